What follows belongs to an exercise in optimizing a design on an open flow for small area; a production flow would make more cautious choices.
RTL that was checked went through simulation tests only; none was proved equivalent to the original.
Order is by start time. A run may have started before the one above it ended, and the first run may already hold edits.
Some runs may be left out. An edit can pass the tests and still lose a function that they never use.
For run 6, only the layout was checked, not whether the RTL still works.
The clock cells of runs 5 to 10 come from the design's own scripts or RTL, not from TritonCTS.
The flow treats the clock pin as an ideal source. Dropping or thinning the clock tree relies on that and would not hold on a real chip.
No activity file was given, so power comes from the tool's default toggle rates.

$ cat run.sh
#!/bin/bash
# synth_recipe.tcl (not shown) runs the flow's synth.tcl, then flattens the netlist and writes it again
# the make line also repeats each setting of config.mk as NAME=value (left out here)
make -C /OpenROAD-flow-scripts/flow DESIGN_CONFIG=/design/flow/config.mk WORK_HOME=/design/flow/orfs CLKGATE_MAP_FILE= SYNTH_SCRIPT=/design/flow/synth_recipe.tcl finish
$ cat config.mk
export PLATFORM = sky130hd
export DESIGN_NAME = top
export DESIGN_NICKNAME = top
export VERILOG_FILES = /design/flow/design.v
export SDC_FILE = /design/flow/constraint.sdc
export NUM_CORES = 4
export LEC_CHECK = 0
export CAP_MARGIN = 20
export CORE_MARGIN = 2
export CORE_UTILIZATION = 40
export SLEW_MARGIN = 20
$ cat design.v
 module top
 (
    input clk,
    input rst,              
    output [7:0] segments,  
    output [3:0] digits     
 );
reg [7:0]   _segments;
reg [3:0]   _digits;
reg [31:0]  _total_segments;
reg [14:0]  _time;               
reg [8:0]   _timer_counter;      
reg [2:0]   _switch_counter;     
assign segments = ~_segments;    
assign digits   = _digits;       
function [7:0] digit_to_segments;
    input [3:0] digit;
    begin
        case (digit)
            4'd0: digit_to_segments = 8'b11111100;
            4'd1: digit_to_segments = 8'b01100000;
            4'd2: digit_to_segments = 8'b11011010;
            4'd3: digit_to_segments = 8'b11110010;
            4'd4: digit_to_segments = 8'b01100110;
            4'd5: digit_to_segments = 8'b10110110;
            4'd6: digit_to_segments = 8'b10111110;
            4'd7: digit_to_segments = 8'b11100000;
            4'd8: digit_to_segments = 8'b11111110;
            4'd9: digit_to_segments = 8'b11110110;
            default:
                  digit_to_segments = 8'b00000000;
        endcase
    end
endfunction
function [31:0] time_to_total_segments;
    input [14:0] time_seconds;
    begin
        time_to_total_segments = {
            digit_to_segments(time_seconds / 1000),          
            digit_to_segments((time_seconds % 1000) / 100),  
            digit_to_segments((time_seconds % 100) / 10),    
            digit_to_segments(time_seconds % 10)             
        };
    end
endfunction
always @(posedge clk)
begin
    if (rst) begin
        _segments       <= 8'b0;
        _digits         <= 4'b1000;
        _total_segments = 32'b0;
        _time           <= 15'b0;
        _timer_counter  <= 9'b0;
        _switch_counter <= 3'b0;
    end else begin
        _timer_counter  <= _timer_counter + 1'b1;
        _switch_counter <= _switch_counter + 1'b1;
        if (_timer_counter >= 270) begin
            _total_segments = time_to_total_segments(_time);
            _timer_counter  <= 9'b0;
            _time           <= (_time < 9999) ? (_time + 1'b1) : (15'b0);
        end
        if (_switch_counter >= 5) begin
            _segments   <= (_digits == 4'b1000) ? (_total_segments[23:16])  :
                           (_digits == 4'b0100) ? (_total_segments[15:8])   :
                           (_digits == 4'b0010) ? (_total_segments[7:0])    :
                           (_digits == 4'b0001) ? (_total_segments[31:24])  :
                                                  (8'b0);
            _digits     <= (_digits == 4'b0001) ? (4'b1000) : (_digits >> 1);
            _switch_counter <= 3'b0;
        end
    end
end
endmodule
$ cat constraint.sdc
create_clock -name core_clock -period 13.5 [get_ports {clk}]
set_input_delay 2.7000 -clock core_clock [delete_from_list [all_inputs] [get_ports {clk}]]
set_output_delay 2.7000 -clock core_clock [all_outputs]
set_load 0.01 [all_outputs]
==> flow_metrics.env, run 1 <==
export IMPL_worst_slew_pin_slew_ps=1100
export IMPL_yosys_top_cells_count="202 x nor2_1, 187 x nand2_1, 127 x a21oi_1"
export IMPL_start_util=0.406
export IMPL_dr_first_iter_drc_count=1687
export IMPL_async_reset_ff_frac=0
export IMPL_area_delta_synth_final_pct=6.14
export IMPL_finClkSkew_ps=13.2
export IMPL_critPathRequiredTime_ps=13720
export IMPL_critPathLaunch="_time[10]"
export IMPL_ioPinCount=14
export IMPL_cts_made_buffers=9
export IMPL_max_cap_violations=0
export IMPL_worstPathArrival_ps=12850
export IMPL_netlist_instances=1909
export IMPL_hold_buffers=0
export IMPL_min_from="_total_segments[8]"
export IMPL_rows=66
export IMPL_wl_mm=40.2
export IMPL_drt_vias_per_instance=6.35
export IMPL_drt_first_pass_iters=6
export IMPL_die_area_mm2=0.0346
export IMPL_crit_type="reg2reg"
export IMPL_wl_per_cell_um=17.4
export IMPL_core_mm2=0.0326
export IMPL_grt_max_degree=43
export IMPL_r2r_start="_time[10]"
export IMPL_final_max_slew_viol_count=0
export IMPL_final_antenna_net_count=0
export IMPL_holdWs_ps=461
export IMPL_crit_fanout=18
export IMPL_synth_top_area_frac=0.107
export IMPL_ctsLongestPathBuffers=2
export IMPL_syn_avg_cell_area_um2=6.94
export IMPL_cts_tree="yes"
export IMPL_synth_ff_type="dfxtp_1"
export IMPL_fp_dieH_um=186
export IMPL_synth_distinct_cells=129
export IMPL_diodes=0
export IMPL_clock_latency_ps=340
export IMPL_grt_antenna_before_repair=0
export IMPL_finalNonFillerCells=2307
export IMPL_synthTopCellsByArea="dfxtp_1 11%, nor2_1 5.7%, nand2_1 5.3%"
export IMPL_dp_hpwl_mm=30.2
export IMPL_die_width_um=186
export IMPL_status="complete, no violations"
export IMPL_setup_viol=0
export IMPL_maxClockFrequency_mhz=79.2
export IMPL_dp_cells=2289
export IMPL_grt_pass1_wl_mm=67.1
export IMPL_cts_sinks=71
export IMPL_h_tree_depth=3
export IMPL_fin_crit_sh=0.936
export IMPL_clkSlewWorstSetupHoldPaths_ps=60
export IMPL_fin_nets=1897
export IMPL_start_kind="register"
export IMPL_via_count=14700
export IMPL_grt_use_total=0.230
export IMPL_slew_headroom=0.261
export IMPL_mappedNetlistNets=1946
export IMPL_drive_above_1_share=0.0933
export IMPL_utilization=0.431
export IMPL_yosysTopAreaCell="dfxtp_1"
export IMPL_yosysMostFrequentCell="nor2_1"
export IMPL_globalplace_congestion=0.919
export IMPL_period_minus_slack_ps=12630
export IMPL_finalHoldViolCount=0
export IMPL_overflow=0
export IMPL_grt_pass1_vias=13300
export IMPL_yosys_warnings=1
export IMPL_cp_slowest_cell="or4_1"
export IMPL_syn_area_mm2=0.0133
export IMPL_cp_end_kind="register"
export IMPL_io_buffers=13
export IMPL_drcViolationCount=0
export IMPL_synth_edff_count=0
export IMPL_clockRootBuffer="clkbuf_16"
export IMPL_max_stage_delay_ps=690
export IMPL_synth_seq_cells=71
export IMPL_yosysSeqAreaShare=0.107
export IMPL_hp_class="reg2reg"
-- placed cells by master (no fill, tap or decap), types with 38 or more instances in the layout --
cell type,count
xnor2_1,76
o211ai_1,38
a21oi_1,127
inv_1,48
o21ai_0,93
nand3_1,70
nand2_1,187
buf_4,41
nor2_1,201
dfxtp_1,70
nor3_1,81
-- kinds of logic (layout without fill, tap and decap cells) --
kind of cell    count (synthesis)  in the layout  synth area share
simple gates                  776            776             0.289
compound gates                715            715             0.411
buf+inv                       166            122            0.0550
xor+xnor                      101            101            0.0679
flops                          71             71             0.107
fa+ha+maj                      46             46            0.0414
mux                            34             34            0.0287
-- through the flow --
stage | area (µm²) | setup WS, ps | setup TNS (ps)
after detailed placement | 13700 | 624 | 0
after CTS | 14000 | 582 | 0
after global routing | 14100 | -9.53 | -9.53
after floorplan | 13300 | 2160 | 0
after global placement | 13700 | 997 | 0
final | 14100 | 868 | 0
-- final timing paths --
kind | endpoint | slack, ps | cells after the start
max | _segments[6] | 870 | 43
min | _total_segments[8] | 460 | 1
max reg2reg | _segments[6] | 870 | 43
min reg2reg | _total_segments[8] | 460 | 1
-- worst max-delay path: cells and delay by family, from the launching register on --
kind            cells  cell delay (ps)
fa+ha+maj           3             1020
compound gates     25             7330
buf+inv             2              310
flops               1              330
simple gates       12             3090
mux                 1              410
-- timing repair --
action,4_1_cts,5_1_grt
setup endpoints to repair,0,18
gates resized for setup,0,8
setup buffers,0,2
-- metal layers --
layer  GRT usage  wire length, µm
met4      0.0466              420
met1       0.318            18900
met3      0.0184             2090
met2       0.390            18800
met5           0                0
-- state kept, by name, indices dropped and copies added, names as in the netlist --
| register | flops |
|---|---|
| _digits | 4 |
| _segments | 8 |
| _switch_counter | 3 |
| _time | 15 |
| _timer_counter | 9 |
| _total_segments | 32 |
-- layout make-up --
class	instances	area (µm²)
fillers	3382	18500
multi-input cells	1672	11200
flip-flops and latches	71	1420
well taps	442	553
repair buffers	54	438
clock buffers	10	229
inverters	52	195
clock inverters	6	68.8
Power of run 1 is not shown: the default activity estimate is doubtful for this run.
==> inputs of run 2 (changes only) <==
==> design.v (replaced) <==
module top
(
    input clk,
    input rst,              
    output [7:0] segments,  
    output [3:0] digits     
);
reg  [8:0] tmr;
wire       sec = tmr[8] & ~tmr[4] & tmr[3] & tmr[2] & ~tmr[1] & tmr[0];
reg  [2:0] sw_cnt;
wire       sw = sw_cnt[2] & ~sw_cnt[1];
reg  [1:0] pos;
reg        pend;
reg  [3:0] d3, d2, d1, d0;
wire inc = sw & (sec | pend);
function [3:0] bcd_inc;
    input [3:0] d;
    begin
        bcd_inc[0] = ~d[0];
        bcd_inc[1] = ~d[3] & (d[1] ^ d[0]);
        bcd_inc[2] = d[2] ^ (d[1] & d[0]);
        bcd_inc[3] = d[3] ^ (d[0] & (d[3] | (d[2] & d[1])));
    end
endfunction
wire c0 = inc;
wire c1 = c0 & d0[3] & d0[0];
wire c2 = c1 & d1[3] & d1[0];
wire c3 = c2 & d2[3] & d2[0];
always @(posedge clk) begin
    if (rst) begin
        tmr    <= 9'h001;
        sw_cnt <= 3'b000;
        pos    <= 2'b00;
        pend   <= 1'b0;
        d0     <= 4'hF;
        d1     <= 4'hF;
        d2     <= 4'hF;
        d3     <= 4'hF;
    end else begin
        tmr    <= sec ? 9'h001 : {tmr[7:0], tmr[8] ^ tmr[3]};
        sw_cnt <= {sw_cnt[1:0], ~sw_cnt[2]};
        pend   <= ~sw & (sec | pend);
        if (sw)
            pos <= {pos[0], ~pos[1]};
        if (c0) d0 <= bcd_inc(d0);
        if (c1) d1 <= bcd_inc(d1);
        if (c2) d2 <= bcd_inc(d2);
        if (c3) d3 <= bcd_inc(d3);
    end
end
wire [3:0] d = (pos == 2'b00) ? d3 :
               (pos == 2'b01) ? d2 :
               (pos == 2'b11) ? d1 : d0;
assign digits = {pos == 2'b00, pos == 2'b01, pos == 2'b11, pos == 2'b10};
assign segments[7] = (~d[3] & ~d[2] & ~d[1] & d[0]) | (d[3] & d[2]) | (d[2] & ~d[1] & ~d[0]);
assign segments[6] = (d[3] & d[2]) | (d[2] & ~d[1] & d[0]) | (d[2] & d[1] & ~d[0]);
assign segments[5] = (d[3] & d[2]) | (~d[2] & d[1] & ~d[0]);
assign segments[4] = (~d[3] & ~d[2] & ~d[1] & d[0]) | (d[2] & ~d[1] & ~d[0]) | (d[2] & d[1] & d[0]);
assign segments[3] = (d[2] & ~d[1]) | d[0];
assign segments[2] = (~d[3] & ~d[2] & d[0]) | (~d[2] & d[1]) | (d[1] & d[0]);
assign segments[1] = (~d[3] & ~d[2] & ~d[1]) | (d[2] & d[1] & d[0]);
assign segments[0] = 1'b1;
endmodule
==> run 2 against run 1 <==
Compared with the run above:
- via count down 92%
- worst setup slack better by 7600 ps
- fmax up 150%
- cell count down 91%
- critical path depth down 38
- largest cell class unchanged
==> flow_metrics.env, run 2 <==
export IMPL_yosysSeqAreaShare=0.407
export IMPL_synth_seq_cells=31
export IMPL_peakVddDrop_mv=0.0598
export IMPL_cp_end_kind="primary output"
export IMPL_finClkSkew_ps=6.77
export IMPL_synth_top_area_frac=0.407
export IMPL_wl_mm=2.94
export IMPL_fp_dieH_um=65.7
export IMPL_dp_hpwl_mm=2.12
export IMPL_cts_resized=0
export IMPL_critPathRequiredTime_ps=10800
export IMPL_clockPowerShare=0.464
export IMPL_grt_max_degree=15
export IMPL_globalplace_congestion=0.814
export IMPL_fillers=340
export IMPL_power_total_uw=188
export IMPL_wl_per_cell_um=13.5
export IMPL_internal_power_uw=150
export IMPL_critPathCapture="segments[6]"
export IMPL_pwr_density_cell_mw_per_mm2=108
export IMPL_syn_area_mm2=0.00152
export IMPL_yosys_top_cells_count="31 x dfxtp_1, 11 x nand2_1, 11 x o21ai_0"
export IMPL_drcViolationCount=0
export IMPL_netlist_instances=162
export IMPL_reg2regPathDepth=4
export IMPL_pwr_share_comb=0.035
export IMPL_cts_sinks=31
export IMPL_diodes=0
export IMPL_overflow=0
export IMPL_clkSlewWorstSetupHoldPaths_ps=70
export IMPL_fin_crit_sh=0.375
export IMPL_multi_input_area_um2=801
export IMPL_final_cell_mix="31 x dfxtp_1, 12 x clkdlybuf4s50_1, 11 x o21ai_0, 11 x nand2_1"
export IMPL_yosys_warnings=1
export IMPL_worstPathArrival_ps=2360
export IMPL_syn_avg_cell_area_um2=9.41
export IMPL_hp_class="reg2reg"
export IMPL_p_seq_frac=0.501
export IMPL_final_max_slew_viol_count=0
export IMPL_rows=22
export IMPL_mappedNetlistNets=168
export IMPL_r2r_start="sw_cnt[1]"
export IMPL_layout_commonest_cell="dfxtp_1"
export IMPL_switchingPower_uw=38.0
export IMPL_grt_pass1_wl_mm=5.00
export IMPL_grt_pass1_vias=1106
export IMPL_ctsLongestPathBuffers=2
export IMPL_r2r_slack_ps=11870
export IMPL_crit_fanout=10
export IMPL_max_cap_violations=0
export IMPL_setup_viol=0
export IMPL_start_kind="register"
export IMPL_synth_edff_count=0
export IMPL_dr_first_iter_drc_count=53
export IMPL_grt_antenna_before_repair=0
export IMPL_fin_nets=176
export IMPL_start_util=0.416
export IMPL_ff_latch_area_um2=621
export IMPL_hold_buffers=0
export IMPL_synthTopCellsByArea="dfxtp_1 41%, mux4_2 5.9%, o21ai_0 3.6%"
export IMPL_grt_use_total=0.151
export IMPL_core_mm2=0.00366
export IMPL_clock_latency_ps=280
export IMPL_worst_slew_pin_slew_ps=560
export IMPL_critPathLaunch="pos[0]"
export IMPL_cts_made_buffers=5
export IMPL_via_count=1201
export IMPL_drt_first_pass_iters=4
export IMPL_post_cts_buffers=0
export IMPL_h_tree_depth=2
export IMPL_ioPinCount=14
export IMPL_crit_type="reg2out"
export IMPL_cts_tree="yes"
export IMPL_yosysTopAreaCell="dfxtp_1"
export IMPL_largest_reg_flops=9
export IMPL_finalHoldViolCount=0
export IMPL_maxClockFrequency_mhz=198
export IMPL_die_width_um=65.7
export IMPL_p_leak_uw=0.000700
export IMPL_synth_distinct_cells=45
export IMPL_io_buffers=12
export IMPL_fin_setup_tns_ps=0
export IMPL_final_antenna_net_count=0
export IMPL_period_minus_slack_ps=5060
export IMPL_p_sw_frac=0.203
export IMPL_yosysMostFrequentCell="dfxtp_1"
export IMPL_reg2reg_to="d3[1]"
export IMPL_async_reset_ff_frac=0
export IMPL_slew_headroom=0.626
export IMPL_status="complete, no violations"
export IMPL_clockRootBuffer="clkbuf_8"
export IMPL_die_area_mm2=0.00432
export IMPL_area_delta_synth_final_pct=14.0
export IMPL_drive_above_1_share=0.100
export IMPL_drt_vias_per_instance=5.51
export IMPL_synth_ff_type="dfxtp_1"
export IMPL_grt_setup_unrepaired="no"
[run 2: cell types whose count changed after synthesis, moves of 76 or more]
cell	change
nor3_1	-79
xnor2_1	-76
o21ai_0	-83
a21oi_1	-122
nor2_1	-194
nand2_1	-176
[run 2: kinds of logic (layout without fill, tap and decap cells)]
family | Yosys count | after routing | synth area share
flip-flops | 31 | 31 | 0.407
AND/OR/NAND/NOR | 63 | 63 | 0.245
adder cells (fa/ha/maj) | 4 | 4 | 0.0328
AO/OA/AOI/OAI | 36 | 36 | 0.167
XOR/XNOR | 2 | 2 | 0.0115
multiplexers | 5 | 5 | 0.0657
other | 1 | 1 | 0.00246
buffers and inverters | 20 | 28 | 0.0673
[run 2: final cells by class]
class / instances / share of cell area
flip-flops and latches: 31 / 0.357
repair buffers: 12 / 0.0691
clock buffers: 6 / 0.0418
well taps: 48 / 0.0346
inverters: 9 / 0.0194
multi-input cells: 111 / 0.461
clock inverters: 1 / 0.0173
[run 2: metrics by stage]
stage / cells / worst slack (ps) / hold WS [ps] / utilization / cell area (µm²)
finish: 218 / 8440 / 428 / 0.475 / 1740
floorplan: 162 / 9360 / 406 / - / 1520
global route: 218 / 8260 / 451 / 0.475 / 1740
detailed placement: 211 / 8720 / 414 / 0.447 / 1640
CTS: 218 / 8410 / 430 / 0.475 / 1740
global placement: 211 / 8760 / 409 / 0.447 / 1640
[run 2: critical path, cell delays in order (launching register included)]
cell and delay, ps:
dfxtp_1 540, mux4_2 630, xor2_1 230, nor2_1 60, nor2_1 80, clkdlybuf4s50_1 540
[run 2: power groups by stage]
| stage | Combinational, µW | Sequential, µW | Clock (µW) |
|---|---|---|---|
| finish | 6.55 | 94.1 | 87.1 |
| global route | 7.15 | 94.2 | 92.2 |
| CTS | 6.63 | 94.1 | 89.2 |
| detailed placement | 6.62 | 96.1 | 0 |
| global placement | 6.43 | 96.1 | 0 |
| floorplan | 5.57 | 95.5 | 0 |
[run 2: worst min path at each step]
stage | start | depth (start not counted) | to | slack (ps)
after floorplan | tmr[5] | 1 | tmr[6] | 410
after global placement | tmr[7] | 1 | tmr[8] | 410
after detailed placement | tmr[7] | 1 | tmr[8] | 410
after CTS | tmr[7] | 1 | tmr[8] | 430
after global routing | tmr[7] | 1 | tmr[8] | 450
final | tmr[7] | 1 | tmr[8] | 430
[run 2: metal layers]
layer	vias up	track usage	share of wire
li1	603	-	-
met1	574	0.187	0.48
met2	18	0.246	0.47
met3	6	0.0411	0.036
met4	0	0.0625	0.015
met5	-	0	0
==> inputs of run 3 (changes only) <==
==> flow/run.sh (new file) <==
#!/bin/bash
# Standard ORFS layout (standard.sh) with smaller port buffers and a lean clock tree.
set -euo pipefail
cd "$(dirname "$0")/.."
export BUFFER_PORTS_ARGS="-buffer_cell sky130_fd_sc_hd__buf_1"
export CTS_ARGS="-sink_clustering_enable -repair_clock_nets -dont_use_dummy_load -buf_list sky130_fd_sc_hd__clkbuf_4 -root_buf sky130_fd_sc_hd__clkbuf_4 -sink_clustering_size 50 -sink_clustering_max_diameter 500"
bash standard.sh > standard.log 2>&1
==> standard.sh (new file) <==
#!/bin/bash
# synth_recipe.tcl (not shown) runs the flow's synth.tcl, then flattens the netlist and writes it again
# the make line also repeats each setting of config.mk as NAME=value (left out here)
make -C /OpenROAD-flow-scripts/flow DESIGN_CONFIG=/design/flow/config.mk WORK_HOME=/design/flow/orfs CLKGATE_MAP_FILE= SYNTH_SCRIPT=/design/flow/synth_recipe.tcl "${@:-finish}"
--- a/config.mk
+++ b/config.mk
@@ -5,6 +5,7 @@
 export SDC_FILE = /design/flow/constraint.sdc
 export NUM_CORES = 4
 export LEC_CHECK = 0
+export ABC_AREA = 1
 export CAP_MARGIN = 20
 export CORE_MARGIN = 2
 export CORE_UTILIZATION = 40
removed: run.sh
==> run 3 against run 2 <==
Compared with the run above:
- critical path type unchanged
- clock-buffer cell count decreased by 1
- flip-flop and latch count unchanged
- wire length decreased by 3.5%
- power decreased by 19%
- worst hold slack got worse by 16 ps
- first-iteration DRC count increased by 13%
- clock skew increased by 11 ps
- fmax increased by 9.8%
- sequential power about the same
- critical path depth increased by 4
- clock power decreased by 47%
==> flow_metrics.env, run 3 <==
export IMPL_final_cell_mix="38 x nand2_1, 31 x dfxtp_1, 28 x inv_1"
export IMPL_synth_distinct_cells=33
export IMPL_die_width_um=65.9
export IMPL_layout_commonest_cell="nand2_1"
export IMPL_clock_latency_ps=330
export IMPL_yosysSeqAreaShare=0.405
export IMPL_status="complete, no violations"
export IMPL_slew_headroom=0.661
export IMPL_overflow=0
export IMPL_wl_mm=2.83
export IMPL_final_antenna_net_count=0
export IMPL_drive_above_1_share=0.0981
export IMPL_finalHoldViolCount=0
export IMPL_die_area_mm2=0.00434
export IMPL_yosysMostFrequentCell="nand2_1"
export IMPL_setup_viol=0
export IMPL_rows=22
export IMPL_max_cap_violations=0
export IMPL_synth_ff_type="dfxtp_1"
export IMPL_grt_pass1_wl_mm=4.96
export IMPL_grt_use_total=0.150
export IMPL_r2r_slack_ps=12030
export IMPL_mappedNetlistNets=208
export IMPL_dpl_cell_area_mm2=0.00160
export IMPL_grt_setup_unrepaired="no"
export IMPL_finClkSkew_ps=18.0
export IMPL_area_delta_synth_final_pct=7.03
export IMPL_grt_antenna_before_repair=0
export IMPL_async_reset_ff_frac=0
export IMPL_synth_top_area_frac=0.405
export IMPL_fp_dieH_um=65.9
export IMPL_largest_reg_flops=9
export IMPL_critPathCapture="segments[7]"
export IMPL_grt_pass1_vias=1114
export IMPL_worstPathArrival_ps=1910
export IMPL_worst_slew_pin_slew_ps=505
export IMPL_fin_crit_sh=0.341
export IMPL_yosys_warnings=1
export IMPL_cts_sinks=31
export IMPL_power_total_uw=153
export IMPL_synth_edff_count=0
export IMPL_design_area_mm2=0.00164
export IMPL_grt_max_degree=19
export IMPL_clockRootBuffer="clkbuf_4"
export IMPL_drt_vias_per_instance=4.79
export IMPL_cp_end_kind="primary output"
export IMPL_fin_nets=222
export IMPL_reg2regPathDepth=9
export IMPL_ctsLongestPathBuffers=2
export IMPL_maxClockFrequency_mhz=217
export IMPL_drcViolationCount=0
export IMPL_peakVddDrop_mv=0.0602
export IMPL_cts_tree="yes"
export IMPL_fin_setup_tns_ps=0
export IMPL_synthTopCellsByArea="dfxtp_1 41%, nand2_1 9.3%, inv_1 6.9%"
export IMPL_io_buffers=12
export IMPL_drt_first_pass_iters=4
export IMPL_diodes=0
export IMPL_yosysTopAreaCell="dfxtp_1"
export IMPL_wl_per_cell_um=10.8
export IMPL_hp_class="reg2reg"
export IMPL_synth_seq_cells=31
export IMPL_r2r_start="tmr[3]"
export IMPL_h_tree_depth=2
export IMPL_yosys_top_cells_count="38 x nand2_1, 31 x dfxtp_1, 28 x inv_1"
export IMPL_start_util=0.418
export IMPL_p_leak_uw=0.000729
export IMPL_globalplace_congestion=0.719
export IMPL_cts_resized=0
export IMPL_netlist_instances=202
export IMPL_min_from="sw_cnt[0]"
export IMPL_crit_type="reg2out"
export IMPL_start_kind="register"
export IMPL_cts_made_buffers=5
export IMPL_pwr_density_cell_mw_per_mm2=93.1
export IMPL_syn_area_mm2=0.00153
export IMPL_ioPinCount=14
export IMPL_final_max_slew_viol_count=0
export IMPL_clkSlewWorstSetupHoldPaths_ps=100
export IMPL_reg2reg_to="d3[1]"
export IMPL_critPathLaunch="pos[0]"
export IMPL_via_count=1255
export IMPL_dp_hpwl_mm=2.08
export IMPL_core_mm2=0.00366
export IMPL_period_minus_slack_ps=4610
export IMPL_syn_avg_cell_area_um2=7.58
export IMPL_hold_buffers=0
export IMPL_critPathRequiredTime_ps=10800
export IMPL_fillers=402
export IMPL_post_cts_buffers=0
export IMPL_crit_fanout=9
export IMPL_dr_first_iter_drc_count=60
==> run 3: cell count changes in the layout (fill, tap and decap cells not counted), moves of 6 or more <==
cell / previous run / this run
inv_1: 8 / 28
and2_1: 7 / 0
nor2_1: 8 / 22
nand2_1: 11 / 38
buf_1: 0 / 12
nor2b_1: 6 / 0
clkdlybuf4s50_1: 12 / 0
nand3_1: 7 / 19
==> run 3: cell type report <==
type | instances | area [µm²] | share of cell area
Tap cell | 48 | 60.1 | 0.0366
Timing Repair Buffer | 12 | 45.0 | 0.0275
Inverter | 32 | 120 | 0.0733
Sequential cell | 31 | 621 | 0.379
Clock buffer | 5 | 37.5 | 0.0229
Multi-Input combinational cell | 134 | 756 | 0.461
==> run 3: per-stage QoR <==
step / worst slack [ps] / utilization / std cells / hold WS (ps)
after floorplan: 9540 / - / 202 / 388
after CTS: 8900 / 0.448 / 262 / 416
after detailed placement: 9250 / 0.437 / 257 / 401
after global routing: 8660 / 0.448 / 262 / 425
after global placement: 9270 / 0.437 / 257 / 390
final: 8890 / 0.448 / 262 / 411
==> run 3: kinds of logic after synthesis <==
logic type               after synthesis  share of synthesized area
flip-flops                            31                      0.405
AND/OR/NAND/NOR                       95                      0.314
buffers and inverters                 37                      0.101
XOR/XNOR                               4                     0.0229
adder cells (fa/ha/maj)                4                     0.0327
AO/OA/AOI/OAI                         30                      0.122
other                                  1                    0.00245
==> run 3: worst min path at each step <==
stage                endpoint  slack [ps]  depth (start not counted)
floorplan           sw_cnt[1]         390                          2
global route           tmr[6]         430                          2
detailed placement  sw_cnt[1]         400                          2
CTS                 sw_cnt[1]         420                          2
global placement    sw_cnt[1]         390                          2
finish              sw_cnt[1]         410                          2
==> run 3: per-layer routing <==
| metal | routed length (µm) | global-route usage | part of all wire |
|---|---|---|---|
| met1 | 1440 | 0.198 | 0.51 |
| met2 | 1230 | 0.225 | 0.43 |
| met4 | 48 | 0.0547 | 0.017 |
| met5 | 0 | 0 | 0 |
| met3 | 109 | 0.0511 | 0.038 |
==> run 3: where the power goes <==
part	internal, µW	leakage [µW]	switching [µW]
clock network	17.4	0.0000230	29.2
logic	3.77	0.000454	8.11
registers	92.9	0.000252	1.37
==> run 3: critical path: stages, from the launching register on <==
cell and delay, ps:
dfxtp_1 510, inv_1 160, o21ai_1 140, o211ai_1 130, o21ai_2 130, inv_2 70
nor2_1 130, nand2_1 90, nand3_1 80, buf_1 150
==> inputs of run 4 (changes only) <==
==> flow/run.sh (replaced) <==
#!/bin/bash
# The standard layout (standard.sh) with three changes:
#  - synthesis maps the logic with an area-oriented ABC script (synth.tcl, area.abc);
#  - port buffers are the smallest buffer, sky130_fd_sc_hd__buf_1;
#  - a lean clock tree: no dummy loads, few clock buffers.
set -euo pipefail
cd "$(dirname "$0")/.."
W=$PWD
sed "s#SYNTH_SCRIPT=[^ ]*#SYNTH_SCRIPT=$W/flow/synth.tcl#" standard.sh > my_standard.sh
grep -q "SYNTH_SCRIPT=$W/flow/synth.tcl" my_standard.sh
export BUFFER_PORTS_ARGS="-buffer_cell sky130_fd_sc_hd__buf_1"
export CTS_ARGS="-sink_clustering_enable -repair_clock_nets -dont_use_dummy_load -buf_list sky130_fd_sc_hd__clkbuf_4 -root_buf sky130_fd_sc_hd__clkbuf_4 -sink_clustering_size 50 -sink_clustering_max_diameter 500"
bash my_standard.sh > standard.log 2>&1
==> flow/area.abc (new file) <==
strash
&get -n
&deepsyn -T 30
&dch -f
&nf -R 1000
&put
topo
==> flow/synth.tcl (new file) <==
# The standard flow's synthesis script (synth_recipe.tcl) with one change: ABC maps the logic with
# area.abc, an area-oriented script, in place of ORFS's own ABC script.
set area_abc [file join [file dirname [file normalize [info script]]] area.abc]
proc synth {args} { yosys synth -nofsm -noshare {*}$args }
proc abc {args} {
  set i [lsearch -exact $args -script]
  if { $i >= 0 } { lset args [expr { $i + 1 }] $::area_abc }
  yosys abc {*}$args
}
source $::env(SCRIPTS_DIR)/synth.tcl
# left out here: clear keep_hierarchy, flatten, clean up, hide names made inside functions, write 1_2_yosys.v
--- a/config.mk
+++ b/config.mk
@@ -5,8 +5,8 @@
 export SDC_FILE = /design/flow/constraint.sdc
 export NUM_CORES = 4
 export LEC_CHECK = 0
-export ABC_AREA = 1
 export CAP_MARGIN = 20
 export CORE_MARGIN = 2
-export CORE_UTILIZATION = 40
+export CORE_UTILIZATION = 65
+export PLACE_DENSITY = 0.75
 export SLEW_MARGIN = 20
==> run 4 against run 3 <==
Compared with the run above:
- wire length is 19% lower
- sequential power is 0.6% lower
- clock-buffer cell count stayed put
- critical endpoint is now segments[6]
- largest power group unchanged
==> flow_metrics.env, run 4 <==
export IMPL_status="complete, no violations"
export IMPL_final_antenna_net_count=0
export IMPL_largest_reg_flops=9
export IMPL_fin_crit_sh=0.393
export IMPL_synth_ff_type="dfxtp_1"
export IMPL_drt_first_pass_iters=4
export IMPL_pwr_share_comb=0.079
export IMPL_synth_top_area_frac=0.482
export IMPL_post_cts_buffers=0
export IMPL_cts_sinks=31
export IMPL_synth_edff_count=0
export IMPL_yosys_top_cells_count="31 x dfxtp_1, 16 x o21ai_0, 11 x nand2_1"
export IMPL_internal_power_uw=115
export IMPL_drt_vias_per_instance=5.62
export IMPL_finClkSkew_ps=3.53
export IMPL_grt_use_total=0.220
export IMPL_clkSlewWorstSetupHoldPaths_ps=80
export IMPL_finalNonFillerCells=185
export IMPL_die_area_mm2=0.00235
export IMPL_fin_setup_tns_ps=0
export IMPL_mappedNetlistNets=148
export IMPL_clockRootBuffer="clkbuf_4"
export IMPL_setup_viol=0
export IMPL_area_delta_synth_final_pct=8.46
export IMPL_cpMostUsedCell="o21ai_0"
export IMPL_multi_input_area_um2=636
export IMPL_wl_per_cell_um=12.4
export IMPL_yosys_warnings=1
export IMPL_cts_resized=0
export IMPL_worstPathArrival_ps=2600
export IMPL_clock_latency_ps=320
export IMPL_ff_latch_area_um2=621
export IMPL_drive_above_1_share=0.0316
export IMPL_ioPinCount=14
export IMPL_crit_fanout=9
export IMPL_max_cap_violations=0
export IMPL_start_util=0.669
export IMPL_rows=16
export IMPL_dr_first_iter_drc_count=27
export IMPL_synth_seq_cells=31
export IMPL_layout_commonest_cell="dfxtp_1"
export IMPL_clockPowerShare=0.294
export IMPL_grt_pass1_wl_mm=3.92
export IMPL_die_width_um=48.5
export IMPL_period_minus_slack_ps=5300
export IMPL_hold_buffers=0
export IMPL_worst_slew_pin_slew_ps=945
export IMPL_hp_class="reg2reg"
export IMPL_syn_avg_cell_area_um2=9.06
export IMPL_cp_slowest_cell="a21boi_0"
export IMPL_dp_cells=180
export IMPL_crit_type="reg2out"
export IMPL_peakVddDrop_mv=0.0972
export IMPL_netlist_instances=142
export IMPL_fin_nets=166
export IMPL_core_mm2=0.00192
export IMPL_wl_mm=2.30
export IMPL_fillers=151
export IMPL_async_reset_ff_frac=0
export IMPL_switchingPower_uw=34.7
export IMPL_max_stage_delay_ps=550
export IMPL_finalHoldViolCount=0
export IMPL_globalplace_congestion=0.849
export IMPL_drcViolationCount=0
export IMPL_pwr_density_cell_mw_per_mm2=107
export IMPL_io_buffers=12
export IMPL_dp_hpwl_mm=1.67
export IMPL_syn_area_mm2=0.00129
export IMPL_yosysTopAreaCell="dfxtp_1"
export IMPL_start_kind="register"
export IMPL_fp_dieH_um=48.5
export IMPL_h_tree_depth=2
export IMPL_final_cell_mix="31 x dfxtp_1, 16 x o21ai_0, 12 x buf_1"
export IMPL_grt_setup_unrepaired="no"
export IMPL_yosysSeqAreaShare=0.482
export IMPL_cts_made_buffers=5
export IMPL_yosysMostFrequentCell="dfxtp_1"
export IMPL_grt_pass1_vias=924
export IMPL_grt_antenna_before_repair=0
export IMPL_maxClockFrequency_mhz=189
export IMPL_cp_end_kind="primary output"
export IMPL_final_max_slew_viol_count=0
export IMPL_critPathRequiredTime_ps=10800
export IMPL_ctsLongestPathBuffers=2
export IMPL_p_leak_uw=0.000547
export IMPL_slew_headroom=0.370
export IMPL_overflow=0
export IMPL_p_sw_frac=0.232
export IMPL_synth_distinct_cells=27
export IMPL_utilization=0.726
export IMPL_synthTopCellsByArea="dfxtp_1 48%, o21ai_0 6.2%, and2_0 3.9%"
export IMPL_p_seq_frac=0.627
export IMPL_via_count=1040
export IMPL_diodes=0
export IMPL_crit_chain="nor2b_1 > a222oi_1 > a21boi_0 > o21ai_0 > o21ai_0 > nand2_1 > o21ai_0 > buf_1"
export IMPL_cts_tree="yes"
export IMPL_grt_max_degree=27
==> run 4: cell count changes after synthesis, moves of 8 or more <==
cell | previous run | this run
nand2b_1 | 0 | 8
inv_1 | 28 | 0
nand2_1 | 38 | 11
and2_0 | 0 | 8
nand3_1 | 19 | 0
nor2_1 | 22 | 8
==> run 4: path summary, 6_finish.rpt <==
check / startpoint / to / slack (ps) / cells past startpoint
min reg2reg: sw_cnt[2] / sw_cnt[0] / 440 / 1
max: pos[0] / segments[6] / 8200 / 8
min: sw_cnt[2] / sw_cnt[0] / 440 / 1
max reg2reg: tmr[3] / d3[3] / 10940 / 10
==> run 4: stage by stage <==
| stage | hold WS, ps | area, µm² | power, µW | worst slack [ps] |
|---|---|---|---|---|
| 4_1_cts | 450 | 1400 | 150 | 8200 |
| 2_1_floorplan | 403 | 1290 | 104 | 8650 |
| 5_1_grt | 470 | 1400 | 156 | 7930 |
| 3_3_place_gp | 415 | 1360 | 107 | 8790 |
| 6_report | 443 | 1400 | 149 | 8200 |
| 3_5_place_dp | 425 | 1360 | 108 | 8560 |
==> run 4: layout make-up <==
| class | count | share of cell area |
|---|---|---|
| multi-input combinational | 104 | 0.456 |
| inverter | 6 | 0.0161 |
| clock buffer | 5 | 0.0269 |
| timing repair buffer | 12 | 0.0323 |
| sequential | 31 | 0.445 |
| tap | 27 | 0.0242 |
==> run 4: worst max-delay path: cells and delay by family, from the launching register on <==
kind | cells | cell delay [ps]
compound gates | 5 | 1440
buf+inv | 1 | 170
flops | 1 | 450
simple gates | 2 | 230
==> run 4: per-layer routing <==
layer | wire length [µm] | global-route usage
met5 | 0 | 0
met4 | 48 | 0.133
met3 | 100 | 0.0679
met2 | 1050 | 0.347
met1 | 1100 | 0.265
==> run 4: logic make-up (layout without fill, tap and decap cells) <==
group / Yosys count / in the layout / share of synthesized area
AND/OR/NAND/NOR: 55 / 55 / 0.229
adder cells (fa/ha/maj): 4 / 4 / 0.0389
flip-flops: 31 / 31 / 0.482
other: 1 / 1 / 0.00292
AO/OA/AOI/OAI: 41 / 41 / 0.203
XOR/XNOR: 3 / 3 / 0.0204
buffers and inverters: 7 / 23 / 0.0233
==> run 4: power groups by stage <==
stage	clock (µW)	sequential, µW	combinational [µW]
3_5_place_dp	0	95.8	11.7
4_1_cts	44.9	93.6	11.8
2_1_floorplan	0	95.5	7.98
5_1_grt	48.9	93.8	13.0
6_report	43.9	93.6	11.7
3_3_place_gp	0	95.7	11.4
==> inputs of run 5 (changes only) <==
--- a/flow/run.sh
+++ b/flow/run.sh
@@ -9,5 +9,7 @@
 sed "s#SYNTH_SCRIPT=[^ ]*#SYNTH_SCRIPT=$W/flow/synth.tcl#" standard.sh > my_standard.sh
 grep -q "SYNTH_SCRIPT=$W/flow/synth.tcl" my_standard.sh
 export BUFFER_PORTS_ARGS="-buffer_cell sky130_fd_sc_hd__buf_1"
-export CTS_ARGS="-sink_clustering_enable -repair_clock_nets -dont_use_dummy_load -buf_list sky130_fd_sc_hd__clkbuf_4 -root_buf sky130_fd_sc_hd__clkbuf_4 -sink_clustering_size 50 -sink_clustering_max_diameter 500"
+export PRE_CTS_TCL=$W/flow/cts_hook.tcl
+export CLK_SLEW_TARGET=0.110
+export CLK_TREE_CONFIGS="clkbuf_4:2 clkbuf_4:3 clkbuf_16:1 clkbuf_8:2 clkbuf_4:4 clkbuf_8:3 clkbuf_8:4"
 bash my_standard.sh > standard.log 2>&1
==> flow/area.abc (replaced) <==
strash
&get -n
&deepsyn -T 30
&put
dch -f
amap -F 20 -A 30
topo
==> flow/cts_hook.tcl (new file) <==
proc cts_clusters {nbuf} {
  set sinks {}
  foreach p [get_pins -hierarchical */CLK] {
    set loc [[sta::sta_to_db_inst [get_cells -of_objects $p]] getLocation]
    lappend sinks [list $p [lindex $loc 0] [lindex $loc 1]]
  }
  set n [llength $sinks]
  set sorted [lsort -real -index 1 $sinks]
  set cent {}
  for {set k 0} {$k < $nbuf} {incr k} {
    set s [lindex $sorted [expr {int(($k + 0.5) * $n / $nbuf)}]]
    lappend cent [list [lindex $s 1] [lindex $s 2]]
  }
  for {set it 0} {$it < 50} {incr it} {
    set groups [lrepeat $nbuf {}]
    foreach s $sinks {
      set best 0
      set bd 1e18
      for {set k 0} {$k < $nbuf} {incr k} {
        set c [lindex $cent $k]
        set d [expr {abs([lindex $s 1] - [lindex $c 0]) + abs([lindex $s 2] - [lindex $c 1])}]
        if {$d < $bd} {
          set bd $d
          set best $k
        }
      }
      lset groups $best [concat [lindex $groups $best] [list $s]]
    }
    set cent {}
    foreach g $groups {
      set sx 0.0
      set sy 0.0
      foreach s $g {
        set sx [expr {$sx + [lindex $s 1]}]
        set sy [expr {$sy + [lindex $s 2]}]
      }
      set m [expr {max(1, [llength $g])}]
      lappend cent [list [expr {$sx / $m}] [expr {$sy / $m}]]
    }
  }
  return [list $groups $cent]
}

proc cts_max_clk_slew {} {
  set worst 0.0
  foreach p [get_pins -hierarchical */CLK] {
    set s [expr {max([get_property $p slew_max_rise], [get_property $p slew_max_fall])}]
    if {$s > $worst} { set worst $s }
  }
  return $worst
}

proc clock_tree_synthesis {args} {
  set block [ord::get_db_block]
  set dbu [$block getDbUnitsPerMicron]
  set target $::env(CLK_SLEW_TARGET)
  set_propagated_clock [all_clocks]
  foreach cfg $::env(CLK_TREE_CONFIGS) {
    lassign [split $cfg :] cell nbuf
    lassign [cts_clusters $nbuf] groups cent
    set bufs {}
    set k 0
    foreach g $groups c $cent {
      if {[llength $g] == 0} continue
      set pins {}
      foreach s $g { lappend pins [lindex $s 0] }
      insert_buffer -buffer_cell sky130_fd_sc_hd__$cell -net clk -load_pins $pins \
        -location [list [expr {double([lindex $c 0]) / $dbu}] [expr {double([lindex $c 1]) / $dbu}]] \
        -buffer_name clkbuf_leaf_${k}_clk -net_name clknet_leaf_${k}_clk
      incr k
    }
    set bufs [get_cells clkbuf_leaf_*]
    detailed_placement
    estimate_parasitics -placement
    set slew [cts_max_clk_slew]
    puts "clock tree $cfg: [llength $bufs] buffers, max clock-pin slew [format %.1f [expr {$slew * 1e3}]] ps"
    if {$slew <= $target} break
    if {[llength $bufs] > 0} { remove_buffers {*}$bufs }
  }
  set_propagated_clock [all_clocks]
}
==> flow/synth.tcl (replaced) <==
# The standard flow's synthesis script (synth_recipe.tcl) with two changes: ABC maps the logic with
# area.abc, an area-oriented script, in place of ORFS's own ABC script; and no half or full
# adder cells are extracted first, so ABC maps that logic too.
set area_abc [file join [file dirname [file normalize [info script]]] area.abc]
proc synth {args} { yosys synth -nofsm -noshare {*}$args }
proc abc {args} {
  set i [lsearch -exact $args -script]
  if { $i >= 0 } { lset args [expr { $i + 1 }] $::area_abc }
  yosys abc {*}$args
}
proc extract_fa {args} {}
source $::env(SCRIPTS_DIR)/synth.tcl
# left out here: clear keep_hierarchy, flatten, clean up, hide names made inside functions, write 1_2_yosys.v
--- a/config.mk
+++ b/config.mk
@@ -6,7 +6,7 @@
 export NUM_CORES = 4
 export LEC_CHECK = 0
 export CAP_MARGIN = 20
-export CORE_MARGIN = 2
-export CORE_UTILIZATION = 65
-export PLACE_DENSITY = 0.75
+export CORE_AREA = 2.3 2.72 61.64 61.2
+export DIE_AREA = 0 0 64 64
+export PLACE_DENSITY = 0.85
 export SLEW_MARGIN = 20
==> run 5 against run 4 <==
Compared with the run above:
- still clean
- sequential power about the same
- critical path depth up 1
- power down 6.9%
- sequential share of layout area up 1.7 points
- global-route usage down 10 points
- largest power group unchanged
==> flow_metrics.env, run 5 <==
export IMPL_drive_above_1_share=0.0179
export IMPL_overflow=0
export IMPL_rows=21
export IMPL_dp_hpwl_mm=1.76
export IMPL_die_area_mm2=0.00410
export IMPL_synth_ff_type="dfxtp_1"
export IMPL_hold_buffers=0
export IMPL_synth_edff_count=0
export IMPL_crit_type="reg2out"
export IMPL_setup_slack_ps=8540
export IMPL_drcViolationCount=0
export IMPL_grt_pass1_vias=897
export IMPL_dr_first_iter_drc_count=78
export IMPL_yosysMostFrequentCell="dfxtp_1"
export IMPL_layout_commonest_cell="dfxtp_1"
export IMPL_fin_nets=172
export IMPL_pwr_density_cell_mw_per_mm2=103
export IMPL_max_cap_violations=0
export IMPL_syn_area_mm2=0.00122
export IMPL_yosysTopAreaCell="dfxtp_1"
export IMPL_critPathRequiredTime_ps=10800
export IMPL_period_minus_slack_ps=4960
export IMPL_synthTopCellsByArea="dfxtp_1 51%, nor2_1 7.7%, o21ai_0 6.9%"
export IMPL_synth_top_area_frac=0.507
export IMPL_grt_antenna_before_repair=0
export IMPL_wl_mm=2.26
export IMPL_netlist_instances=154
export IMPL_io_buffers=12
export IMPL_setup_viol=0
export IMPL_globalplace_congestion=0.839
export IMPL_dp_cells=211
export IMPL_clkSlewWorstSetupHoldPaths_ps=110
export IMPL_finClkSkew_ps=13.3
export IMPL_cp_end_kind="primary output"
export IMPL_async_reset_ff_frac=0
export IMPL_ioPinCount=14
export IMPL_via_count=1008
export IMPL_dpl_cell_area_mm2=0.00132
export IMPL_fin_crit_sh=0.368
export IMPL_critPathCapture="segments[6]"
export IMPL_grt_pass1_wl_mm=4.00
export IMPL_grt_setup_unrepaired="no"
export IMPL_yosys_warnings=1
export IMPL_mappedNetlistNets=156
export IMPL_r2r_start="tmr[3]"
export IMPL_area_delta_synth_final_pct=9.60
export IMPL_diodes=0
export IMPL_largest_reg_flops=9
export IMPL_p_leak_uw=0.000520
export IMPL_yosysSeqAreaShare=0.507
export IMPL_wl_per_cell_um=10.5
export IMPL_fin_setup_tns_ps=0
export IMPL_reg2reg_to="d3[2]"
export IMPL_status="complete, no violations"
export IMPL_finalHoldViolCount=0
export IMPL_utilization=0.396
export IMPL_crit_fanout=5
export IMPL_dp_slack_ps=8760
export IMPL_finalNonFillerCells=214
export IMPL_final_max_slew_viol_count=0
export IMPL_slew_headroom=0.653
export IMPL_post_cts_buffers=0
export IMPL_synth_distinct_cells=22
export IMPL_critPathLaunch="pos[0]"
export IMPL_worst_slew_pin_slew_ps=517
export IMPL_worstPathArrival_ps=2260
export IMPL_drt_vias_per_instance=4.71
export IMPL_fp_dieH_um=64
export IMPL_grt_use_total=0.116
export IMPL_final_antenna_net_count=0
export IMPL_core_mm2=0.00339
export IMPL_reg2regPathDepth=14
export IMPL_peakVddDrop_mv=0.0565
export IMPL_start_util=0.361
export IMPL_syn_avg_cell_area_um2=7.95
export IMPL_maxClockFrequency_mhz=202
export IMPL_final_cell_mix="31 x dfxtp_1, 25 x nor2_1, 22 x clkinv_1"
export IMPL_design_area_mm2=0.00134
export IMPL_grt_max_degree=14
export IMPL_clock_latency_ps=170
export IMPL_yosys_top_cells_count="31 x dfxtp_1, 25 x nor2_1, 22 x clkinv_1"
export IMPL_start_kind="register"
export IMPL_drt_first_pass_iters=4
export IMPL_r2r_slack_ps=10490
export IMPL_hp_class="reg2reg"
export IMPL_synth_seq_cells=31
export IMPL_die_width_um=64
export IMPL_cts_resized=0
[run 5: through the flow]
stage | hold slack, ps | power [µW]
floorplan | 400 | 105
global placement | 415 | 109
detailed placement | 414 | 109
CTS | 431 | 140
global route | 444 | 147
finish | 426 | 139
[run 5: critical path: stages (launching register included)]
cell      delay, ps
dfxtp_1         370
clkinv_1        130
nor2_1          320
a222oi_1        180
o21ai_0         160
clkinv_1        160
o21a_1          210
or2_0           230
o21ai_0         150
buf_1           170
[run 5: where the power goes]
part	switching [µW]	internal, µW	total, µW
Combinational	8.80	4.44	13.2
Clock	21.5	10.7	32.2
Sequential	0.680	92.8	93.5
Total	31.0	108	139
[run 5: cell families after synthesis]
family / share of synthesized area
other: 0.00306
and+or+nand+nor: 0.248
DFF: 0.507
AOI/OAI and AO/OA: 0.169
buffers and inverters: 0.0735
[run 5: layer usage]
metal / wire length [µm] / vias to the layer above / part of all wire / GRT usage
met4: 34 / 0 / 0.015 / 0.0217
li1: - / 545 / - / -
met5: 0 / - / 0 / 0
met3: 98 / 3 / 0.043 / 0.0141
met1: 1070 / 441 / 0.48 / 0.162
met2: 1050 / 19 / 0.47 / 0.193
[run 5: worst min path at each step]
| stage | slack, ps | depth (start not counted) | end | start |
|---|---|---|---|---|
| finish | 430 | 2 | tmr[2] | tmr[1] |
| floorplan | 400 | 2 | tmr[5] | tmr[4] |
| global placement | 420 | 2 | tmr[2] | tmr[1] |
| global route | 440 | 2 | tmr[5] | tmr[4] |
| detailed placement | 410 | 2 | tmr[5] | tmr[4] |
| CTS | 430 | 2 | tmr[5] | tmr[4] |
[run 5: layout make-up, clock buffers not listed]
| cell class | count | area, µm² |
|---|---|---|
| timing repair buffer | 12 | 45.0 |
| multi-input combinational | 100 | 514 |
| inverter | 22 | 82.6 |
| tap | 46 | 57.6 |
| sequential | 31 | 621 |
| fill | 329 | 2050 |
==> inputs of run 6 (changes only) <==
==> design.v (replaced) <==
module top
(
    input clk,
    input rst,
    output [7:0] segments,
    output [3:0] digits
);
reg  [8:0] tmr_q;
wire [8:0] tmr = tmr_q ^ 9'd173;
wire       sec = tmr[8] & ~tmr[4] & tmr[3] & tmr[2] & ~tmr[1] & tmr[0];
reg  [2:0] sw_q;
wire [2:0] sw_cnt = sw_q ^ 3'd2;
wire       sw = sw_cnt[2] & ~sw_cnt[1];
reg  [1:0] pos_q;
wire [1:0] pos = pos_q ^ 2'd0;
reg        pend_q;
wire       pend = pend_q ^ 1'd0;
reg  [3:0] d3_q, d2_q, d1_q, d0_q;
wire [3:0] d3 = d3_q ^ 4'd11, d2 = d2_q ^ 4'd13, d1 = d1_q ^ 4'd15, d0 = d0_q ^ 4'd11;
wire inc = sw & (sec | pend);
function [3:0] nxt;
    input [3:0] d;
    begin
        nxt[0] = (~d[0]);
        nxt[1] = (~d[3]&~d[1]&d[0]) | (d[1]&~d[0]);
        nxt[2] = (~d[2]&d[1]&d[0]) | (d[2]&~d[1]) | (d[2]&~d[0]);
        nxt[3] = (~d[3]&d[2]&d[1]&d[0]) | (d[3]&~d[0]);
    end
endfunction
function cy;
    input [3:0] d;
    cy = (d[3]&d[0]);
endfunction
wire c0 = inc;
wire c1 = c0 & cy(d0);
wire c2 = c1 & cy(d1);
wire c3 = c2 & cy(d2);
always @(posedge clk) begin
    if (rst) begin
        tmr_q  <= 9'h001 ^ 9'd173;
        sw_q   <= 3'b000 ^ 3'd2;
        pos_q  <= 2'b00 ^ 2'd0;
        pend_q <= 1'b0 ^ 1'd0;
        d0_q   <= 4'd15 ^ 4'd11;
        d1_q   <= 4'd15 ^ 4'd15;
        d2_q   <= 4'd15 ^ 4'd13;
        d3_q   <= 4'd15 ^ 4'd11;
    end else begin
        tmr_q  <= (sec ? 9'h001 : {tmr[7:0], tmr[8] ^ tmr[3]}) ^ 9'd173;
        sw_q   <= {sw_cnt[1:0], ~sw_cnt[2]} ^ 3'd2;
        pend_q <= (~sw & (sec | pend)) ^ 1'd0;
        if (sw)
            pos_q <= {pos[0], ~pos[1]} ^ 2'd0;
        if (c0) d0_q <= nxt(d0) ^ 4'd11;
        if (c1) d1_q <= nxt(d1) ^ 4'd15;
        if (c2) d2_q <= nxt(d2) ^ 4'd13;
        if (c3) d3_q <= nxt(d3) ^ 4'd11;
    end
end
wire [3:0] d = (pos == 2'b00) ? d3 :
               (pos == 2'b01) ? d2 :
               (pos == 2'b11) ? d1 : d0;
assign digits = {pos == 2'b00, pos == 2'b01, pos == 2'b11, pos == 2'b10};
assign segments[7] = (~d[3]&~d[2]&~d[1]&d[0]) | (d[3]&d[2]) | (d[2]&~d[1]&~d[0]);
assign segments[6] = (d[3]&d[2]) | (d[2]&~d[1]&d[0]) | (d[2]&d[1]&~d[0]);
assign segments[5] = (d[3]&d[2]) | (~d[2]&d[1]&~d[0]);
assign segments[4] = (~d[3]&~d[2]&~d[1]&d[0]) | (d[2]&~d[1]&~d[0]) | (d[2]&d[1]&d[0]);
assign segments[3] = (d[2]&~d[1]) | (d[0]);
assign segments[2] = (~d[3]&~d[2]&d[0]) | (~d[2]&d[1]) | (d[1]&d[0]);
assign segments[1] = (~d[3]&~d[2]&~d[1]) | (d[2]&d[1]&d[0]);
assign segments[0] = 1'b1;
endmodule
==> flow/area.abc (replaced) <==
strash
dch -f
amap -F 20 -A 30
topo
==> run 6 against run 5 <==
Compared with the run above:
- cell count decreased by 5.6%
- wire length down 4.6%
- combinational power fell by 63%
- still clean on timing, DRC and antenna
- first-iteration DRC count fell by 62%
- largest cell class unchanged
- flip-flop and latch count unchanged
- die area stayed put
==> flow_metrics.env, run 6 <==
export IMPL_switchingPower_uw=25.7
export IMPL_via_count=999
export IMPL_synthTopCellsByArea="dfxtp_1 53%, nor2_1 9.9%, a21oi_1 5.1%"
export IMPL_ff_latch_area_um2=621
export IMPL_drt_vias_per_instance=4.95
export IMPL_whs_endpoint="tmr_q[7]"
export IMPL_grt_use_total=0.111
export IMPL_drt_first_pass_iters=4
export IMPL_rows=21
export IMPL_fin_crit_sh=0.372
export IMPL_die_area_mm2=0.00410
export IMPL_p_leak_uw=0.000442
export IMPL_multi_input_area_um2=510
export IMPL_final_antenna_net_count=0
export IMPL_hp_class="reg2reg"
export IMPL_dr_first_iter_drc_count=30
export IMPL_drive_above_1_share=0.0128
export IMPL_fp_dieH_um=64
export IMPL_diodes=0
export IMPL_min_path_cells=1
export IMPL_wl_per_cell_um=10.7
export IMPL_synth_seq_cells=31
export IMPL_dp_hpwl_mm=1.65
export IMPL_fin_setup_tns_ps=0
export IMPL_dpl_cell_area_mm2=0.00127
export IMPL_reg2regPathDepth=10
export IMPL_design_area_mm2=0.00130
export IMPL_cts_resized=0
export IMPL_clockPowerShare=0.260
export IMPL_area_delta_synth_final_pct=10.4
export IMPL_final_cell_mix="31 x nor2_1, 31 x dfxtp_1, 13 x nand2_1"
export IMPL_async_reset_ff_frac=0
export IMPL_r2r_slack_ps=10310
export IMPL_globalplace_congestion=0.923
export IMPL_slew_headroom=0.505
export IMPL_grt_setup_unrepaired="no"
export IMPL_crit_type="reg2out"
export IMPL_crit_fanout=8
export IMPL_max_cap_violations=0
export IMPL_wl_mm=2.15
export IMPL_worst_slew_pin_slew_ps=742
export IMPL_post_cts_buffers=0
export IMPL_worstPathArrival_ps=2320
export IMPL_synth_edff_count=0
export IMPL_hold_buffers=0
export IMPL_syn_area_mm2=0.00118
export IMPL_finalHoldViolCount=0
export IMPL_overflow=0
export IMPL_r2r_start="tmr_q[3]"
export IMPL_period_minus_slack_ps=5020
export IMPL_grt_antenna_before_repair=0
export IMPL_start_util=0.348
export IMPL_ioPinCount=14
export IMPL_min_from="tmr_q[6]"
export IMPL_grt_max_degree=18
export IMPL_mappedNetlistNets=145
export IMPL_fin_nets=160
export IMPL_clock_latency_ps=150
export IMPL_die_width_um=64
export IMPL_maxClockFrequency_mhz=199
export IMPL_internal_power_uw=108
export IMPL_reg2reg_to="d3_q[2]"
export IMPL_start_kind="register"
export IMPL_drcViolationCount=0
export IMPL_io_buffers=12
export IMPL_setup_viol=0
export IMPL_status="complete, no violations"
export IMPL_yosysTopAreaCell="dfxtp_1"
export IMPL_finClkSkew_ps=3.19
export IMPL_grt_pass1_wl_mm=3.87
export IMPL_p_sw_frac=0.192
export IMPL_peakVddDrop_mv=0.0789
export IMPL_synth_top_area_frac=0.526
export IMPL_yosys_top_cells_count="31 x dfxtp_1, 31 x nor2_1, 13 x nand2_1"
export IMPL_cp_end_kind="primary output"
export IMPL_synth_distinct_cells=21
export IMPL_pwr_share_comb=0.037
export IMPL_p_seq_frac=0.703
export IMPL_clkSlewWorstSetupHoldPaths_ps=90
export IMPL_syn_avg_cell_area_um2=8.25
export IMPL_fillers=347
export IMPL_utilization=0.384
export IMPL_final_max_slew_viol_count=0
export IMPL_holdWs_ps=376
export IMPL_critPathRequiredTime_ps=10800
export IMPL_grt_pass1_vias=937
export IMPL_core_mm2=0.00339
export IMPL_synth_ff_type="dfxtp_1"
export IMPL_pwr_density_cell_mw_per_mm2=102
export IMPL_yosysSeqAreaShare=0.526
export IMPL_netlist_instances=143
export IMPL_yosys_warnings=1
run 6: changes by cell type in the layout (fill, tap and decap cells not counted), sizes merged, moves of 2 or more:
cell | before | now
clkinv | 22 | 11
nor2b | 7 | 0
o21ai | 17 | 10
a21oi | 6 | 12
nor2 | 25 | 31
a31oi | 0 | 5
or2 | 7 | 3
a211oi | 0 | 3
and3 | 3 | 0
o22ai | 3 | 0
nor3 | 4 | 6
or3 | 2 | 4
run 6: per-stage QoR:
step                      worst slack, ps  cells  power, µW
after floorplan                      8890    143       98.9
after global placement               8810    200        101
after detailed placement             8650    200        101
after CTS                            8480    202        135
after global routing                 8180    202        139
final                                8480    202        133
run 6: worst max-delay path by stage:
stage,from,to,slack (ps),depth (start not counted)
floorplan,pos_q[0],segments[4],8890,8
global placement,pos_q[0],segments[4],8810,10
detailed placement,pos_q[0],segments[7],8650,9
CTS,pos_q[0],segments[7],8480,9
global route,pos_q[0],segments[4],8180,9
finish,pos_q[0],segments[7],8480,9
run 6: layout make-up, clock buffers not listed:
cell class / count / area share
Sequential cell: 31 / 0.476
Timing Repair Buffer: 12 / 0.0346
Tap cell: 46 / 0.0442
Multi-Input combinational cell: 100 / 0.392
Inverter: 11 / 0.0317
run 6: logic make-up (layout without fill, tap and decap cells):
family	Yosys count	in the layout	share of synthesized area
AO/OA/AOI/OAI	39	39	0.209
other	1	1	0.00318
buffers and inverters	12	25	0.0414
AND/OR/NAND/NOR	60	60	0.221
flip-flops	31	31	0.526
run 6: worst max-delay path, stage by stage, from the launching register on:
cell,delay [ps]
dfxtp_1,390
clkinv_1,210
nor2_1,320
a222oi_1,170
o32ai_1,210
clkinv_1,200
nor3_1,260
o21a_1,150
nand2b_1,100
buf_1,150
run 6: metal layers:
metal / vias to the layer above / part of all wire / global-route usage
met2: 14 / 0.45 / 0.190
met4: 0 / 0.0084 / 0.0190
met3: 4 / 0.036 / 0.0106
met1: 451 / 0.50 / 0.153
li1: 530 / - / -
met5: - / 0 / 0
run 6: power by group through the flow:
stage	Sequential (µW)	Clock [µW]	Combinational, µW
floorplan	95.7	0	3.26
global placement	95.9	0	4.76
detailed placement	95.9	0	4.93
CTS	93.8	36.3	4.89
global route	94.0	39.6	5.57
finish	93.8	34.6	4.92
==> inputs of run 7 (changes only) <==
==> design.v (replaced) <==
module top
(
    input clk,
    input rst,
    output [7:0] segments,
    output [3:0] digits
);
reg  [8:0] tmr_q;
wire [8:0] tmr = tmr_q ^ 9'd165;
wire       sec = tmr[8] & ~tmr[4] & tmr[3] & tmr[2] & ~tmr[1] & tmr[0];
reg  [2:0] sw_q;
wire [2:0] sw_cnt = sw_q ^ 3'd2;
wire       sw = sw_cnt[2] & ~sw_cnt[1];
reg  [1:0] pos_q;
wire [1:0] pos = pos_q ^ 2'd3;
reg        pend_q;
wire       pend = pend_q ^ 1'd0;
reg  [3:0] d3_q, d2_q, d1_q, d0_q;
wire [3:0] d3 = d3_q ^ 4'd12, d2 = d2_q ^ 4'd9, d1 = d1_q ^ 4'd9, d0 = d0_q ^ 4'd1;
wire [3:0] m3 = 4'd12, m2 = 4'd9, m1 = 4'd9, m0 = 4'd1;
wire inc = sw & (sec | pend);
function cy;
    input [3:0] d;
    cy = d[3] & d[0];
endfunction
wire c0 = inc;
wire c1 = c0 & cy(d0);
wire c2 = c1 & cy(d1);
wire c3 = c2 & cy(d2);
always @(posedge clk) begin
    if (rst) begin
        tmr_q  <= 9'h001 ^ 9'd165;
        sw_q   <= 3'b000 ^ 3'd2;
        pos_q  <= 2'b00 ^ 2'd3;
        pend_q <= 1'b0 ^ 1'd0;
        d0_q   <= 4'hF ^ 4'd1;
        d1_q   <= 4'hF ^ 4'd9;
        d2_q   <= 4'hF ^ 4'd9;
        d3_q   <= 4'hF ^ 4'd12;
    end else begin
        tmr_q  <= (sec ? 9'h001 : {tmr[7:0], tmr[8] ^ tmr[3]}) ^ 9'd165;
        sw_q   <= {sw_cnt[1:0], ~sw_cnt[2]} ^ 3'd2;
        pend_q <= (~sw & (sec | pend)) ^ 1'd0;
        if (sw)
            pos_q <= {pos[0], ~pos[1]} ^ 2'd3;
        if (c0) d0_q[0] <= ~d0[0] ^ m0[0];
        if (c0 & d0[0]) d0_q[1] <= (~d0[3] & ~d0[1]) ^ m0[1];
        if (c0 & d0[1] & d0[0]) d0_q[2] <= ~d0[2] ^ m0[2];
        if (c0 & d0[0]) d0_q[3] <= (~d0[3] & d0[2] & d0[1]) ^ m0[3];
        if (c1) d1_q[0] <= ~d1[0] ^ m1[0];
        if (c1 & d1[0]) d1_q[1] <= (~d1[3] & ~d1[1]) ^ m1[1];
        if (c1 & d1[1] & d1[0]) d1_q[2] <= ~d1[2] ^ m1[2];
        if (c1 & d1[0]) d1_q[3] <= (~d1[3] & d1[2] & d1[1]) ^ m1[3];
        if (c2) d2_q[0] <= ~d2[0] ^ m2[0];
        if (c2 & d2[0]) d2_q[1] <= (~d2[3] & ~d2[1]) ^ m2[1];
        if (c2 & d2[1] & d2[0]) d2_q[2] <= ~d2[2] ^ m2[2];
        if (c2 & d2[0]) d2_q[3] <= (~d2[3] & d2[2] & d2[1]) ^ m2[3];
        if (c3) d3_q[0] <= ~d3[0] ^ m3[0];
        if (c3 & d3[0]) d3_q[1] <= (~d3[3] & ~d3[1]) ^ m3[1];
        if (c3 & d3[1] & d3[0]) d3_q[2] <= ~d3[2] ^ m3[2];
        if (c3 & d3[0]) d3_q[3] <= (~d3[3] & d3[2] & d3[1]) ^ m3[3];
    end
end
wire [3:0] d = (pos == 2'b00) ? d3 :
               (pos == 2'b01) ? d2 :
               (pos == 2'b11) ? d1 : d0;
assign digits = {pos == 2'b00, pos == 2'b01, pos == 2'b11, pos == 2'b10};
assign segments[7] = (~d[3]&~d[2]&~d[1]&d[0]) | (d[3]&d[2]) | (d[2]&~d[1]&~d[0]);
assign segments[6] = (d[3]&d[2]) | (d[2]&~d[1]&d[0]) | (d[2]&d[1]&~d[0]);
assign segments[5] = (d[3]&d[2]) | (~d[2]&d[1]&~d[0]);
assign segments[4] = (~d[3]&~d[2]&~d[1]&d[0]) | (d[2]&~d[1]&~d[0]) | (d[2]&d[1]&d[0]);
assign segments[3] = (d[2]&~d[1]) | (d[0]);
assign segments[2] = (~d[3]&~d[2]&d[0]) | (~d[2]&d[1]) | (d[1]&d[0]);
assign segments[1] = (~d[3]&~d[2]&~d[1]) | (d[2]&d[1]&d[0]);
assign segments[0] = 1'b1;
endmodule
--- a/flow/run.sh
+++ b/flow/run.sh
@@ -11,5 +11,5 @@
 export BUFFER_PORTS_ARGS="-buffer_cell sky130_fd_sc_hd__buf_1"
 export PRE_CTS_TCL=$W/flow/cts_hook.tcl
 export CLK_SLEW_TARGET=0.110
-export CLK_TREE_CONFIGS="clkbuf_4:2 clkbuf_4:3 clkbuf_16:1 clkbuf_8:2 clkbuf_4:4 clkbuf_8:3 clkbuf_8:4"
+export CLK_TREE_CONFIGS="clkbuf_4:2 buf_4:2 buf_12:1 buf_4:3 buf_6:2 clkbuf_4:3 clkbuf_16:1 buf_6:3 clkbuf_8:2 clkbuf_4:4 clkbuf_8:3"
 bash my_standard.sh > standard.log 2>&1
==> run 7 against run 6 <==
Compared with the run above:
- wire length rose by 1.3%
- largest power group unchanged
- area after synthesis fell by 0.21%
- via count decreased by 1.7%
- fmax fell by 1.7%
- final area decreased by 0.58%
- cell count is the same
- utilization down 0.22 points
- clock skew rose by 24 ps
- die area is the same
- sequential power is essentially flat
- first-iteration DRC count up 77%
- largest cell class unchanged
- register-to-register slack gained 80 ps
- still clean on timing, DRC and antenna
==> flow_metrics.env, run 7 <==
export IMPL_grt_max_degree=15
export IMPL_grt_pass1_vias=909
export IMPL_wl_per_cell_um=10.8
export IMPL_rows=21
export IMPL_grt_antenna_before_repair=0
export IMPL_drive_above_1_share=0.0192
export IMPL_min_path_cells=1
export IMPL_crit_type="reg2out"
export IMPL_path_buf_inv=4
export IMPL_dr_first_iter_drc_count=53
export IMPL_status="complete, no violations"
export IMPL_whs_endpoint="tmr_q[7]"
export IMPL_area_delta_synth_final_pct=9.99
export IMPL_grt_setup_unrepaired="no"
export IMPL_grt_use_total=0.110
export IMPL_synth_ff_type="dfxtp_1"
export IMPL_reg2regPathDepth=11
export IMPL_max_stage_delay_ps=450
export IMPL_yosysMostFrequentCell="dfxtp_1"
export IMPL_hp_class="reg2reg"
export IMPL_start_kind="register"
export IMPL_clock_latency_ps=140
export IMPL_internal_power_uw=107
export IMPL_p_seq_frac=0.696
export IMPL_ff_latch_area_um2=621
export IMPL_pwr_density_cell_mw_per_mm2=104
export IMPL_async_reset_ff_frac=0
export IMPL_clockPowerShare=0.245
export IMPL_synth_seq_cells=31
export IMPL_layout_commonest_cell="dfxtp_1"
export IMPL_dpl_cell_area_mm2=0.00127
export IMPL_final_max_slew_viol_count=0
export IMPL_power_total_uw=135
export IMPL_grt_pass1_wl_mm=3.79
export IMPL_critPathRequiredTime_ps=10800
export IMPL_fin_crit_sh=0.378
export IMPL_final_cell_mix="31 x dfxtp_1, 25 x nor2_1, 19 x clkinv_1"
export IMPL_p_sw_frac=0.207
export IMPL_syn_avg_cell_area_um2=8.29
export IMPL_dp_hpwl_mm=1.68
export IMPL_period_minus_slack_ps=5110
export IMPL_globalplace_congestion=0.808
export IMPL_yosysTopAreaCell="dfxtp_1"
export IMPL_yosys_top_cells_count="31 x dfxtp_1, 25 x nor2_1, 19 x clkinv_1"
export IMPL_wl_mm=2.18
export IMPL_synth_distinct_cells=22
export IMPL_hold_buffers=0
export IMPL_cp_slowest_cell="dfxtp_1"
export IMPL_cpLargestDelayFamily="compound AO/OA/AOI/OAI gates"
export IMPL_finClkSkew_ps=27.4
export IMPL_design_area_mm2=0.00129
export IMPL_die_width_um=64
export IMPL_largest_reg_flops=9
export IMPL_p_leak_uw=0.000453
export IMPL_worst_slew_pin_slew_ps=618
export IMPL_drt_vias_per_instance=4.86
export IMPL_setup_viol=0
export IMPL_peakVddDrop_mv=0.0519
export IMPL_start_util=0.347
export IMPL_yosys_warnings=1
export IMPL_cp_end_kind="primary output"
export IMPL_utilization=0.382
export IMPL_netlist_instances=142
export IMPL_r2r_start="tmr_q[3]"
export IMPL_syn_area_mm2=0.00118
export IMPL_maxClockFrequency_mhz=196
export IMPL_via_count=982
export IMPL_io_buffers=12
export IMPL_clkSlewWorstSetupHoldPaths_ps=110
export IMPL_drcViolationCount=0
export IMPL_fin_setup_tns_ps=0
export IMPL_die_area_mm2=0.00410
export IMPL_diodes=0
export IMPL_finalHoldViolCount=0
export IMPL_synthTopCellsByArea="dfxtp_1 53%, nor2_1 8.0%, clkinv_1 6.1%"
export IMPL_fp_dieH_um=64
export IMPL_r2r_slack_ps=10390
export IMPL_crit_chain="clkinv_1 > nor2_1 > clkinv_1 > o22ai_1 > clkinv_1 > o32ai_1 > o21bai_1 > buf_1"
export IMPL_cts_resized=0
export IMPL_post_cts_buffers=0
export IMPL_max_cap_violations=0
export IMPL_switchingPower_uw=27.8
export IMPL_final_antenna_net_count=0
export IMPL_drt_first_pass_iters=4
export IMPL_mappedNetlistNets=144
export IMPL_fin_nets=160
export IMPL_core_mm2=0.00339
export IMPL_crit_fanout=7
export IMPL_slew_headroom=0.588
export IMPL_ioPinCount=14
export IMPL_fillers=345
export IMPL_yosysSeqAreaShare=0.527
export IMPL_holdWs_ps=374
export IMPL_cpMostUsedCell="clkinv_1"
export IMPL_worstPathArrival_ps=2410
export IMPL_min_from="tmr_q[6]"
export IMPL_synth_top_area_frac=0.527
export IMPL_pwr_share_comb=0.059
export IMPL_reg2reg_to="d3_q[2]"
export IMPL_overflow=0
export IMPL_synth_edff_count=0
export IMPL_multi_input_area_um2=478
[run 7: kinds of logic (layout without fill, tap and decap cells)]
| kind of cell | count (synthesis) | count (layout) | share of synthesized area |
|---|---|---|---|
| compound gates | 44 | 44 | 0.237 |
| simple gates | 46 | 46 | 0.166 |
| buf+inv | 20 | 34 | 0.0670 |
| other cells | 1 | 1 | 0.00319 |
| flops | 31 | 31 | 0.527 |
[run 7: how the worst max path moves through the flow]
stage,startpoint,cells after the start,to,slack [ps]
final,pos_q[0],8,segments[4],8390
after global routing,pos_q[0],8,segments[7],8130
after CTS,pos_q[0],8,segments[4],8410
after detailed placement,pos_q[0],8,segments[4],8590
after global placement,pos_q[0],8,segments[4],8740
after floorplan,pos_q[0],8,segments[7],8850
[run 7: area by class of cell, clock buffers not listed]
type | count | share of cell area
inverters | 19 | 0.0551
multi-input cells | 91 | 0.369
flip-flops and latches | 31 | 0.479
well taps | 46 | 0.0444
repair buffers | 12 | 0.0348
[run 7: layer usage]
layer,part of all wire,vias up,GRT usage
li1,-,524,-
met1,0.46,438,0.139
met2,0.47,17,0.198
met3,0.067,3,0.0211
met4,0.0069,0,0.0109
met5,0,-,0
[run 7: per-stage QoR]
step	instances	worst slack, ps
finish	202	8390
global placement	199	8740
CTS	202	8410
floorplan	142	8850
global route	202	8130
detailed placement	199	8590
[run 7: power by group through the flow]
stage | clock network [µW] | logic (µW) | registers (µW)
final | 33.0 | 7.88 | 93.8
after global routing | 36.0 | 8.86 | 94.0
after CTS | 34.6 | 7.98 | 93.8
after detailed placement | 0 | 7.97 | 95.9
after global placement | 0 | 7.75 | 95.8
after floorplan | 0 | 5.51 | 95.7
==> inputs of run 8 (changes only) <==
--- a/design.v
+++ b/design.v
@@ -1,12 +1,12 @@
 module top
 (
     input clk,
-    input rst,
-    output [7:0] segments,
-    output [3:0] digits
+    input rst,              
+    output [7:0] segments,  
+    output [3:0] digits     
 );
 reg  [8:0] tmr_q;
-wire [8:0] tmr = tmr_q ^ 9'd165;
+wire [8:0] tmr = tmr_q ^ 9'd173;
 wire       sec = tmr[8] & ~tmr[4] & tmr[3] & tmr[2] & ~tmr[1] & tmr[0];
 reg  [2:0] sw_q;
 wire [2:0] sw_cnt = sw_q ^ 3'd2;
@@ -16,8 +16,8 @@
 reg        pend_q;
 wire       pend = pend_q ^ 1'd0;
 reg  [3:0] d3_q, d2_q, d1_q, d0_q;
-wire [3:0] d3 = d3_q ^ 4'd12, d2 = d2_q ^ 4'd9, d1 = d1_q ^ 4'd9, d0 = d0_q ^ 4'd1;
-wire [3:0] m3 = 4'd12, m2 = 4'd9, m1 = 4'd9, m0 = 4'd1;
+wire [3:0] d3 = d3_q ^ 4'd10, d2 = d2_q ^ 4'd9, d1 = d1_q ^ 4'd9, d0 = d0_q ^ 4'd1;
+wire [3:0] m3 = 4'd10, m2 = 4'd9, m1 = 4'd9, m0 = 4'd1;
 wire inc = sw & (sec | pend);
 function cy;
     input [3:0] d;
@@ -29,16 +29,16 @@
 wire c3 = c2 & cy(d2);
 always @(posedge clk) begin
     if (rst) begin
-        tmr_q  <= 9'h001 ^ 9'd165;
+        tmr_q  <= 9'h001 ^ 9'd173;
         sw_q   <= 3'b000 ^ 3'd2;
         pos_q  <= 2'b00 ^ 2'd3;
         pend_q <= 1'b0 ^ 1'd0;
         d0_q   <= 4'hF ^ 4'd1;
         d1_q   <= 4'hF ^ 4'd9;
         d2_q   <= 4'hF ^ 4'd9;
-        d3_q   <= 4'hF ^ 4'd12;
+        d3_q   <= 4'hF ^ 4'd10;
     end else begin
-        tmr_q  <= (sec ? 9'h001 : {tmr[7:0], tmr[8] ^ tmr[3]}) ^ 9'd165;
+        tmr_q  <= (sec ? 9'h001 : {tmr[7:0], tmr[8] ^ tmr[3]}) ^ 9'd173;
         sw_q   <= {sw_cnt[1:0], ~sw_cnt[2]} ^ 3'd2;
         pend_q <= (~sw & (sec | pend)) ^ 1'd0;
         if (sw)
==> run 8 against run 7 <==
Compared with the run above:
- largest power group unchanged
- still clean on timing, DRC and antenna
- fmax increased by 0.41%
- largest cell class unchanged
- register-to-register slack improved by 210 ps
- critical path type unchanged
- critical endpoint unchanged
- utilization decreased by 0.11 points
- global-route usage about the same
- synthesized cell count decreased by 0.70%
- highest routed layer unchanged
==> flow_metrics.env, run 8 <==
export IMPL_status="complete, no violations"
export IMPL_area_delta_synth_final_pct=10.0
export IMPL_synth_seq_cells=31
export IMPL_worstPathArrival_ps=2390
export IMPL_diodes=0
export IMPL_drt_first_pass_iters=4
export IMPL_fin_crit_sh=0.377
export IMPL_clockPowerShare=0.244
export IMPL_hold_buffers=0
export IMPL_post_cts_buffers=0
export IMPL_wl_per_cell_um=11.0
export IMPL_dp_cells=198
export IMPL_final_max_slew_viol_count=0
export IMPL_synthTopCellsByArea="dfxtp_1 53%, nor2_1 7.4%, o21ai_0 6.4%"
export IMPL_switchingPower_uw=27.9
export IMPL_p_leak_uw=0.000451
export IMPL_yosysSeqAreaShare=0.529
export IMPL_p_sw_frac=0.207
export IMPL_drt_vias_per_instance=4.94
export IMPL_synth_ff_type="dfxtp_1"
export IMPL_cp_end_kind="primary output"
export IMPL_mappedNetlistNets=143
export IMPL_grt_pass1_vias=887
export IMPL_synthAdderAreaFrac=0
export IMPL_fp_dieH_um=64
export IMPL_yosys_warnings=1
export IMPL_start_util=0.346
export IMPL_cts_resized=0
export IMPL_clkSlewWorstSetupHoldPaths_ps=80
export IMPL_synth_distinct_cells=21
export IMPL_final_antenna_net_count=0
export IMPL_fin_nets=159
export IMPL_period_minus_slack_ps=5090
export IMPL_ioPinCount=14
export IMPL_yosysMostFrequentCell="dfxtp_1"
export IMPL_dp_hpwl_mm=1.70
export IMPL_synth_xor_area_frac=0
export IMPL_globalplace_congestion=0.782
export IMPL_grt_max_degree=16
export IMPL_grt_pass1_wl_mm=3.80
export IMPL_pwr_share_comb=0.059
export IMPL_pwr_density_cell_mw_per_mm2=104
export IMPL_yosysTopAreaCell="dfxtp_1"
export IMPL_synth_top_area_frac=0.529
export IMPL_synth_mux_area_frac=0
export IMPL_core_mm2=0.00339
export IMPL_yosys_area_share_simple=0.174
export IMPL_rows=21
export IMPL_die_area_mm2=0.00410
export IMPL_overflow=0
export IMPL_syn_area_mm2=0.00117
export IMPL_finalHoldViolCount=0
export IMPL_setup_viol=0
export IMPL_drive_above_1_share=0.0194
export IMPL_io_buffers=12
export IMPL_grt_antenna_before_repair=0
export IMPL_via_count=993
export IMPL_synth_compound_area_share=0.237
export IMPL_start_kind="register"
export IMPL_layout_commonest_cell="dfxtp_1"
export IMPL_internal_power_uw=107
export IMPL_peakVddDrop_mv=0.0685
export IMPL_dr_first_iter_drc_count=50
export IMPL_finClkSkew_ps=19.6
export IMPL_critPathRequiredTime_ps=10800
export IMPL_crit_fanout=7
export IMPL_syn_avg_cell_area_um2=8.32
export IMPL_yosys_top_cells_count="31 x dfxtp_1, 23 x nor2_1, 16 x clkinv_1"
export IMPL_final_cell_mix="31 x dfxtp_1, 23 x nor2_1, 16 x clkinv_1"
export IMPL_largest_reg_flops=9
export IMPL_maxClockFrequency_mhz=197
export IMPL_finalNonFillerCells=201
export IMPL_synth_edff_count=0
export IMPL_netlist_instances=141
export IMPL_slew_headroom=0.544
export IMPL_clock_latency_ps=140
export IMPL_hp_class="reg2reg"
export IMPL_die_width_um=64
export IMPL_drcViolationCount=0
export IMPL_grt_setup_unrepaired="no"
export IMPL_crit_type="reg2out"
export IMPL_synth_top_family_by_area="compound AO/OA/AOI/OAI gates"
export IMPL_wl_mm=2.22
export IMPL_p_seq_frac=0.697
export IMPL_grt_use_total=0.109
export IMPL_worst_slew_pin_slew_ps=684
export IMPL_max_cap_violations=0
export IMPL_async_reset_ff_frac=0
export IMPL_fin_setup_tns_ps=0
==> run 8: path summary, 6_finish.rpt <==
path                            startpoint     endpoint  slack (ps)  depth (start not counted)
worst max-delay path              pos_q[0]  segments[4]        8410                          8
worst min-delay path               sw_q[0]      sw_q[1]         380                          1
worst max register to register    tmr_q[0]      d3_q[2]       10600                         10
worst min register to register     sw_q[0]      sw_q[1]         380                          1
==> run 8: kinds of logic after synthesis <==
logic type	Yosys count
other	1
buffers and inverters	17
flip-flops	31
AO/OA/AOI/OAI	45
AND/OR/NAND/NOR	47
==> run 8: final cells by class, clock buffers not listed <==
type | instances | area, µm²
fillers | 328 | 2100
inverters | 16 | 60.1
flip-flops and latches | 31 | 621
repair buffers | 12 | 45.0
well taps | 46 | 57.6
multi-input cells | 93 | 485
==> run 8: per-stage QoR <==
stage	setup WS [ps]	instance area [µm²]	hold slack [ps]	util	total power, µW
6_report	8410	1290	379	0.381	135
5_1_grt	8070	1290	387	0.381	140
3_3_place_gp	8740	1270	345	0.374	104
4_1_cts	8440	1290	386	0.381	136
3_5_place_dp	8610	1270	365	0.374	104
2_1_floorplan	8860	1170	343	-	101
==> run 8: power groups by stage <==
| stage | logic (µW) | clock network (µW) | registers [µW] |
|---|---|---|---|
| CTS | 8.00 | 34.3 | 93.8 |
| floorplan | 5.48 | 0 | 95.7 |
| detailed placement | 8.01 | 0 | 95.9 |
| global route | 8.95 | 37.0 | 94.0 |
| global placement | 7.74 | 0 | 95.9 |
| finish | 7.99 | 32.9 | 93.8 |
==> run 8: per-layer routing <==
layer  track usage  part of all wire  vias to the layer above  routed length (µm)
met2         0.211              0.51                       15                1140
met5             0                 0                        -                   0
li1              -                 -                      527                   -
met3       0.00704             0.037                        3                  82
met1         0.135              0.44                      448                 977
met4        0.0136            0.0095                        0                  21
==> run 8: worst max-delay path: stages (launching register included) <==
cell and delay [ps]:
dfxtp_1 440, clkinv_1 180, nor2_1 350, clkinv_1 180, o22ai_1 430, clkinv_1 200, o32ai_1 170, o21bai_1 150
buf_1 160
==> inputs of run 9 (changes only) <==
--- a/config.mk
+++ b/config.mk
@@ -8,5 +8,5 @@
 export CAP_MARGIN = 20
 export CORE_AREA = 2.3 2.72 61.64 61.2
 export DIE_AREA = 0 0 64 64
-export PLACE_DENSITY = 0.85
+export PLACE_DENSITY = 0.95
 export SLEW_MARGIN = 20
==> run 9 against run 8 <==
Compared with the run above:
- still clean on timing, DRC and antenna
- sequential power is essentially flat
- clock skew is 10 ps higher
- critical path depth unchanged
- fmax shrank 0.87%
- final area is the same
- critical endpoint unchanged
- largest cell class unchanged
- largest power group unchanged
==> flow_metrics.env, run 9 <==
export IMPL_critPathRequiredTime_ps=10800
export IMPL_io_buffers=12
export IMPL_via_count=998
export IMPL_dr_first_iter_drc_count=59
export IMPL_fin_setup_tns_ps=0
export IMPL_worstPathArrival_ps=2430
export IMPL_grt_antenna_before_repair=0
export IMPL_fin_nets=159
export IMPL_drcViolationCount=0
export IMPL_synth_distinct_cells=21
export IMPL_synth_seq_cells=31
export IMPL_yosysSeqAreaShare=0.529
export IMPL_synth_top_area_frac=0.529
export IMPL_yosys_top_cells_count="31 x dfxtp_1, 23 x nor2_1, 16 x clkinv_1"
export IMPL_grt_max_degree=16
export IMPL_final_max_slew_viol_count=0
export IMPL_fp_dieH_um=64
export IMPL_setup_viol=0
export IMPL_period_minus_slack_ps=5130
export IMPL_setup_slack_ps=8370
export IMPL_drt_first_pass_iters=4
export IMPL_finalNonFillerCells=201
export IMPL_rows=21
export IMPL_die_area_mm2=0.00410
export IMPL_top_layer="met4"
export IMPL_yosys_warnings=1
export IMPL_status="complete, no violations"
export IMPL_met3_length_um=68
export IMPL_dp_slack_ps=8610
export IMPL_fillers=326
export IMPL_async_reset_ff_frac=0
export IMPL_maxClockFrequency_mhz=195
export IMPL_worst_slew_pin_slew_ps=643
export IMPL_diodes=0
export IMPL_syn_area_mm2=0.00117
export IMPL_max_cap_violations=0
export IMPL_dpl_cell_area_mm2=0.00127
export IMPL_grt_pass1_vias=916
export IMPL_synthTopCellsByArea="dfxtp_1 53%, nor2_1 7.4%, o21ai_0 6.4%"
export IMPL_netlist_instances=141
export IMPL_design_area_mm2=0.00129
export IMPL_clkSlewWorstSetupHoldPaths_ps=100
export IMPL_cp_end_kind="primary output"
export IMPL_dp_hpwl_mm=1.73
export IMPL_layout_commonest_cell="dfxtp_1"
export IMPL_grt_setup_unrepaired="no"
export IMPL_hold_buffers=0
export IMPL_area_delta_synth_final_pct=10.0
export IMPL_yosysTopAreaCell="dfxtp_1"
export IMPL_syn_avg_cell_area_um2=8.32
export IMPL_pwr_density_cell_mw_per_mm2=104
export IMPL_hp_class="reg2reg"
export IMPL_wl_mm=2.24
export IMPL_final_antenna_net_count=0
export IMPL_fin_crit_sh=0.380
export IMPL_core_mm2=0.00339
export IMPL_synth_edff_count=0
export IMPL_grt_use_total=0.108
export IMPL_wl_met1_mm=1.01
export IMPL_wl_per_cell_um=11.1
export IMPL_grt_pass1_wl_mm=3.68
export IMPL_yosysMostFrequentCell="dfxtp_1"
export IMPL_start_util=0.346
export IMPL_ioPinCount=14
export IMPL_start_kind="register"
export IMPL_multi_input_area_um2=485
export IMPL_cts_resized=0
export IMPL_dp_cells=198
export IMPL_clock_latency_ps=140
export IMPL_mappedNetlistNets=143
export IMPL_crit_fanout=7
export IMPL_drt_vias_per_instance=4.97
export IMPL_largest_reg_flops=9
export IMPL_overflow=0
export IMPL_wl_met2_mm=1.12
export IMPL_peakVddDrop_mv=0.0862
export IMPL_finalHoldViolCount=0
export IMPL_ff_latch_area_um2=621
export IMPL_die_width_um=64
export IMPL_synth_ff_type="dfxtp_1"
export IMPL_slew_headroom=0.572
export IMPL_post_cts_buffers=0
export IMPL_finClkSkew_ps=29.7
export IMPL_final_cell_mix="31 x dfxtp_1, 23 x nor2_1, 16 x clkinv_1"
export IMPL_globalplace_congestion=0.849
export IMPL_drive_above_1_share=0.0194
export IMPL_crit_type="reg2out"
export IMPL_p_leak_uw=0.000451
## run 9: cell counts after synthesis
No cell type changed its count.
## run 9: worst max-delay path, stage by stage (launching register included)
cell and delay [ps]:
dfxtp_1 440, clkinv_1 160, nor2_1 360, clkinv_1 200, o22ai_1 310, nand2_1 160
o32ai_1 320, o21bai_1 150, buf_1 170
## run 9: worst paths after layout
kind                  from           to  slack, ps  depth (start not counted)
setup / recovery  pos_q[0]  segments[4]       8370                          8
hold / removal    tmr_q[1]     tmr_q[2]        370                          1
setup reg to reg  tmr_q[0]      d3_q[2]      10620                         10
hold reg to reg   tmr_q[1]     tmr_q[2]        370                          1
## run 9: cell type report, clock buffers not listed
class,instances,share of cell area
Sequential cell,31,0.481
Timing Repair Buffer,12,0.0349
Multi-Input combinational cell,93,0.376
Tap cell,46,0.0446
Inverter,16,0.0465
## run 9: where the power goes
group / leakage [µW] / switching [µW] / internal [µW]
Clock: 0.0000144 / 21.4 / 11.7
Sequential: 0.000252 / 0.947 / 92.9
Combinational: 0.000185 / 5.67 / 2.28
## run 9: layer usage
layer  vias up  track usage
met4         0       0.0245
met3         5      0.00880
met2        21        0.208
li1        529            -
met1       443        0.126
met5         -            0
## run 9: kinds of logic (layout without fill, tap and decap cells)
family                 after synthesis  count (layout)  synth area share
AOI/OAI and AO/OA                   45              45             0.237
buffers and inverters               17              31            0.0576
DFF                                 31              31             0.529
other                                1               1           0.00320
and+or+nand+nor                     47              47             0.174
## run 9: per-stage QoR
stage                     total power, µW  utilization  hold slack [ps]
final                                 135        0.381              367
after global routing                  141        0.381              385
after detailed placement              104        0.374              360
after global placement                103        0.374              352
after floorplan                       101            -              343
after CTS                             136        0.381              373
==> inputs of run 10 (changes only) <==
--- a/design.v
+++ b/design.v
@@ -66,11 +66,11 @@
                (pos == 2'b11) ? d1 : d0;
 assign digits = {pos == 2'b00, pos == 2'b01, pos == 2'b11, pos == 2'b10};
 assign segments[7] = (~d[3]&~d[2]&~d[1]&d[0]) | (d[3]&d[2]) | (d[2]&~d[1]&~d[0]);
-assign segments[6] = (d[3]&d[2]) | (d[2]&~d[1]&d[0]) | (d[2]&d[1]&~d[0]);
-assign segments[5] = (d[3]&d[2]) | (~d[2]&d[1]&~d[0]);
+assign segments[6] = (d[3]&d[2]&d[0]) | (d[2]&~d[1]&d[0]) | (d[2]&d[1]&~d[0]);
+assign segments[5] = (d[3]&d[1]&d[0]) | (~d[2]&d[1]&~d[0]);
 assign segments[4] = (~d[3]&~d[2]&~d[1]&d[0]) | (d[2]&~d[1]&~d[0]) | (d[2]&d[1]&d[0]);
-assign segments[3] = (d[2]&~d[1]) | (d[0]);
-assign segments[2] = (~d[3]&~d[2]&d[0]) | (~d[2]&d[1]) | (d[1]&d[0]);
+assign segments[3] = (d[2]&~d[1]&~d[0]) | (d[0]);
+assign segments[2] = (~d[3]&~d[2]&d[1]&~d[0]) | (~d[3]&~d[2]&d[0]) | (d[1]&d[0]);
 assign segments[1] = (~d[3]&~d[2]&~d[1]) | (d[2]&d[1]&d[0]);
 assign segments[0] = 1'b1;
 endmodule
--- a/config.mk
+++ b/config.mk
@@ -8,5 +8,5 @@
 export CAP_MARGIN = 20
 export CORE_AREA = 2.3 2.72 61.64 61.2
 export DIE_AREA = 0 0 64 64
-export PLACE_DENSITY = 0.95
+export PLACE_DENSITY = 0.85
 export SLEW_MARGIN = 20
==> run 10 against run 9 <==
Compared with the run above:
- critical path depth rose by 1
- clock power fell by 1%
- first-iteration DRC count fell by 73%
- worst setup slack improved by 100 ps
- cell count fell by 1.5%
- register-to-register slack improved by 30 ps
- final area fell by 1.1%
- utilization fell by 0.41 points
- synthesized cell count fell by 1.4%
- fmax rose by 2.0%
- sequential power barely moved
- critical path type unchanged
- critical endpoint unchanged
==> flow_metrics.env, run 10 <==
export IMPL_ioPinCount=14
export IMPL_p_leak_uw=0.000443
export IMPL_drive_above_1_share=0.0132
export IMPL_overflow=0
export IMPL_synth_seq_cells=31
export IMPL_yosysMostFrequentCell="dfxtp_1"
export IMPL_cp_slowest_cell="dfxtp_1"
export IMPL_die_width_um=64
export IMPL_finClkSkew_ps=6.53
export IMPL_drt_vias_per_instance=4.89
export IMPL_dp_cells=196
export IMPL_setup_slack_ps=8470
export IMPL_synth_edff_count=0
export IMPL_core_mm2=0.00339
export IMPL_netlist_instances=139
export IMPL_max_cap_violations=0
export IMPL_crit_fanout=7
export IMPL_grt_setup_unrepaired="no"
export IMPL_clock_latency_ps=130
export IMPL_final_antenna_net_count=0
export IMPL_mappedNetlistNets=141
export IMPL_fin_crit_sh=0.373
export IMPL_post_cts_buffers=0
export IMPL_yosys_top_cells_count="31 x dfxtp_1, 24 x nor2_1, 19 x o21ai_0"
export IMPL_status="complete, no violations"
export IMPL_drcViolationCount=0
export IMPL_period_minus_slack_ps=5030
export IMPL_finalNonFillerCells=198
export IMPL_async_reset_ff_frac=0
export IMPL_cts_resized=0
export IMPL_hold_buffers=0
export IMPL_pwr_density_cell_mw_per_mm2=105
export IMPL_fp_dieH_um=64
export IMPL_syn_area_mm2=0.00116
export IMPL_grt_use_total=0.111
export IMPL_grt_pass1_vias=916
export IMPL_final_max_slew_viol_count=0
export IMPL_slew_headroom=0.555
export IMPL_yosysTopAreaCell="dfxtp_1"
export IMPL_crit_type="reg2out"
export IMPL_grt_max_degree=18
export IMPL_synth_top_area_frac=0.535
export IMPL_drt_first_pass_iters=4
export IMPL_hp_class="reg2reg"
export IMPL_fin_nets=156
export IMPL_yosys_warnings=1
export IMPL_cpMostUsedCell="clkinv_1"
export IMPL_setup_viol=0
export IMPL_wl_per_cell_um=10.8
export IMPL_diodes=0
export IMPL_crit_chain="clkinv_1 > nor2_1 > clkinv_1 > o22ai_1 > clkinv_1 > nor2_1 > clkinv_1 > o21ai_0 > buf_1"
export IMPL_syn_avg_cell_area_um2=8.34
export IMPL_rows=21
export IMPL_die_area_mm2=0.00410
export IMPL_grt_antenna_before_repair=0
export IMPL_worstPathArrival_ps=2330
export IMPL_critPathRequiredTime_ps=10800
export IMPL_finalHoldViolCount=0
export IMPL_dr_first_iter_drc_count=16
export IMPL_synthTopCellsByArea="dfxtp_1 54%, o21ai_0 8.2%, nor2_1 7.8%"
export IMPL_largest_reg_flops=9
export IMPL_start_util=0.342
export IMPL_yosysSeqAreaShare=0.535
export IMPL_area_delta_synth_final_pct=10.1
export IMPL_start_kind="register"
export IMPL_peakVddDrop_mv=0.0944
export IMPL_clkSlewWorstSetupHoldPaths_ps=100
export IMPL_layout_commonest_cell="dfxtp_1"
export IMPL_max_stage_delay_ps=450
export IMPL_cp_end_kind="primary output"
export IMPL_maxClockFrequency_mhz=199
export IMPL_dpl_cell_area_mm2=0.00125
export IMPL_io_buffers=12
export IMPL_worst_slew_pin_slew_ps=668
export IMPL_grt_pass1_wl_mm=3.85
export IMPL_design_area_mm2=0.00128
export IMPL_final_cell_mix="31 x dfxtp_1, 24 x nor2_1, 19 x o21ai_0"
export IMPL_dp_slack_ps=8650
export IMPL_wl_mm=2.15
export IMPL_dp_hpwl_mm=1.70
export IMPL_fin_setup_tns_ps=0
export IMPL_via_count=969
export IMPL_synth_distinct_cells=18
export IMPL_synth_ff_type="dfxtp_1"
export IMPL_globalplace_congestion=0.783
run 10: worst max-delay path, delay by kind of cell (launching register included):
family	cells	cell delay, ps
and+or+nand+nor	2	490
buffers and inverters	5	790
DFF	1	450
AOI/OAI and AO/OA	2	470
run 10: area by class of cell, clock buffers not listed:
type | count | area, µm²
fillers | 347 | 2110
multi-input cells | 93 | 479
inverters | 14 | 52.6
well taps | 46 | 57.6
flip-flops and latches | 31 | 621
repair buffers | 12 | 45.0
run 10: kinds of logic after synthesis:
logic type,share of synthesized area
AO/OA/AOI/OAI,0.241
AND/OR/NAND/NOR,0.169
flip-flops,0.535
buffers and inverters,0.0518
other,0.00323
run 10: report_power, final:
part	total (µW)	internal, µW	leakage (µW)	switching [µW]
Sequential	93.9	92.9	0.000252	0.962
Combinational	8.09	2.32	0.000179	5.77
Clock	32.7	11.9	0.0000121	20.8
Total	135	107	0.000443	27.5
run 10: per-layer routing:
layer,vias to the layer above,part of all wire,GRT usage
met5,-,0,0
met4,0,0.0056,0.0163
met3,2,0.023,0.00704
met2,8,0.50,0.210
met1,442,0.47,0.141
li1,517,-,-
run 10: path summary, 6_finish.rpt:
kind | endpoint | start | slack, ps | cells past startpoint
max | segments[4] | pos_q[0] | 8470 | 9
min reg2reg | tmr_q[7] | tmr_q[6] | 380 | 1
max reg2reg | d3_q[1] | tmr_q[0] | 10650 | 11
min | tmr_q[7] | tmr_q[6] | 380 | 1
run 10: stage by stage:
| stage | utilization | hold WS (ps) | total power [µW] |
|---|---|---|---|
| finish | 0.377 | 378 | 135 |
| global route | 0.377 | 394 | 141 |
| CTS | 0.377 | 382 | 136 |
| detailed placement | 0.370 | 358 | 104 |
| global placement | 0.370 | 354 | 104 |
| floorplan | - | 343 | 101 |

==> afterwards: timing with drivers on the ports <==
No port has a modelled driver above. Below, the same layouts with a new extraction and two added sets of constraints.
Step 1 assumes that a clkbuf_16 drives the clock port and a buf_2 every other input.
Step 2 also shifts input and output timing later by t, the mid clock arrival at the registers, as if the neighbouring blocks saw the same clock.
a / b / c = ideal / step 1 / step 2; a / b = the first two.
run | t, ns | setup slack, ns | latest minus earliest clock arrival (ns) | slew at the worst register clock pin (ns)
run 1 | 0.379 | 0.868 / 0.868 / 0.868 | 0.013 / 0.014 | 0.07 / 0.07
run 2 | 0.302 | 8.444 / 8.419 / 8.722 | 0.007 / 0.007 | 0.07 / 0.07
run 3 | 0.347 | 8.894 / 8.872 / 9.219 | 0.018 / 0.018 | 0.10 / 0.10
run 4 | 0.338 | 8.200 / 8.178 / 8.516 | 0.003 / 0.004 | 0.08 / 0.08
run 5 | 0.194 | 8.539 / 8.505 / 8.699 | 0.014 / 0.013 | 0.11 / 0.11
run 6 | 0.177 | 8.477 / 8.446 / 8.623 | 0.003 / 0.004 | 0.09 / 0.09
run 7 | 0.167 | 8.393 / 8.356 / 8.523 | 0.028 / 0.028 | 0.11 / 0.11
run 8 | 0.168 | 8.414 / 8.379 / 8.547 | 0.019 / 0.020 | 0.11 / 0.11
run 9 | 0.161 | 8.369 / 8.335 / 8.496 | 0.029 / 0.030 | 0.10 / 0.11
run 10 | 0.155 | 8.471 / 8.439 / 8.594 | 0.007 / 0.006 | 0.10 / 0.10
After both steps setup and hold are still met in every run listed.
